Context: an optimization exercise on an open-source flow, tuned for a short achievable clock period and few clock cycles. The choices shown serve that exercise and are no tape-out recipe.
In this exercise RTL edits were held to simulation tests only and were not proved equivalent to the original.
Runs are listed by start time; runs that overlapped did not see each other's results, and the first one shown may already differ from the original design.
Some runs may be left out. An edit can pass the tests and still lose a function that they never use.
No activity file was given, so power comes from the tool's default toggle rates.

$ cat design.v
`default_nettype none
`timescale 1ns / 10ps
module alu(
    input [3:0] aluControl,
    input [31:0] aluIn1,
    input [31:0] aluIn2,
    output logic [31:0] aluRes,
    output wire isZero
);
  always_comb begin
    case (aluControl)
      4'b0000: aluRes = aluIn1 + aluIn2;
      4'b0001: aluRes = aluIn1 - aluIn2;
      4'b0011: aluRes = (aluIn1 | aluIn2);
      4'b0010: aluRes = (aluIn1 & aluIn2);
      4'b0110: aluRes = (aluIn1 ^ aluIn2);
      4'b0101: aluRes = {31'b0, {(($signed(aluIn1) < $signed(aluIn2)))}};
      4'b0111: aluRes = {31'b0, {(aluIn1 < aluIn2)}};
      4'b1000: aluRes = aluIn1 << aluIn2[4:0];
      4'b1001: aluRes = aluIn1 >> aluIn2[4:0];
      4'b1010: aluRes = $signed(aluIn1) >>> aluIn2[4:0];
      default: aluRes = 32'b0;
    endcase
  end
  assign isZero = (aluRes == 32'b0);
endmodule
`default_nettype none
`timescale 1ns / 10ps
module immgen (
    input [31:0] instr,
    output logic [31:0] imm
);
wire [31:0] Uimm = {instr[31], instr[30:12], {12{1'b0}}};
wire [31:0] Iimm = {{21{instr[31]}}, instr[30:20]};
wire [31:0] Simm = {{21{instr[31]}}, instr[30:25], instr[11:7]};
wire [31:0] Bimm = {{20{instr[31]}}, instr[7], instr[30:25], instr[11:8], 1'b0};
wire [31:0] Jimm = {{12{instr[31]}}, instr[19:12], instr[20], instr[30:21], 1'b0};
wire isALUimm = (instr[6:0] == 7'b0010011);   
wire isBranch = (instr[6:0] == 7'b1100011);   
wire isJALR = (instr[6:0] == 7'b1100111);   
wire isJAL = (instr[6:0] == 7'b1101111);   
wire isAUIPC = (instr[6:0] == 7'b0010111);   
wire isLUI = (instr[6:0] == 7'b0110111);   
wire isLoad = (instr[6:0] == 7'b0000011);   
wire isStore = (instr[6:0] == 7'b0100011);   
wire isUtype = isAUIPC || isLUI;
wire isItype = isALUimm || isJALR || isLoad;
wire isStype = isStore;
wire isBtype = isBranch;
wire isJtype = isJAL;
always_comb begin
    if (isUtype) imm = Uimm;
    else if (isItype) imm = Iimm;
    else if (isStype) imm = Simm;
    else if (isBtype) imm = Bimm;
    else if (isJtype) imm = Jimm;
    else imm = 32'b0;
end
endmodule
`default_nettype none
`timescale 1ns / 10ps
module regfile (
    input clk,
    input write_en,
    input [4:0] A1,
    input [4:0] A2,
    input [4:0] A3,
    input [31:0] WD,
    output wire [31:0] RD1,
    output wire [31:0] RD2
);
reg [31:0] RegisterFile [32];
assign RD1 = (A1 != 0) ? RegisterFile[A1] : 0;
assign RD2 = (A2 != 0) ? RegisterFile[A2] : 0;
always @(posedge clk) begin
    if((write_en) && (A3 != 32'b0)) begin
        RegisterFile[A3] <= WD;
    end
end
endmodule
`default_nettype none
`timescale 1ns / 10ps
module controller (
    input clk,
    input rst,
    input [6:0] opcode,
    input [2:0] funct3,
    input funct7_5,
    input aluIsZero,
    output logic PCWrite,
    output logic AdrSrc,
    output logic MemWrite,
    output logic IRWrite,
    output logic [1:0] ResultSrc,
    output logic [3:0] aluControl,
    output logic [1:0] ALUSrcB,
    output logic [1:0] ALUSrcA,
    output logic RegWrite
);
localparam FETCH = 5'd0, DECODE = 5'd1, MEMADR = 5'd2, MEMREAD = 5'd3, MEMWB = 5'd4,
MEMWRITE = 5'd5, EXECUTER = 5'd6, ALUWB = 5'd7, EXECUTEI = 5'd8, JAL = 5'd9,
JALR = 5'd10, LUI = 5'd11, AUIPC = 5'd12,
BEQ = 5'd13, BNE = 5'd14, BLT = 5'd15, BGE = 5'd16, BLTU = 5'd17, BGEU = 5'd18;
reg [4:0] state;
reg [4:0] next_state;
logic PCUpdate;
logic Branch;
logic BranchSel;
logic BranchCondition;
assign BranchCondition = BranchSel ? (!aluIsZero) : aluIsZero;
assign PCWrite = ((BranchCondition & Branch) || PCUpdate);
always @(posedge clk) begin
    if (rst)
        state <= FETCH;
    else
        state <= next_state;
end
always_comb begin
    case(state)
      FETCH:
        next_state = DECODE;
      DECODE: begin
        case(opcode)
          7'b0000011, 7'b0100011, 7'b1100111: next_state = MEMADR;
          7'b0110011: next_state = EXECUTER;
          7'b0010011: next_state = EXECUTEI;
          7'b1101111: next_state = JAL;
          7'b0110111: next_state = LUI;
          7'b0010111: next_state = AUIPC;
          7'b1100011: begin
            case(funct3)
              3'b000: next_state = BEQ;
              3'b001: next_state = BNE;
              3'b100: next_state = BLT;
              3'b101: next_state = BGE;
              3'b110: next_state = BLTU;
              3'b111: next_state = BGEU;
              default: next_state = DECODE;
            endcase
          end
          default: next_state = DECODE;
        endcase
      end
      MEMADR: begin
        case(opcode)
          7'b0000011: next_state = MEMREAD;
          7'b0100011: next_state = MEMWRITE;
          7'b1100111: next_state = JALR;
          default: next_state = MEMADR;
        endcase
      end
      EXECUTER, EXECUTEI, AUIPC, JAL, JALR: next_state = ALUWB;
      MEMREAD: next_state = MEMWB;
      MEMWRITE, MEMWB, ALUWB, LUI: next_state = FETCH;
      BEQ, BNE, BLT, BGE, BLTU, BGEU: next_state = FETCH;
      default: next_state = state;
    endcase
end
logic [1:0] ALUOp;
always_comb begin
    AdrSrc = 1'b0;
    ALUSrcA = 2'b00;
    ALUSrcB = 2'b00;
    ALUOp = 2'b00;
    ResultSrc = 2'b10;
    IRWrite = 1'b0;
    RegWrite = 1'b0;
    MemWrite = 1'b0;
    PCUpdate = 1'b0;
    Branch = 1'b0;
    BranchSel = 1'b0;
    case(state)
      FETCH: begin
        ALUSrcB = 2'b10;
        IRWrite = 1'b1;
        PCUpdate = 1'b1;
      end
      DECODE: begin
        ALUSrcA = 2'b01;
        ALUSrcB = 2'b01;
      end
      EXECUTER: begin
        ALUSrcA = 2'b10;
        ALUSrcB = 2'b00;
        ALUOp = 2'b10;
      end
      EXECUTEI: begin
        ALUSrcA = 2'b10;
        ALUSrcB = 2'b01;
        ALUOp = 2'b10;
      end
      LUI: begin
        ALUSrcA = 2'b11;
        ALUSrcB = 2'b01;
        ResultSrc = 2'b10;
        RegWrite = 1'b1;
      end
      AUIPC: begin
        ALUSrcA = 2'b01;
        ALUSrcB = 2'b01;
      end
      JAL: begin
        ALUSrcA = 2'b01;
        ALUSrcB = 2'b10;
        ResultSrc = 2'b00;
        PCUpdate = 1'b1;
      end
      ALUWB: begin
        ResultSrc = 2'b00;
        RegWrite = 1'b1;
        ALUSrcB = 2'b10;
      end
      JALR: begin
        ResultSrc = 2'b00;
        ALUSrcA = 2'b01;
        ALUSrcB = 2'b10;
        PCUpdate = 1'b1;
      end
      MEMADR: begin
        ALUSrcA = 2'b10;
        ALUSrcB = 2'b01;
      end
      MEMREAD: begin
        ALUSrcA = 2'b10;
        ALUSrcB = 2'b01;
        ResultSrc = 2'b00;
        AdrSrc = 1'b1;
      end
      MEMWRITE: begin
        ALUSrcA = 2'b10;
        ALUSrcB = 2'b01;
        ResultSrc = 2'b00;
        AdrSrc = 1'b1;
        MemWrite = 1'b1;
      end
      MEMWB: begin
        ALUSrcA = 2'b10;
        ALUSrcB = 2'b01;
        ResultSrc = 2'b01;
        RegWrite = 1'b1;
      end
      BEQ, BNE, BLT, BGE, BLTU, BGEU: begin
        ALUSrcA = 2'b10;
        ALUSrcB = 2'b00;
        ALUOp = 2'b01;
        ResultSrc = 2'b00;
        Branch = 1'b1;
        BranchSel = (state == BNE) || (state == BLT) || (state == BLTU);
      end
      default: ;
    endcase
end
always_comb begin
    case(ALUOp)
      2'b00: aluControl = 4'b0000;
      2'b01: begin
        case(funct3)
          3'b000, 3'b001: aluControl = 4'b0001;  
          3'b100, 3'b101: aluControl = 4'b0101;  
          3'b110, 3'b111: aluControl = 4'b0111;  
          default: aluControl = 4'b0000;
        endcase
      end
      2'b10: begin
        case(funct3)
          3'b000: begin
            if({opcode[5], funct7_5} == 2'b11) begin
              aluControl = 4'b0001;
            end else begin
              aluControl = 4'b0000;
            end
          end
          3'b101: begin
            if(funct7_5 == 1'b1) begin
              aluControl = 4'b1010;
            end else begin
              aluControl = 4'b1001;
            end
          end
          3'b001: aluControl = 4'b1000;
          3'b010: aluControl = 4'b0101;
          3'b011: aluControl = 4'b0111;
          3'b100: aluControl = 4'b0110;
          3'b110: aluControl = 4'b0011;
          3'b111: aluControl = 4'b0010;
          default: aluControl = 4'b0000;
        endcase
      end
      default: aluControl = 4'b0000;
    endcase
end
endmodule
`default_nettype none
`timescale 1ns / 10ps
module rv32i_mc (
    input clk,
    input rst,
    output wire [31:0] mem_addr,
    output wire [3:0] mem_wstrb,
    output wire [31:0] mem_wdata,
    input [31:0] mem_rdata
);
reg [31:0] pc;
always @(posedge clk) begin
  if(rst) begin
    pc <= 32'h1000;
  end else if(PCWrite) begin
    pc <= res;
  end
end
wire [31:0] Adr;
wire [31:0] instr;
wire [31:0] data;
reg decode;
reg [31:0] ir;
always @(posedge clk) begin
  decode <= IRWrite;
  if(decode) begin
    ir <= mem_rdata;
  end
end
assign instr = decode ? mem_rdata : ir;
wire [2:0] funct3 = instr[14:12];
wire [1:0] ld_off = aluOut[1:0];
wire [15:0] ld_half = ld_off[1] ? mem_rdata[31:16] : mem_rdata[15:0];
logic [7:0] ld_byte;
always_comb begin
  case (ld_off)
    2'b00: ld_byte = mem_rdata[7:0];
    2'b01: ld_byte = mem_rdata[15:8];
    2'b10: ld_byte = mem_rdata[23:16];
    default: ld_byte = mem_rdata[31:24];
  endcase
end
assign data = funct3[1] ? mem_rdata :
              funct3[0] ? {{16{ld_half[15] & ~funct3[2]}}, ld_half} :
                          {{24{ld_byte[7] & ~funct3[2]}}, ld_byte};
wire [1:0] st_off = Adr[1:0];
logic [3:0] st_strb;
always_comb begin
  if (funct3[1]) st_strb = 4'b1111;
  else if (funct3[0]) st_strb = st_off[1] ? 4'b1100 : 4'b0011;
  else st_strb = 4'b0001 << st_off;
end
assign mem_wstrb = MemWrite ? st_strb : 4'b0000;
assign mem_wdata = funct3[1] ? B :
                   funct3[0] ? {2{B[15:0]}} :
                               {4{B[7:0]}};
assign mem_addr = Adr;
assign Adr = AdrSrc ? res : pc;
reg [31:0] oldpc;
always @(posedge clk) begin
  if(IRWrite) begin
    oldpc <= pc;
  end
end
wire [31:0] imm;
immgen immgen (
  .instr(instr),
  .imm(imm)
);
wire [4:0] A1 = instr[19:15];
wire [4:0] A2 = instr[24:20];
wire [4:0] A3 = instr[11:7];
wire [31:0] RD1;
wire [31:0] RD2;
regfile regfile (
  .clk(clk),
  .write_en(RegWrite),
  .A1(A1),
  .A2(A2),
  .A3(A3),
  .WD(res),
  .RD1(RD1),
  .RD2(RD2)
);
reg [31:0] A;
reg [31:0] B;
always @(posedge clk) begin
  A <= RD1;
  B <= RD2;
end
logic [31:0] aluIn1;
logic [31:0] aluIn2;
wire [31:0] aluRes;
wire isZero;
always_comb begin
  case (ALUSrcA)
    2'b00: aluIn1 = pc;
    2'b01: aluIn1 = oldpc;
    2'b10: aluIn1 = A;
    default: aluIn1 = 0;
  endcase
  case (ALUSrcB)
    2'b00: aluIn2 = B;
    2'b01: aluIn2 = imm;
    2'b10: aluIn2 = 32'd4;
    2'b11: aluIn2 = aluOut;
    default: aluIn2 = 0;
  endcase
end
alu alu (
  .aluControl(aluControl),
  .aluIn1(aluIn1),
  .aluIn2(aluIn2),
  .aluRes(aluRes),
  .isZero(isZero)
);
reg [31:0] aluOut;
always @(posedge clk) begin
  aluOut <= aluRes;
end
logic [31:0] res;
always_comb begin
  case (ResultSrc)
    2'b00: res = aluOut;
    2'b01: res = data;
    2'b10: res = aluRes;
    default: res = 0;
  endcase
end
wire PCWrite;
wire AdrSrc;
wire MemWrite;
wire IRWrite;
wire [1:0] ResultSrc;
wire [3:0] aluControl;
wire [1:0] ALUSrcB;
wire [1:0] ALUSrcA;
wire RegWrite;
controller controller (
  .clk(clk),
  .rst(rst),
  .opcode(instr[6:0]),
  .funct3(instr[14:12]),
  .funct7_5(instr[30]),
  .aluIsZero(isZero),
  .PCWrite(PCWrite),
  .AdrSrc(AdrSrc),
  .MemWrite(MemWrite),
  .IRWrite(IRWrite),
  .ResultSrc(ResultSrc),
  .aluControl(aluControl),
  .ALUSrcB(ALUSrcB),
  .ALUSrcA(ALUSrcA),
  .RegWrite(RegWrite)
);
endmodule
$ cat run.sh
#!/bin/bash
# synth_recipe.tcl (not shown) runs the flow's synth.tcl, then flattens the netlist and writes it again
# the make line also repeats each setting of config.mk as NAME=value (left out here)
make -C /OpenROAD-flow-scripts/flow DESIGN_CONFIG=/design/flow/config.mk WORK_HOME=/design/flow/orfs CLKGATE_MAP_FILE= SYNTH_SCRIPT=/design/flow/synth_recipe.tcl finish
$ cat config.mk
export PLATFORM = sky130hd
export DESIGN_NAME = rv32i_mc
export DESIGN_NICKNAME = rv32i_mc
export VERILOG_FILES = /design/flow/design.v
export SDC_FILE = /design/flow/constraint.sdc
export NUM_CORES = 4
export LEC_CHECK = 0
export CAP_MARGIN = 20
export CORE_MARGIN = 2
export CORE_UTILIZATION = 40
export SLEW_MARGIN = 20
$ cat constraint.sdc
create_clock -name core_clock -period 12.0 [get_ports {clk}]
set_input_delay 2.4000 -clock core_clock [delete_from_list [all_inputs] [get_ports {clk}]]
set_output_delay 2.4000 -clock core_clock [all_outputs]
set_load 0.01 [all_outputs]
==> flow_metrics.py, run 1 <==
metrics = {
    "status": {
        "status": "no timing/DRC/antenna violations",
    },
    "critical_path": {
        "end_kind": "primary output",
        "critPathArrivalTime_ns": 9.39,
        "reg2reg_depth": 26,
        "critPathMaxFanout": 6,
        "critPathTopFamily": "compound AO/OA/AOI/OAI gates",
        "critPathLaunchType": "input pin",
        "r2r-start": "controller.state[2]",
        "r2r_slack_ns": 3.25,
        "cp_data_required_time_ns": 9.60,
        "path_buf_inv": 6,
        "slowest_delay_ns": 0.56,
        "cp_slowest_cell": "clkdlybuf4s50_1",
        "crit_type": "in2out",
        "rr_endpoint": "pc[28]",
    },
    "finish": {
        "fill_cells": 15684,
        "layout.nets": 6693,
        "syn2layout_area_growth_pct": 13.0,
        "layout-drive-gt1-share_pct": 14.0,
        "final_util_pct": 45.5,
    },
    "placed_design": {
        "place.gp.congestion": 1.06,
        "post-dp-hpwl_um": 197000,
        "pre_cts_slack_ns": 0.258,
        "port_buffers": 101,
    },
    "floorplanning": {
        "fp.dieW_um": 417,
        "rows": 151,
        "coreArea_um2": 169000,
        "die_area_um2": 174000,
        "start_util_pct": 40.3,
        "die_y_um": 417,
        "boundaryPins": 102,
    },
    "sta": {
        "max_freq_ghz": 0.0848,
        "fin_crit_sh_pct": 98.2,
        "finalMaxSlewViolations": 0,
        "setup_viol": 0,
        "rsz0062_at_grt": "false",
        "slew_headroom_pct": 21.1,
        "tightest_slew_ns": 1.18,
        "hold-worst-slack_ns": 0.480,
        "finClkSkew_ns": 0.0277,
        "setup_ws_ns": 0.213,
        "min_period_ns": 11.79,
        "finalSetupTns_ns": 0,
        "hold_viol": 0,
    },
    "global_routing": {
        "use_met1_pct": 41.5,
        "track_usage_pct": 34.4,
        "grt_use_met2_pct": 54.4,
        "grt_antenna_before_repair": 8,
        "grt_max_degree": 156,
        "grt_busiest_layer": "met2",
        "overflow": 0,
        "grt_pass1_wl_um": 427000,
        "use_met3_pct": 5.97,
        "grt_pass1_vias": 55301,
    },
    "clock_tree": {
        "hold_buffers": 0,
        "cts_sinks": 1222,
        "cts_buffer_depth": 3,
        "cts_buffers": 118,
        "ctsResizeCount": 0,
        "clk_latency_ns": 0.76,
        "clk_transition_reported_paths_ns": 0.06,
        "htreeDepth": 3,
        "cts_tree": "built",
        "root_buffer": "clkbuf_16",
        "cts_setup_buffers": 0,
    },
    "synth": {
        "syn_avg_cell_area_um2": 10.4,
        "synthesis.area_um2": 68100,
        "synth-edff-count": 1056,
        "yosys-top-cells-count": "nand2_1, edfxtp_1, nand3_1",
        "netlist_instances": 6535,
        "yosys_warnings": 5,
        "synthFlopType": "edfxtp_1",
        "synth_cell_type_count": 104,
        "ys_ff_latch": 1222,
        "synth_top_area_share_pct": 46.5,
        "synth.largest_area_cell": "edfxtp_1",
        "synth_seq_area_share_pct": 51.4,
        "synthTopCellsByArea": "edfxtp_1, mux4_2, nand2_1",
        "yosysMostFrequentCell": "nand2_1",
        "async_flop_share_pct": 0,
    },
    "drt": {
        "dr.pass1.iters": 6,
        "wl_per_cell_um": 34.5,
        "drt_wl_total_um": 306000,
        "drc": 0,
        "vias_per_cell": 6.55,
        "vias": 58196,
        "first_iter_violations": 7771,
        "drtAntennaViolNets": 0,
    },
    "flow_run": {
        "drv_cap": 0,
    },
    "pwr": {
        "irDropWorstVdd_v": 0.000124,
        "p_per_area_nw_per_um2": 176,
        "power_leakage_nw": 27.4,
    },
    "hold_path": {
        "hold_class": "reg2reg",
        "worstHoldEndpoint": "oldpc[6]",
        "hold_depth": 0,
        "min-delay-start": "pc[6]",
    },
}
[per-stage QoR]
| stage | instances | total power, mW | cell area, µm² |
|---|---|---|---|
| 6_report | 8886 | 13.5 | 77000 |
| 5_1_grt | 8878 | 13.9 | 77000 |
| 4_1_cts | 8875 | 13.4 | 76900 |
| 3_5_place_dp | 8653 | 9.60 | 72900 |
| 3_3_place_gp | 8653 | 9.61 | 72900 |
| 2_1_floorplan | 6566 | 7.67 | 68300 |
[worst max-delay path by stage]
stage,from,endpoint,depth (start not counted),slack (ns)
6_report,mem_rdata[6],mem_addr[29],27,0.21
5_1_grt,mem_rdata[6],mem_addr[29],20,0.04
4_1_cts,mem_rdata[6],mem_addr[29],23,0.25
3_5_place_dp,mem_rdata[6],mem_addr[29],23,0.26
3_3_place_gp,mem_rdata[5],mem_addr[29],27,0.34
2_1_floorplan,mem_rdata[4],mem_wstrb[1],25,0.85
[layout by cell type, fill, tap and decap left out, types with 21 or more instances in the layout]
master	n
a211oi_1	30
a21oi_1	224
a221oi_1	36
a22o_1	30
a22oi_1	32
a311oi_1	205
a31oi_1	107
and3_1	108
buf_4	289
clkbuf_1	26
clkbuf_16	122
clkdlybuf4s50_1	101
clkinv_1	31
conb_1	32
dfxtp_1	165
edfxtp_1	1056
ha_1	99
inv_1	132
mux2_2	43
mux2i_1	93
mux4_2	261
nand2_1	1543
nand3_1	625
nor2_1	312
nor2_4	30
nor2b_1	21
nor3_1	52
o2111ai_1	34
o211a_1	32
o211ai_1	58
o21ai_0	145
o221ai_1	26
o22ai_1	45
or4_1	39
[report_power, final]
part | internal (mW) | switching (mW) | total [mW]
clock | 2.21 | 1.66 | 3.86
sequential | 5.14 | 0.220 | 5.36
combinational | 1.32 | 2.98 | 4.30
total | 8.67 | 4.86 | 13.5
[sequential cells by signal (all words and copies together), names as in the netlist]
name and flops:
aluOut 32, A 32, B 32, regfile.RegisterFile 1024, controller.state 5, ir 32
oldpc 32, decode 1, pc 32
[cell type report]
cell class / count / area, µm² / share of cell area (%)
sequential: 1222 / 35000 / 45.5
multi-input combinational: 4649 / 31000 / 40.2
timing repair buffer: 410 / 3600 / 4.68
clock buffer: 153 / 3220 / 4.18
tap: 2218 / 2780 / 3.60
clock inverter: 69 / 734 / 0.954
inverter: 157 / 634 / 0.824
antenna: 8 / 20.0 / 0.0260
[logic make-up (layout without fill, tap and decap cells)]
group / count (synthesis) / in the layout / synth area share (%)
AND/OR/NAND/NOR: 2850 / 2850 / 18.2
AO/OA/AOI/OAI: 1234 / 1234 / 13.1
flip-flops: 1222 / 1222 / 51.4
buffers and inverters: 695 / 789 / 4.13
multiplexers: 416 / 416 / 11.1
adder cells (fa/ha/maj): 101 / 101 / 1.88
XOR/XNOR: 16 / 16 / 0.206
other: 1 / 40 / 0.00550
[worst register-to-register path, delay by kind of cell, from the launching register on]
family	cells	cell delay, ns
simple gates	8	2.84
buf+inv	5	1.13
xor+xnor	1	0.17
fa+ha+maj	1	0.36
compound gates	11	3.30
flops	1	0.87
[per-layer routing]
metal | wire (µm) | vias to the layer above
li1 | - | 24651
met1 | 109000 | 29024
met2 | 139000 | 3616
met3 | 28200 | 899
met4 | 29300 | 6
met5 | 42 | -
Testbench counts, summed over its fixed seeds: cycles 229,612.
==> run 2, diff against run 1 <==
==> design.v (replaced) <==
`default_nettype none
`timescale 1ns / 10ps
module alu (
    input [31:0] a,
    input [31:0] b,
    input        sub,       
    input        s_add,
    input        s_sll,
    input        s_srl,
    input        s_sra,
    input        s_slt,
    input        s_sltu,
    input        s_xor,
    input        s_or,
    input        s_and,
    output wire [31:0] sum,   
    output wire [31:0] res,
    output wire eq,
    output wire lt,
    output wire ltu
);
  assign sum = a + (b ^ {32{sub}}) + {31'b0, sub};
  wire [32:0] diff = {1'b0, a} - {1'b0, b};
  assign ltu = diff[32];
  assign lt  = (a[31] ^ b[31]) ? a[31] : diff[31];
  assign eq  = (a == b);
  wire [31:0] sll = a << b[4:0];
  wire [31:0] srl = a >> b[4:0];
  wire [31:0] sra = $signed(a) >>> b[4:0];
  assign res = ({32{s_add}}  & sum)
             | ({32{s_sll}}  & sll)
             | ({32{s_srl}}  & srl)
             | ({32{s_sra}}  & sra)
             | ({32{s_slt}}  & {31'b0, lt})
             | ({32{s_sltu}} & {31'b0, ltu})
             | ({32{s_xor}}  & (a ^ b))
             | ({32{s_or}}   & (a | b))
             | ({32{s_and}}  & (a & b));
endmodule
`default_nettype none
`timescale 1ns / 10ps
module immgen (
    input [31:0] instr,
    output wire [31:0] imm_x,
    output wire [31:0] imm_t,
    output wire [31:0] imm_u
);
wire [31:0] Uimm = {instr[31:12], 12'b0};
wire [31:0] Iimm = {{21{instr[31]}}, instr[30:20]};
wire [31:0] Simm = {{21{instr[31]}}, instr[30:25], instr[11:7]};
wire [31:0] Bimm = {{20{instr[31]}}, instr[7], instr[30:25], instr[11:8], 1'b0};
wire [31:0] Jimm = {{12{instr[31]}}, instr[19:12], instr[20], instr[30:21], 1'b0};
assign imm_x = (instr[6:5] == 2'b01) ? Simm : Iimm;
assign imm_t = instr[2] ? (instr[3] ? Jimm : Uimm) : Bimm;
assign imm_u = Uimm;
endmodule
`default_nettype none
`timescale 1ns / 10ps
module regfile (
    input clk,
    input we1,
    input [4:0] wa1,
    input [31:0] wd1,
    input we2,
    input [4:0] wa2,
    input [31:0] wd2,
    input [4:0] A1,
    input [4:0] A2,
    output wire [31:0] RD1,
    output wire [31:0] RD2
);
reg [31:0] RegisterFile [32];
assign RD1 = (A1 != 0) ? RegisterFile[A1] : 0;
assign RD2 = (A2 != 0) ? RegisterFile[A2] : 0;
always @(posedge clk) begin
    if (we2 && !(we1 && wa1 == wa2))
        RegisterFile[wa2] <= wd2;
    if (we1)
        RegisterFile[wa1] <= wd1;
end
endmodule
`default_nettype none
`timescale 1ns / 10ps
module controller (
    input [31:0] instr,
    output wire isLUI,
    output wire isAUIPC,
    output wire isJAL,
    output wire isJALR,
    output wire isBR,
    output wire isLD,
    output wire isST,
    output wire uses1,     
    output wire uses2,     
    output wire bReg,      
    output wire wen,       
    output wire lwen,      
    output wire useConst,  
    output wire sub,
    output wire s_add,
    output wire s_sll,
    output wire s_srl,
    output wire s_sra,
    output wire s_slt,
    output wire s_sltu,
    output wire s_xor,
    output wire s_or,
    output wire s_and
);
wire [6:0] op = instr[6:0];
wire [2:0] f3 = instr[14:12];
wire f7 = instr[30];
wire rdnz = (instr[11:7] != 5'd0);
assign isLUI   = (op == 7'b0110111);
assign isAUIPC = (op == 7'b0010111);
assign isJAL   = (op == 7'b1101111);
assign isJALR  = (op == 7'b1100111);
assign isBR    = (op == 7'b1100011);
assign isLD    = (op == 7'b0000011);
assign isST    = (op == 7'b0100011);
wire isOPI     = (op == 7'b0010011);
wire isOP      = (op == 7'b0110011);
assign uses1 = isJALR | isBR | isLD | isST | isOPI | isOP;
assign uses2 = isBR | isST | isOP;
assign bReg  = isBR | isOP;
assign wen   = (isLUI | isAUIPC | isJAL | isJALR | isOPI | isOP) & rdnz;
assign lwen  = isLD & rdnz;
assign useConst = isLUI | isAUIPC | isJAL | isJALR;
wire arith = isOPI | isOP;
assign sub    = isOP & (f3 == 3'b000) & f7;
assign s_add  = arith & (f3 == 3'b000);
assign s_sll  = arith & (f3 == 3'b001);
assign s_slt  = arith & (f3 == 3'b010);
assign s_sltu = arith & (f3 == 3'b011);
assign s_xor  = arith & (f3 == 3'b100);
assign s_srl  = arith & (f3 == 3'b101) & !f7;
assign s_sra  = arith & (f3 == 3'b101) & f7;
assign s_or   = arith & (f3 == 3'b110);
assign s_and  = arith & (f3 == 3'b111);
endmodule
`default_nettype none
`timescale 1ns / 10ps
module rv32i_mc (
    input clk,
    input rst,
    output wire [31:0] mem_addr,
    output wire [3:0] mem_wstrb,
    output wire [31:0] mem_wdata,
    input [31:0] mem_rdata
);
reg [31:0] ma;       
reg        fv;       
reg [31:0] nfa;      
reg        av;       
reg [31:0] apc;      
reg        apt;      
assign mem_addr = ma;
reg [15:0] bv;
reg [25:0] btag [16];
reg [29:0] btgt [16];
wire [3:0] bidx = ma[5:2];
wire bhit = bv[bidx] && (btag[bidx] == ma[31:6]);
wire [31:0] pred = bhit ? {btgt[bidx], 2'b00} : ma + 32'd4;
reg [3:0]   qv;      
reg [127:0] qi;      
reg [127:0] qp;      
reg [3:0]   qt;      
wire kill;           
wire pop;            
wire push = av;
wire [4:0]   qv_x = {1'b0, qv};
wire [159:0] qi_x = {32'b0, qi};
wire [159:0] qp_x = {32'b0, qp};
wire [4:0]   qt_x = {1'b0, qt};
reg [3:0]   qv_n;
reg [127:0] qi_n;
reg [127:0] qp_n;
reg [3:0]   qt_n;
wire [3:0] qkeep = pop ? qv_x[4:1] : qv;       
wire [3:0] qprev = {qkeep[2:0], 1'b1};          
integer qk;
always @* begin
  for (qk = 0; qk < 4; qk = qk + 1) begin
    if (qkeep[qk]) begin
      qi_n[32*qk +: 32] = pop ? qi_x[32*(qk+1) +: 32] : qi_x[32*qk +: 32];
      qp_n[32*qk +: 32] = pop ? qp_x[32*(qk+1) +: 32] : qp_x[32*qk +: 32];
      qt_n[qk] = pop ? qt_x[qk+1] : qt_x[qk];
      qv_n[qk] = 1'b1;
    end else begin
      qi_n[32*qk +: 32] = mem_rdata;
      qp_n[32*qk +: 32] = apc;
      qt_n[qk] = apt;
      qv_n[qk] = push && qprev[qk];
    end
  end
end
always @(posedge clk) begin
  qi <= qi_n;
  qp <= qp_n;
  qt <= qt_n;
  if (rst || kill) qv <= 4'b0;
  else qv <= qv_n;
end
wire [2:0] qcnt = {2'b0, qv[0]} + {2'b0, qv[1]} + {2'b0, qv[2]} + {2'b0, qv[3]};
wire room = ({1'b0, qcnt} + {3'b0, av} + {3'b0, fv}) <= 4'd3;
wire        dv  = qv[0];
wire [31:0] ir  = qi[31:0];
wire [31:0] dpc = qp[31:0];
wire        dpt = qt[0];
wire dLUI, dAUIPC, dJAL, dJALR, dBR, dLD, dST, uses1, uses2, bReg, dWen, dLwen, dConst;
wire dSub, dAdd, dSll, dSrl, dSra, dSlt, dSltu, dXor, dOr, dAnd;
controller controller (
  .instr(ir),
  .isLUI(dLUI), .isAUIPC(dAUIPC), .isJAL(dJAL), .isJALR(dJALR), .isBR(dBR),
  .isLD(dLD), .isST(dST), .uses1(uses1), .uses2(uses2), .bReg(bReg),
  .wen(dWen), .lwen(dLwen), .useConst(dConst),
  .sub(dSub), .s_add(dAdd), .s_sll(dSll), .s_srl(dSrl), .s_sra(dSra),
  .s_slt(dSlt), .s_sltu(dSltu), .s_xor(dXor), .s_or(dOr), .s_and(dAnd)
);
wire [31:0] imm_x, imm_t, imm_u;
immgen immgen (.instr(ir), .imm_x(imm_x), .imm_t(imm_t), .imm_u(imm_u));
wire [4:0] rs1 = ir[19:15];
wire [4:0] rs2 = ir[24:20];
wire [4:0] rd  = ir[11:7];
wire [31:0] tgt = dpc + imm_t;
wire [31:0] pc4 = dpc + 32'd4;
reg        wV;       
reg [4:0]  wRd;
reg [31:0] wRes;
reg        l2Wen;    
reg [4:0]  l2Rd;
wire [31:0] ldval;
wire [31:0] RD1, RD2;
regfile regfile (
  .clk(clk),
  .we1(wV), .wa1(wRd), .wd1(wRes),
  .we2(l2Wen), .wa2(l2Rd), .wd2(ldval),
  .A1(rs1), .A2(rs2), .RD1(RD1), .RD2(RD2)
);
wire [31:0] r1 = (wV && wRd == rs1) ? wRes : (l2Wen && l2Rd == rs1) ? ldval : RD1;
wire [31:0] r2 = (wV && wRd == rs2) ? wRes : (l2Wen && l2Rd == rs2) ? ldval : RD2;
reg        eV;
reg        eWen, eLwen, eLD, eST, eBR, eJAL, eJALR;
reg [4:0]  eRd;
reg        mWen;     
reg [4:0]  mRd;
reg        lWen;     
reg [4:0]  lRd;
wire haz1 = uses1 && rs1 != 5'd0 &&
            ((eV && eLwen && eRd == rs1) || (mWen && mRd == rs1) || (lWen && lRd == rs1));
wire haz2 = uses2 && rs2 != 5'd0 &&
            ((eV && eLwen && eRd == rs2) || (mWen && mRd == rs2) || (lWen && lRd == rs2));
wire stall = haz1 || haz2;
wire fA = eV && eWen && eRd == rs1;
wire fB = eV && eWen && eRd == rs2;
wire sTaken = !dpt && (dJAL || (dBR && ir[31]));
wire go = dv && !stall;
wire redD = go && sTaken;
wire dPt = dpt || sTaken;
wire redE;
assign pop = go;
reg [31:0] eA, eB, eS, eConst, eTgt, eRtgt, ePc;
reg        efA, efB, efS;
reg        eSub, eAdd, eSll, eSrl, eSra, eSlt, eSltu, eXor, eOr, eAnd, eCst;
reg [2:0]  eF3;
reg        ePt, eBpt;
reg [31:0] resF;     
always @(posedge clk) begin
  if (rst) eV <= 1'b0;
  else eV <= go && !redE;
  eWen <= dWen; eLwen <= dLwen; eLD <= dLD; eST <= dST; eBR <= dBR;
  eJAL <= dJAL; eJALR <= dJALR;
  eRd <= rd;
  eA <= r1;
  eB <= bReg ? r2 : imm_x;
  eS <= r2;
  efA <= fA && uses1;
  efB <= fB && bReg;
  efS <= fB && dST;
  eSub <= dSub; eAdd <= dAdd; eSll <= dSll; eSrl <= dSrl; eSra <= dSra;
  eSlt <= dSlt; eSltu <= dSltu; eXor <= dXor; eOr <= dOr; eAnd <= dAnd;
  eCst <= dConst;
  eConst <= dLUI ? imm_u : dAUIPC ? tgt : pc4;
  eF3 <= ir[14:12];
  eTgt <= tgt;
  eRtgt <= dPt ? pc4 : tgt;
  ePc <= dpc;
  ePt <= dPt;
  eBpt <= dpt;
end
wire [31:0] a = efA ? resF : eA;
wire [31:0] b = efB ? resF : eB;
wire [31:0] s = efS ? resF : eS;
wire [31:0] sum, alures;
wire eq, lt, ltu;
alu alu (
  .a(a), .b(b), .sub(eSub),
  .s_add(eAdd), .s_sll(eSll), .s_srl(eSrl), .s_sra(eSra), .s_slt(eSlt),
  .s_sltu(eSltu), .s_xor(eXor), .s_or(eOr), .s_and(eAnd),
  .sum(sum), .res(alures), .eq(eq), .lt(lt), .ltu(ltu)
);
wire [31:0] res = alures | ({32{eCst}} & eConst);
wire cond = (eF3[2] ? (eF3[1] ? ltu : lt) : eq) ^ eF3[0];
wire taken = eBR && cond;
wire redB = eV && eBR && (cond ^ ePt);
wire redJ = eV && eJALR;
assign redE = redB || redJ;
assign kill = redE || redD;
wire ldst = eV && (eLD || eST);
wire [31:0] sumc = {sum[31:1], sum[0] & !eJALR};
wire [31:0] other = redD ? tgt : (fv ? pred : nfa);
wire issue = !ldst && (kill || room);
always @(posedge clk) begin
  if (rst) begin
    ma <= 32'h1000;
    nfa <= 32'h1000;
    fv <= 1'b1;
    av <= 1'b0;
  end else begin
    ma <= redB ? eRtgt : (ldst || redJ) ? sumc : other;
    nfa <= redB ? eRtgt : redJ ? sumc : other;
    fv <= issue;
    av <= fv && !kill;
  end
  apc <= ma;
  apt <= bhit;
end
wire bwr = eV && (eJAL || taken);
wire bclr = eV && eBR && eBpt && !cond;
wire [3:0] uidx = ePc[5:2];
always @(posedge clk) begin
  if (rst) bv <= 16'b0;
  else if (bwr) bv[uidx] <= 1'b1;
  else if (bclr) bv[uidx] <= 1'b0;
  if (bwr) begin
    btag[uidx] <= ePc[31:6];
    btgt[uidx] <= eTgt[31:2];
  end
end
always @(posedge clk) begin
  resF <= res;
  wRes <= res;
  wRd <= eRd;
  if (rst) wV <= 1'b0;
  else wV <= eV && eWen;
end
reg [3:0]  wstrb;
reg [31:0] wdata;
assign mem_wstrb = wstrb;
assign mem_wdata = wdata;
logic [3:0] st_strb;
always_comb begin
  if (eF3[1]) st_strb = 4'b1111;
  else if (eF3[0]) st_strb = sum[1] ? 4'b1100 : 4'b0011;
  else st_strb = 4'b0001 << sum[1:0];
end
wire eWr = eV && (eWen || eLwen);
reg [2:0] mF3, lF3, l2F3;
reg [1:0] mOff, lOff, l2Off;
reg [31:0] ldraw;
always @(posedge clk) begin
  if (rst) begin
    wstrb <= 4'b0;
    mWen <= 1'b0;
    lWen <= 1'b0;
    l2Wen <= 1'b0;
  end else begin
    wstrb <= (eV && eST) ? st_strb : 4'b0;
    mWen <= eV && eLwen;
    lWen <= mWen && !(eWr && eRd == mRd);
    l2Wen <= lWen && !(eWr && eRd == lRd);
  end
  wdata <= eF3[1] ? s : eF3[0] ? {2{s[15:0]}} : {4{s[7:0]}};
  mRd <= eRd; mF3 <= eF3; mOff <= sum[1:0];
  lRd <= mRd; lF3 <= mF3; lOff <= mOff;
  l2Rd <= lRd; l2F3 <= lF3; l2Off <= lOff;
  ldraw <= mem_rdata;
end
wire [15:0] ld_half = l2Off[1] ? ldraw[31:16] : ldraw[15:0];
logic [7:0] ld_byte;
always_comb begin
  case (l2Off)
    2'b00: ld_byte = ldraw[7:0];
    2'b01: ld_byte = ldraw[15:8];
    2'b10: ld_byte = ldraw[23:16];
    default: ld_byte = ldraw[31:24];
  endcase
end
assign ldval = l2F3[1] ? ldraw :
               l2F3[0] ? {{16{ld_half[15] & ~l2F3[2]}}, ld_half} :
                         {{24{ld_byte[7] & ~l2F3[2]}}, ld_byte};
endmodule
--- a/config.mk
+++ b/config.mk
@@ -7,2 +7,3 @@
 export LEC_CHECK = 0
+export ABC_CLOCK_PERIOD_IN_PS = 3000
 export CAP_MARGIN = 20
@@ -10,2 +11,3 @@
 export CORE_UTILIZATION = 40
+export SETUP_SLACK_MARGIN = 5
 export SLEW_MARGIN = 20
==> run 2 against run 1 <==
Effect of this change:
- hold slack got worse by 0.15 ns
- area after synthesis rose by 94%
- die area rose by 93%
- setup slack improved by 4.9 ns
- first-iteration DRC count rose by 66%
- sequential power rose by 120%
- routed wire length rose by 56%
- flip-flop and latch count rose by 1473
- power rose by 100%
- non-clock buffer count fell by 14
- global-route usage fell by 6.6 points
- critical path type is now reg2reg
- largest cell class unchanged
- highest routed layer unchanged
==> flow_metrics.py, run 2 <==
metrics = {
    "pwr": {
        "p_per_area_nw_per_um2": 184,
        "irDropWorstVdd_v": 0.000150,
        "power_leakage_nw": 50.8,
        "p_total_mw": 27.4,
    },
    "finish": {
        "layout.nets": 10040,
        "layout_commonest_cell": "edfxtp_1",
        "final_util_pct": 45.1,
        "final_cell_mix": "edfxtp_1, mux4_2, nor2_1, nand2_1, a21oi_1",
        "stdcell_area_um2": 149000,
        "final_cell_count_no_fill": 14446,
        "layout-drive-gt1-share_pct": 21.0,
        "reg_top3": "regfile.RegisterFile x1024, btgt x480, btag x416",
        "largest_reg_flops": 1024,
        "largest_register": "regfile.RegisterFile",
        "syn2layout_area_growth_pct": 12.3,
    },
    "clock_tree": {
        "clk_transition_reported_paths_ns": 0.06,
        "cts_setup_buffers": 0,
        "hold_buffers": 0,
        "clk_latency_ns": 0.94,
        "cts_buffer_depth": 4,
        "cts_buffers": 295,
        "cts_tree": "built",
        "cts_sinks": 2695,
        "htreeDepth": 5,
        "root_buffer": "clkbuf_16",
    },
    "placed_design": {
        "place_inst": 13880,
        "place.gp.congestion": 0.989,
        "pre_cts_slack_ns": 4.44,
        "post-dp-hpwl_um": 309000,
        "port_buffers": 101,
        "place_area_um2": 139000,
    },
    "sta": {
        "finalSetupTns_ns": 0,
        "setup_viol": 0,
        "fin_crit_sh_pct": 57.3,
        "setup_ws_ns": 5.12,
        "min_period_ns": 6.88,
        "rsz0062_at_grt": "true",
        "hold_viol": 0,
        "max_freq_ghz": 0.145,
        "hold-worst-slack_ns": 0.327,
        "slew_headroom_pct": 13.6,
        "finalMaxSlewViolations": 0,
        "finClkSkew_ns": 0.0456,
        "tightest_slew_ns": 1.26,
    },
    "drt": {
        "vias_per_cell": 6.29,
        "drc": 0,
        "drtAntennaViolNets": 0,
        "wl_per_cell_um": 33.0,
        "vias": 90894,
        "first_iter_violations": 12909,
        "dr.pass1.iters": 10,
        "drt_wl_total_um": 477000,
    },
    "floorplanning": {
        "coreArea_um2": 330000,
        "fp.dieW_um": 579,
        "rows": 211,
        "start_util_pct": 40.1,
        "boundaryPins": 102,
        "die_area_um2": 336000,
        "die_y_um": 579,
    },
    "flow_run": {
        "drv_cap": 0,
    },
    "global_routing": {
        "grt_antenna_before_repair": 28,
        "track_usage_pct": 27.8,
        "grt_pass1_vias": 87568,
        "grt_max_degree": 120,
        "grt_pass1_wl_um": 664000,
        "overflow": 0,
    },
    "critical_path": {
        "r2r_slack_ns": 5.12,
        "r2r-start": "efB",
        "crit_type": "reg2reg",
        "end_kind": "register",
        "rr_endpoint": "btgt[13][16]",
        "reg2reg_depth": 23,
        "critPathLaunchType": "register",
        "critPathMaxFanout": 36,
        "cp_data_required_time_ns": 12.54,
        "critPathArrivalTime_ns": 7.42,
    },
    "synth": {
        "synth.largest_area_cell": "edfxtp_1",
        "synthesis.area_um2": 132000,
        "async_flop_share_pct": 0,
        "synth_seq_area_share_pct": 57.2,
        "synth_top_area_share_pct": 49.4,
        "synth_cell_type_count": 86,
        "synthTopCellsByArea": "edfxtp_1, mux4_2, dfxtp_1",
        "yosys_warnings": 2,
        "syn_avg_cell_area_um2": 13.2,
        "synth-edff-count": 2180,
        "yosys-top-cells-count": "edfxtp_1, nor2_1, mux4_2",
        "yosysMostFrequentCell": "edfxtp_1",
        "synthFlopType": "edfxtp_1",
        "netlist_instances": 10053,
        "ys_ff_latch": 2695,
    },
    "hold_path": {
        "min-delay-start": "lOff[1]",
        "hold_depth": 0,
        "worstHoldEndpoint": "l2Off[1]",
        "hold_class": "reg2reg",
    },
    "status": {
        "status": "no timing/DRC/antenna violations",
    },
}
## run 2: how the worst max path moves through the flow
stage	cells after the start	from	slack, ns	endpoint
global route	22	efB	4.96	btag[15][24]
floorplan	23	efB	5.25	btag[12][0]
detailed placement	23	efB	4.44	btag[4][21]
CTS	24	efB	5.12	nfa[15]
finish	23	efB	5.12	btgt[13][16]
global placement	23	efB	4.41	btgt[6][8]
## run 2: final cells by class
type,count,area (µm²)
Multi-Input combinational cell,6285,53800
Sequential cell,2695,75800
Tap cell,4366,5460
Clock inverter,140,1430
Fill cell,29166,181000
Inverter,164,617
Timing Repair Buffer,396,3480
Antenna cell,11,27.5
Clock buffer,389,8130
## run 2: metal layers
metal	global-route usage, %	vias up	share of wire (%)
met1	37.0	46098	38
met4	13.2	14	5.4
met3	5.64	1071	10
li1	-	38186	-
met2	43.8	5525	46
met5	0.0284	-	0.022
## run 2: what timing repair did
item                                    4_1_cts  5_1_grt
gates resized for setup                      17        9
endpoints found under the setup margin      947      238
cloned                                       14        1
endpoints found under the hold margin         0        0
pin swaps                                    14        1
## run 2: kinds of logic after synthesis
group                    synth area share [%]
XOR/XNOR                                 1.39
AND/OR/NAND/NOR                          7.19
multiplexers                             19.3
flip-flops                               57.2
adder cells (fa/ha/maj)                  1.63
AO/OA/AOI/OAI                            10.1
buffers and inverters                    3.16
## run 2: power breakdown
part	leakage, nW	total, mW	internal, mW	switching, mW
Sequential	24.5	11.6	11.0	0.652
Clock	4.68	9.12	5.25	3.87
Combinational	21.6	6.69	2.39	4.29
Total	50.8	27.4	18.6	8.81
## run 2: worst max-delay path: stages, from the launching register on
cell and delay, ns:
dfxtp_2 0.32, buf_6 0.42, mux2i_4 0.15, clkinv_1 0.07, buf_4 0.45, ha_1 0.25
o21bai_1 0.08, a221oi_2 0.44, o21bai_1 0.12, a21oi_1 0.18, nor2_1 0.08, o2111ai_1 0.22
a21oi_1 0.12, o21ai_0 0.31, a2111oi_0 0.18, nor3_1 0.42, fa_1 0.32, inv_1 0.05
o21ai_0 0.17, a31oi_1 0.08, o221a_2 0.41, a21oi_1 0.22, o21a_4 0.44, and3_2 0.89
Testbench counts for the RTL of run 2, summed over its fixed seeds: cycles 79,356.
==> run 3, diff against run 2 <==
==> flow/run.sh (new file) <==
#!/bin/bash
# Standard layout, with repair_timing aiming well below the design's period.
cat standard.sh > standard_sh_copy.log
echo "export SETUP_SLACK_MARGIN = 8" >> config.mk
echo "export ABC_CLOCK_PERIOD_IN_PS = 3000" >> config.mk
bash standard.sh > standard.log 2>&1
==> standard.sh (new file) <==
#!/bin/bash
# synth_recipe.tcl (not shown) runs the flow's synth.tcl, then flattens the netlist and writes it again
# the make line also repeats each setting of config.mk as NAME=value (left out here)
make -C /OpenROAD-flow-scripts/flow DESIGN_CONFIG=/design/flow/config.mk WORK_HOME=/design/flow/orfs CLKGATE_MAP_FILE= SYNTH_SCRIPT=/design/flow/synth_recipe.tcl "${@:-finish}"
--- a/config.mk
+++ b/config.mk
@@ -7,3 +7,2 @@
 export LEC_CHECK = 0
-export ABC_CLOCK_PERIOD_IN_PS = 3000
 export CAP_MARGIN = 20
@@ -11,3 +10,4 @@
 export CORE_UTILIZATION = 40
-export SETUP_SLACK_MARGIN = 5
 export SLEW_MARGIN = 20
+export SETUP_SLACK_MARGIN = 8
+export ABC_CLOCK_PERIOD_IN_PS = 3000
removed: run.sh
==> run 3 against run 2 <==
Effect of this change:
- critical path depth shrank 2
- clock skew grew 0.039 ns
- non-clock buffer count grew 437
- clock power shrank 2.7%
- first-iteration DRC count grew 7.6%
- flip-flop and latch count is the same
- hold slack is essentially flat
- die area is the same
- power grew 1.6%
- fmax grew 25%
- largest cell class unchanged
- largest power group unchanged
==> flow_metrics.py, run 3 <==
metrics = {
    "status": {
        "status": "no timing/DRC/antenna violations",
    },
    "clock_tree": {
        "cts_buffer_depth": 4,
        "htreeDepth": 5,
        "root_buffer": "clkbuf_16",
        "cts_tree": "built",
        "clk_latency_ns": 0.95,
        "clk_transition_reported_paths_ns": 0.06,
        "cts_sinks": 2695,
        "cts_buffers": 290,
    },
    "critical_path": {
        "crit_type": "reg2reg",
        "crit_chain": "buf_12, buf_4, buf_12, buf_4, mux2i_1, ha_1, nor4_2, nand3_1, nor2_1, a2111oi_0, o2bb2ai_1, o2111ai_2, a21oi_4, buf_6, buf_12, o21a_4, buf_6, buf_6, buf_6, and3_4, buf_12",
        "critPathLaunchType": "register",
        "cp_data_required_time_ns": 12.64,
        "critPathArrivalTime_ns": 6.15,
        "cp_slowest_cell": "o2111ai_2",
        "critPathTopFamily": "compound AO/OA/AOI/OAI gates",
        "path_buf_inv": 10,
        "critPathMaxFanout": 10,
        "end_kind": "register",
        "slowest_delay_ns": 0.63,
    },
    "sta": {
        "min_period_ns": 5.51,
        "slew_headroom_pct": 13.7,
        "hold-worst-slack_ns": 0.327,
        "fin_crit_sh_pct": 45.9,
        "finalMaxSlewViolations": 0,
        "finClkSkew_ns": 0.0848,
        "finalSetupTns_ns": 0,
        "hold_viol": 0,
        "setup_ws_ns": 6.49,
        "max_freq_ghz": 0.181,
        "tightest_slew_ns": 1.29,
        "setup_viol": 0,
        "rsz0062_at_grt": "true",
    },
    "pwr": {
        "irDropWorstVdd_v": 0.000128,
        "internal_power_mw": 18.8,
        "p_per_area_nw_per_um2": 177,
        "p_sw_mw": 9.13,
        "p_total_mw": 27.9,
        "power_frac_seq_pct": 41.5,
        "comb_power_share_pct": 26.7,
        "power_leakage_nw": 54.5,
        "swShare_pct": 32.7,
        "p_clk_share_pct": 31.8,
    },
    "global_routing": {
        "grt_pass1_vias": 90744,
        "grt_pass1_wl_um": 708000,
        "grt_max_degree": 119,
        "track_usage_pct": 30.0,
        "grt_antenna_before_repair": 54,
        "overflow": 0,
    },
    "hold_path": {
        "hold_class": "reg2reg",
    },
    "floorplanning": {
        "rows": 211,
        "fp.dieW_um": 579,
        "die_area_um2": 336000,
        "coreArea_um2": 330000,
        "start_util_pct": 40.1,
        "die_y_um": 579,
        "boundaryPins": 102,
    },
    "flow_run": {
        "drv_cap": 0,
    },
    "drt": {
        "drc": 0,
        "vias_per_cell": 6.41,
        "wl_met1_um": 189000,
        "first_iter_violations": 13891,
        "wl_met3_um": 58300,
        "wl_met2_um": 233000,
        "wl_per_cell_um": 34.7,
        "dr.pass1.iters": 9,
        "vias": 95694,
        "route.top_layer_used": "met5",
        "drt_wl_total_um": 518000,
        "drtAntennaViolNets": 0,
    },
    "placed_design": {
        "place.gp.congestion": 0.984,
        "port_buffers": 101,
        "post-dp-hpwl_um": 306000,
        "pre_cts_slack_ns": 4.94,
    },
    "synth": {
        "yosysMostFrequentCell": "edfxtp_1",
        "synth-edff-count": 2180,
        "synth_top_area_share_pct": 49.4,
        "synthTopCellsByArea": "edfxtp_1, mux4_2, dfxtp_1",
        "syn_avg_cell_area_um2": 13.2,
        "synth_cell_type_count": 86,
        "yosys-top-cells-count": "edfxtp_1, nor2_1, mux4_2",
        "async_flop_share_pct": 0,
        "synthesis.area_um2": 132000,
        "synth_seq_area_share_pct": 57.2,
        "netlist_instances": 10053,
        "ys_ff_latch": 2695,
        "synthFlopType": "edfxtp_1",
        "yosys_warnings": 2,
        "synth.largest_area_cell": "edfxtp_1",
    },
    "finish": {
        "regArea_um2": 75900,
        "largest_register": "regfile.RegisterFile",
        "fill_cells": 28429,
        "syn2layout_area_growth_pct": 18.7,
        "layout.nets": 10521,
        "final_cell_mix": "edfxtp_1, mux4_2, nor2_1, nand2_1, a21oi_1",
        "multiInputGateArea_um2": 56100,
        "largest_reg_flops": 1024,
        "layout_commonest_cell": "edfxtp_1",
        "layout-drive-gt1-share_pct": 27.1,
        "reg_top3": "regfile.RegisterFile x1024, btgt x480, btag x416",
    },
}
[run 3: cell counts after synthesis]
Identical to the previous run, type by type.
[run 3: kinds of logic (layout without fill, tap and decap cells)]
family	after synthesis	in the layout	share of synthesized area, %
compound gates	2242	2252	10.1
xor+xnor	210	210	1.39
fa+ha+maj	169	169	1.63
buf+inv	1088	1511	3.16
flops	2695	2695	57.2
mux	1419	1419	19.3
other cells	0	34	0
simple gates	2230	2284	7.19
[run 3: path summary, 6_finish.rpt]
check | cells after the start | end | from | slack, ns
worst min register to register | 0 | l2F3[0] | lF3[0] | 0.33
worst min-delay path | 0 | l2F3[0] | lF3[0] | 0.33
worst max register to register | 21 | btgt[4][15] | efB | 6.49
worst max-delay path | 21 | btgt[4][15] | efB | 6.49
[run 3: final cells by class]
class / instances / share of cell area [%]
antenna: 34 / 0.0541
clock buffer: 383 / 5.06
clock inverter: 131 / 0.759
inverter: 164 / 0.409
multi-input combinational: 6334 / 35.7
sequential: 2695 / 48.3
tap: 4366 / 3.47
timing repair buffer: 833 / 6.28
[run 3: power by group through the flow]
stage          sequential [mW]  clock, mW  combinational, mW
2_1_floorplan             11.4          0               4.07
3_3_place_gp              11.8          0               6.45
3_5_place_dp              11.8          0               6.50
4_1_cts                   11.6       8.92               6.97
5_1_grt                   11.6       9.29               7.72
6_report                  11.6       8.87               7.44
[run 3: through the flow]
step / util (%) / instance area (µm²) / instances
after floorplan: - / 133000 / 10053
after global placement: 42.1 / 139000 / 13881
after detailed placement: 42.1 / 139000 / 13881
after CTS: 47.0 / 155000 / 14796
after global routing: 47.6 / 157000 / 14911
final: 47.6 / 157000 / 14940
[run 3: layer usage]
| layer | vias up | track usage (%) |
|---|---|---|
| met1 | 48430 | 38.6 |
| met3 | 1426 | 7.07 |
| met4 | 38 | 17.9 |
| met5 | - | 0 |
| li1 | 39303 | - |
| met2 | 6497 | 46.1 |
[run 3: timing repair]
item | 4_1_cts | 5_1_grt
cloned | 82 | 18
resized for setup | 657 | 178
setup endpoints to repair | 1650 | 1140
pin swaps | 111 | 57
hold buffers | 0 | 0
buffers inserted | 319 | 88
==> run 4, diff against run 3 <==
--- a/design.v
+++ b/design.v
@@ -2,2 +2,33 @@
 `timescale 1ns / 10ps
+module ks_add #(parameter W = 32, parameter L = 5) (
+    input [W-1:0] a,
+    input [W-1:0] b,
+    input cin,
+    output wire [W-1:0] sum,
+    output wire cout
+);
+  wire [W-1:0] p0 = a ^ b;
+  wire [W-1:0] g0 = a & b;
+  wire [(L+1)*W-1:0] G;
+  wire [(L+1)*W-1:0] P;
+  assign G[W-1:0] = {g0[W-1:1], g0[0] | (p0[0] & cin)};
+  assign P[W-1:0] = p0;
+  genvar l, i;
+  generate
+    for (l = 0; l < L; l = l + 1) begin : lvl
+      for (i = 0; i < W; i = i + 1) begin : bit_
+        if (i >= (1 << l)) begin : comb
+          assign G[(l+1)*W+i] = G[l*W+i] | (P[l*W+i] & G[l*W+i-(1<<l)]);
+          assign P[(l+1)*W+i] = P[l*W+i] & P[l*W+i-(1<<l)];
+        end else begin : pass
+          assign G[(l+1)*W+i] = G[l*W+i];
+          assign P[(l+1)*W+i] = P[l*W+i];
+        end
+      end
+    end
+  endgenerate
+  wire [W-1:0] c = {G[L*W +: W-1], cin};
+  assign sum = p0 ^ c;
+  assign cout = G[L*W+W-1];
+endmodule
 module alu (
@@ -21,6 +52,9 @@
 );
-  assign sum = a + (b ^ {32{sub}}) + {31'b0, sub};
-  wire [32:0] diff = {1'b0, a} - {1'b0, b};
-  assign ltu = diff[32];
-  assign lt  = (a[31] ^ b[31]) ? a[31] : diff[31];
+  wire unused_c;
+  ks_add #(32) adder (.a(a), .b(b ^ {32{sub}}), .cin(sub), .sum(sum), .cout(unused_c));
+  wire [31:0] unused_d;
+  wire geu;
+  ks_add #(32) cmp (.a(a), .b(~b), .cin(1'b1), .sum(unused_d), .cout(geu));
+  assign ltu = !geu;
+  assign lt  = (a[31] ^ b[31]) ? a[31] : ltu;
   assign eq  = (a == b);
@@ -157,8 +191,21 @@
 assign mem_addr = ma;
-reg [15:0] bv;
-reg [25:0] btag [16];
-reg [29:0] btgt [16];
-wire [3:0] bidx = ma[5:2];
-wire bhit = bv[bidx] && (btag[bidx] == ma[31:6]);
-wire [31:0] pred = bhit ? {btgt[bidx], 2'b00} : ma + 32'd4;
+localparam BN = 4;
+reg [BN-1:0] bv;
+reg [29:0] bpc  [BN];
+reg [29:0] btgt [BN];
+reg [BN-1:0] bm;
+reg [29:0] btsel;
+integer bi;
+always @* begin
+  btsel = 30'b0;
+  for (bi = 0; bi < BN; bi = bi + 1) begin
+    bm[bi] = bv[bi] && (bpc[bi] == ma[31:2]);
+    btsel = btsel | ({30{bm[bi]}} & btgt[bi]);
+  end
+end
+wire bhit = |bm;
+wire [31:0] ma4;
+wire ma4_c;
+ks_add #(32) ma_inc (.a(ma), .b(32'd4), .cin(1'b0), .sum(ma4), .cout(ma4_c));
+wire [31:0] pred = bhit ? {btsel, 2'b00} : ma4;
 reg [3:0]   qv;      
@@ -224,4 +271,6 @@
 wire [4:0] rd  = ir[11:7];
-wire [31:0] tgt = dpc + imm_t;
-wire [31:0] pc4 = dpc + 32'd4;
+wire [31:0] tgt, pc4;
+wire tgt_c, pc4_c;
+ks_add #(32) tgt_add (.a(dpc), .b(imm_t), .cin(1'b0), .sum(tgt), .cout(tgt_c));
+ks_add #(32) pc4_add (.a(dpc), .b(32'd4), .cin(1'b0), .sum(pc4), .cout(pc4_c));
 reg        wV;       
@@ -262,3 +311,2 @@
 reg [31:0] eA, eB, eS, eConst, eTgt, eRtgt, ePc;
-reg        efA, efB, efS;
 reg        eSub, eAdd, eSll, eSrl, eSra, eSlt, eSltu, eXor, eOr, eAnd, eCst;
@@ -266,3 +314,3 @@
 reg        ePt, eBpt;
-reg [31:0] resF;     
+wire [31:0] res;     
 always @(posedge clk) begin
@@ -273,8 +321,5 @@
   eRd <= rd;
-  eA <= r1;
-  eB <= bReg ? r2 : imm_x;
-  eS <= r2;
-  efA <= fA && uses1;
-  efB <= fB && bReg;
-  efS <= fB && dST;
+  eA <= fA ? res : r1;
+  eB <= !bReg ? imm_x : fB ? res : r2;
+  eS <= fB ? res : r2;
   eSub <= dSub; eAdd <= dAdd; eSll <= dSll; eSrl <= dSrl; eSra <= dSra;
@@ -290,5 +335,5 @@
 end
-wire [31:0] a = efA ? resF : eA;
-wire [31:0] b = efB ? resF : eB;
-wire [31:0] s = efS ? resF : eS;
+wire [31:0] a = eA;
+wire [31:0] b = eB;
+wire [31:0] s = eS;
 wire [31:0] sum, alures;
@@ -301,3 +346,3 @@
 );
-wire [31:0] res = alures | ({32{eCst}} & eConst);
+assign res = alures | ({32{eCst}} & eConst);
 wire cond = (eF3[2] ? (eF3[1] ? ltu : lt) : eq) ^ eF3[0];
@@ -320,3 +365,3 @@
     ma <= redB ? eRtgt : (ldst || redJ) ? sumc : other;
-    nfa <= redB ? eRtgt : redJ ? sumc : other;
+    nfa <= other;    
     fv <= issue;
@@ -327,12 +372,43 @@
 end
-wire bwr = eV && (eJAL || taken);
-wire bclr = eV && eBR && eBpt && !cond;
-wire [3:0] uidx = ePc[5:2];
+reg [BN-1:0] em;      
+integer bj;
+always @* begin
+  for (bj = 0; bj < BN; bj = bj + 1)
+    em[bj] = bv[bj] && (bpc[bj] == ePc[31:2]);
+end
+reg        uwr, uclr;
+reg [BN-1:0] um;
+reg [29:0] upc;
+reg [29:0] utgt;
+reg [1:0] bptr;    
 always @(posedge clk) begin
-  if (rst) bv <= 16'b0;
-  else if (bwr) bv[uidx] <= 1'b1;
-  else if (bclr) bv[uidx] <= 1'b0;
-  if (bwr) begin
-    btag[uidx] <= ePc[31:6];
-    btgt[uidx] <= eTgt[31:2];
+  if (rst) begin
+    uwr <= 1'b0;
+    uclr <= 1'b0;
+  end else begin
+    uwr <= eV && (eJAL || taken);
+    uclr <= eV && eBR && eBpt && !cond;
+  end
+  um <= em;
+  upc <= ePc[31:2];
+  utgt <= eTgt[31:2];
+end
+integer bk;
+always @(posedge clk) begin
+  if (rst) begin
+    bv <= {BN{1'b0}};
+    bptr <= 0;
+  end else if (uwr) begin
+    if (um == 0) begin
+      bv[bptr] <= 1'b1;
+      bptr <= bptr + 1'b1;
+    end
+  end else if (uclr) begin
+    bv <= bv & ~um;
+  end
+  for (bk = 0; bk < BN; bk = bk + 1) begin
+    if (uwr && (um == 0 ? (bptr == bk) : um[bk])) begin
+      bpc[bk] <= upc;
+      btgt[bk] <= utgt;
+    end
   end
@@ -340,3 +416,2 @@
 always @(posedge clk) begin
-  resF <= res;
   wRes <= res;
==> flow/run.sh (replaced) <==
#!/bin/bash
# Standard layout (standard.sh), with repair_timing aiming well below
# the design's clock period.
echo "export SETUP_SLACK_MARGIN = 8.5" >> config.mk
echo "export ABC_CLOCK_PERIOD_IN_PS = 3000" >> config.mk
bash standard.sh > standard.log 2>&1
--- a/config.mk
+++ b/config.mk
@@ -11,3 +11,3 @@
 export SLEW_MARGIN = 20
-export SETUP_SLACK_MARGIN = 8
+export SETUP_SLACK_MARGIN = 8.5
 export ABC_CLOCK_PERIOD_IN_PS = 3000
==> run 4 against run 3 <==
Effect of this change:
- flip-flop and latch count down 603
- sequential power down about 20%
- area after synthesis fell by 18%
- die area is 18% lower
- fmax rose by 38%
- clock-buffer cell count is 67 lower
- largest cell class unchanged
- highest routed layer unchanged
==> flow_metrics.py, run 4 <==
metrics = {
    "synth": {
        "synthesis.area_um2": 109000,
        "synth_seq_area_share_pct": 52.6,
        "ys_ff_latch": 2092,
        "yosysMostFrequentCell": "edfxtp_1",
        "netlist_instances": 9132,
        "synth_cell_type_count": 96,
        "synth_top_area_share_pct": 42.1,
        "synthTopCellsByArea": "edfxtp_1, mux4_2, dfxtp_1",
        "yosys-top-cells-count": "edfxtp_1, nor2_1, nand2_1",
        "synthFlopType": "edfxtp_1",
        "synth-edff-count": 1524,
        "async_flop_share_pct": 0,
        "synth.largest_area_cell": "edfxtp_1",
        "yosys_warnings": 4,
        "syn_avg_cell_area_um2": 11.9,
    },
    "placed_design": {
        "place.gp.congestion": 0.997,
        "post-dp-hpwl_um": 265000,
        "pre_cts_slack_ns": 6.55,
        "place_inst": 12163,
        "port_buffers": 101,
        "place_area_um2": 114000,
    },
    "drt": {
        "wl_per_cell_um": 33.4,
        "dr.pass1.iters": 9,
        "vias": 82576,
        "first_iter_violations": 12525,
        "drt_wl_total_um": 433000,
        "drtAntennaViolNets": 0,
        "drc": 0,
        "vias_per_cell": 6.37,
    },
    "finish": {
        "layout.nets": 9409,
        "syn2layout_area_growth_pct": 18.4,
        "layout_commonest_cell": "edfxtp_1",
        "fill_cells": 23781,
        "layout-drive-gt1-share_pct": 28.0,
        "stdcell_area_um2": 129000,
        "final_cell_count_no_fill": 12970,
        "final_util_pct": 47.5,
        "final_cell_mix": "edfxtp_1, nor2_1, nand2_1, mux4_2, a21oi_1",
        "largest_register": "regfile.RegisterFile",
        "reg_top3": "regfile.RegisterFile x1024, qi x128, qp x128",
        "largest_reg_flops": 1024,
    },
    "pwr": {
        "power_frac_seq_pct": 39.1,
        "internal_power_mw": 15.7,
        "power_leakage_nw": 45.8,
        "p_sw_mw": 7.91,
        "p_clk_share_pct": 30.6,
        "irDropWorstVdd_v": 0.000129,
        "p_per_area_nw_per_um2": 184,
        "comb_power_share_pct": 30.3,
        "p_total_mw": 23.6,
        "swShare_pct": 33.5,
    },
    "global_routing": {
        "overflow": 0,
        "track_usage_pct": 30.3,
        "grt_antenna_before_repair": 22,
        "grt_pass1_vias": 78547,
        "grt_pass1_wl_um": 601000,
        "grt_max_degree": 68,
    },
    "hold_path": {
        "min-delay-start": "lF3[1]",
        "worstHoldEndpoint": "l2F3[1]",
        "hold_class": "reg2reg",
        "hold_depth": 0,
    },
    "sta": {
        "tightest_slew_ns": 1.22,
        "fin_crit_sh_pct": 33.3,
        "setup_ws_ns": 8.00,
        "slew_headroom_pct": 18.8,
        "finalMaxSlewViolations": 0,
        "finalSetupTns_ns": 0,
        "max_freq_ghz": 0.250,
        "min_period_ns": 4.00,
        "rsz0062_at_grt": "true",
        "hold-worst-slack_ns": 0.322,
        "setup_viol": 0,
        "hold_viol": 0,
        "finClkSkew_ns": 0.115,
    },
    "flow_run": {
        "drv_cap": 0,
    },
    "clock_tree": {
        "cts_buffers": 227,
        "cts_buffer_depth": 4,
        "cts_sinks": 2092,
        "htreeDepth": 4,
        "clk_transition_reported_paths_ns": 0.07,
        "hold_buffers": 0,
        "clk_latency_ns": 0.97,
        "cts_tree": "built",
        "root_buffer": "clkbuf_16",
    },
    "critical_path": {
        "r2r-start": "qi[2]",
        "cp_data_required_time_ns": 9.60,
        "r2r_slack_ns": 8.07,
        "crit_type": "reg2out",
        "critPathArrivalTime_ns": 1.60,
        "end_kind": "primary output",
        "critPathMaxFanout": 2,
        "reg2reg_depth": 16,
        "rr_endpoint": "ma[29]",
        "critPathLaunchType": "register",
        "cp-startpoint": "ma[29]",
    },
    "floorplanning": {
        "start_util_pct": 40.2,
        "coreArea_um2": 271000,
        "die_area_um2": 276000,
        "rows": 191,
        "boundaryPins": 102,
        "fp.dieW_um": 525,
        "die_y_um": 525,
    },
    "status": {
        "status": "no timing/DRC/antenna violations",
    },
}
## run 4: changes by cell type after synthesis, moves of 43 or more
cell      previous run  this run
edfxtp_1          2180      1524
mux4_2             882       698
xnor2_1            123       296
mux2i_1            253       130
nor2b_1             26       100
and2_1              83        26
dfxtp_1            515       568
clkbuf_1           792       740
xor2_1              87       138
nor2_1             894       943
nand4_1             36        84
mux2_2             284       241
## run 4: power by group through the flow
stage | logic [mW] | registers, mW | clock network (mW)
after floorplan | 3.78 | 8.98 | 0
after global placement | 5.60 | 9.47 | 0
after detailed placement | 5.64 | 9.49 | 0
after CTS | 6.57 | 9.22 | 7.27
after global routing | 7.47 | 9.28 | 7.53
final | 7.17 | 9.24 | 7.22
## run 4: what timing repair did
action                     4_1_cts  5_1_grt
resized for setup              895      303
setup buffers                  252       96
cloned                          26        5
pin swaps                      122      148
setup endpoints to repair      884      461
## run 4: routing by layer
metal  part of all wire (%)  track usage, %  vias up
li1                       -               -    34257
met1                     38            40.5    41453
met2                     44            46.0     5765
met3                     12            7.27     1091
met4                    6.1            15.6       10
met5                  0.016               0        -
## run 4: how the worst max path moves through the flow
stage,end,slack (ns),depth (start not counted)
floorplan,regfile.RegisterFile[24][0],7.75,8
global placement,eB[15],6.46,9
detailed placement,eB[10],6.55,10
CTS,mem_addr[29],7.97,2
global route,mem_addr[29],8.00,2
finish,mem_addr[29],8.00,2
## run 4: cell type report
class | count | area (µm²) | share of cell area, %
diodes | 9 | 22.5 | 0.0175
clock buffers | 316 | 6470 | 5.03
clock inverters | 103 | 1090 | 0.847
inverters | 138 | 554 | 0.431
multi-input cells | 6006 | 51000 | 39.6
flip-flops and latches | 2092 | 57400 | 44.6
well taps | 3570 | 4470 | 3.47
repair buffers | 736 | 7600 | 5.91
## run 4: worst max-delay path, stage by stage, from the launching register on
cell and delay [ns]:
dfxtp_4 0.37, buf_8 0.14, buf_6 0.12
## run 4: cell families (layout without fill, tap and decap cells)
family	after synthesis	count (layout)	share of synthesized area (%)
mux	1071	1072	18.2
fa+ha+maj	174	174	2.03
buf+inv	1041	1293	3.68
flops	2092	2092	52.6
simple gates	2284	2289	8.97
other cells	0	9	0
compound gates	2036	2037	11.0
xor+xnor	434	434	3.50
Testbench counts for the RTL of run 4, summed over its fixed seeds: cycles 79,356.
==> run 5, diff against run 4 <==
--- a/design.v
+++ b/design.v
@@ -184,6 +184,10 @@
 );
+reg [31:0] fpc;      
+reg        fen;      
 reg [31:0] ma;       
-reg        fv;       
-reg [31:0] nfa;      
+reg        bf;       
 reg        av;       
+reg        afc;      
+reg [31:0] acw;      
+reg        afill;    
 reg [31:0] apc;      
@@ -201,3 +205,3 @@
   for (bi = 0; bi < BN; bi = bi + 1) begin
-    bm[bi] = bv[bi] && (bpc[bi] == ma[31:2]);
+    bm[bi] = bv[bi] && (bpc[bi] == fpc[31:2]);
     btsel = btsel | ({30{bm[bi]}} & btgt[bi]);
@@ -206,6 +210,24 @@
 wire bhit = |bm;
-wire [31:0] ma4;
-wire ma4_c;
-ks_add #(32) ma_inc (.a(ma), .b(32'd4), .cin(1'b0), .sum(ma4), .cout(ma4_c));
-wire [31:0] pred = bhit ? {btsel, 2'b00} : ma4;
+wire [31:0] fpc4;
+wire fpc4_c;
+ks_add #(32) fpc_inc (.a(fpc), .b(32'd4), .cin(1'b0), .sum(fpc4), .cout(fpc4_c));
+wire [31:0] pred = bhit ? {btsel, 2'b00} : fpc4;
+localparam CK = 5;
+localparam CN = 1 << CK;
+reg [CN-1:0] cv;
+reg [29-CK:0] ctag [CN];
+reg [31:0] cdat [CN];
+wire [CK-1:0] cidx = fpc[CK+1:2];
+wire chit = cv[cidx] && (ctag[cidx] == fpc[31:CK+2]);
+wire fok = fen && (chit || bf);      
+wire [31:0] incoming = afc ? acw : mem_rdata;
+wire [CK-1:0] fidx = apc[CK+1:2];
+always @(posedge clk) begin
+  if (rst) cv <= {CN{1'b0}};
+  else if (afill) cv[fidx] <= 1'b1;
+  if (afill) begin
+    ctag[fidx] <= apc[31:CK+2];
+    cdat[fidx] <= mem_rdata;
+  end
+end
 reg [3:0]   qv;      
@@ -236,3 +258,3 @@
     end else begin
-      qi_n[32*qk +: 32] = mem_rdata;
+      qi_n[32*qk +: 32] = incoming;
       qp_n[32*qk +: 32] = apc;
@@ -251,3 +273,3 @@
 wire [2:0] qcnt = {2'b0, qv[0]} + {2'b0, qv[1]} + {2'b0, qv[2]} + {2'b0, qv[3]};
-wire room = ({1'b0, qcnt} + {3'b0, av} + {3'b0, fv}) <= 4'd3;
+wire room = ({1'b0, qcnt} + {3'b0, av} + {3'b0, fen}) <= 4'd3;
 wire        dv  = qv[0];
@@ -355,4 +377,3 @@
 wire [31:0] sumc = {sum[31:1], sum[0] & !eJALR};
-wire [31:0] other = redD ? tgt : (fv ? pred : nfa);
-wire issue = !ldst && (kill || room);
+wire [31:0] other = redD ? tgt : (fok ? pred : fpc);
 always @(posedge clk) begin
@@ -360,12 +381,18 @@
     ma <= 32'h1000;
-    nfa <= 32'h1000;
-    fv <= 1'b1;
+    fpc <= 32'h1000;
+    fen <= 1'b1;
+    bf <= 1'b1;
     av <= 1'b0;
+    afill <= 1'b0;
   end else begin
     ma <= redB ? eRtgt : (ldst || redJ) ? sumc : other;
-    nfa <= other;    
-    fv <= issue;
-    av <= fv && !kill;
+    fpc <= redB ? eRtgt : redJ ? sumc : other;
+    fen <= kill || room;
+    bf <= !ldst;
+    av <= fok && !kill;
+    afill <= fen && bf && !chit;
   end
-  apc <= ma;
+  afc <= chit;
+  acw <= cdat[cidx];
+  apc <= fpc;
   apt <= bhit;
==> run 5 against run 4 <==
Effect of this change:
- still clean on timing, DRC and antenna
- clock-buffer cell count rose by 234
- core utilization down 0.31 points
- clock skew decreased by 0.047 ns
- clock power up about 80%
- sequential power grew 79%
- critical path type is now reg2reg
- highest routed layer unchanged
==> flow_metrics.py, run 5 <==
metrics = {
    "placed_design": {
        "port_buffers": 101,
        "post-dp-hpwl_um": 369000,
        "place.gp.congestion": 0.979,
    },
    "floorplanning": {
        "start_util_pct": 40.1,
        "die_area_um2": 459000,
        "boundaryPins": 102,
        "rows": 247,
        "die_y_um": 677,
        "fp.dieW_um": 677,
        "coreArea_um2": 452000,
    },
    "clock_tree": {
        "htreeDepth": 5,
        "cts_buffers": 405,
        "cts_buffer_depth": 4,
        "hold_buffers": 0,
        "root_buffer": "clkbuf_16",
        "clk_transition_reported_paths_ns": 0.06,
        "clk_latency_ns": 1.02,
        "cts_tree": "built",
        "cts_sinks": 3983,
    },
    "finish": {
        "layout_commonest_cell": "edfxtp_1",
        "layout.nets": 13006,
        "syn2layout_area_growth_pct": 17.7,
        "layout-drive-gt1-share_pct": 28.0,
        "reg_top3": "cdat x1024, regfile.RegisterFile x1024, ctag x800",
        "final_cell_mix": "edfxtp_1, mux4_2, nor2_1, a21oi_1, nand2_1",
    },
    "pwr": {
        "p_per_area_nw_per_um2": 178,
        "irDropWorstVdd_v": 0.000141,
        "power_leakage_nw": 70.8,
        "p_total_mw": 37.9,
    },
    "sta": {
        "setup_viol": 0,
        "slew_headroom_pct": 18.3,
        "finalMaxSlewViolations": 0,
        "max_freq_ghz": 0.234,
        "hold_viol": 0,
        "min_period_ns": 4.27,
        "fin_crit_sh_pct": 35.6,
        "finClkSkew_ns": 0.0679,
        "tightest_slew_ns": 1.22,
        "finalSetupTns_ns": 0,
        "rsz0062_at_grt": "true",
    },
    "drt": {
        "drt_wl_total_um": 636000,
        "vias_per_cell": 6.23,
        "first_iter_violations": 17633,
        "drtAntennaViolNets": 0,
        "dr.pass1.iters": 9,
        "drc": 0,
        "wl_per_cell_um": 33.3,
        "vias": 119263,
    },
    "global_routing": {
        "grt_pass1_wl_um": 885000,
        "grt_max_degree": 89,
        "overflow": 0,
        "track_usage_pct": 26.9,
        "grt_pass1_vias": 113555,
        "grt_antenna_before_repair": 24,
    },
    "synth": {
        "synthesis.area_um2": 181000,
        "synthFlopType": "edfxtp_1",
        "synth.largest_area_cell": "edfxtp_1",
        "synth_cell_type_count": 96,
        "syn_avg_cell_area_um2": 14.5,
        "synthTopCellsByArea": "edfxtp_1, mux4_2, dfxtp_1",
        "synth_top_area_share_pct": 55.5,
        "yosys_warnings": 4,
        "synth_seq_area_share_pct": 62.5,
        "netlist_instances": 12516,
        "async_flop_share_pct": 0,
        "ys_ff_latch": 3983,
        "synth-edff-count": 3348,
        "yosys-top-cells-count": "edfxtp_1, mux4_2, nor2_1",
        "yosysMostFrequentCell": "edfxtp_1",
    },
    "critical_path": {
        "critPathLaunchType": "register",
        "crit_type": "reg2reg",
        "cp_data_required_time_ns": 12.89,
        "critPathArrivalTime_ns": 5.15,
        "critPathMaxFanout": 8,
        "end_kind": "register",
    },
    "status": {
        "status": "no timing/DRC/antenna violations",
    },
    "flow_run": {
        "drv_cap": 0,
    },
    "hold_path": {
        "hold_class": "reg2reg",
    },
}
==> run 5: per-layer routing <==
metal  global-route usage, %  routed length (µm)  up-vias
li1                        -                   -    49071
met1                    35.8              239000    61076
met2                    42.2              293000     7478
met3                    5.56               68400     1624
met4                    13.0               36700       14
met5                       0                 170        -
==> run 5: logic make-up after synthesis <==
group | after synthesis | synth area share (%)
mux | 1650 | 17.3
buf+inv | 1255 | 2.72
flops | 3983 | 62.5
fa+ha+maj | 179 | 1.25
compound gates | 2460 | 8.00
simple gates | 2571 | 6.19
xor+xnor | 418 | 2.02
==> run 5: final timing paths <==
kind / endpoint / startpoint / slack, ns / cells after the start
max reg2reg: fpc[21] / fpc[2] / 7.73 / 18
min reg2reg: utgt[8] / eTgt[10] / 0.33 / 0
max: fpc[21] / fpc[2] / 7.73 / 18
min: utgt[8] / eTgt[10] / 0.33 / 0
==> run 5: power by group <==
| part | leakage, nW | switching (mW) | total [mW] | internal, mW |
|---|---|---|---|---|
| clock network | 6.62 | 5.58 | 13.0 | 7.43 |
| logic | 29.0 | 4.85 | 8.43 | 3.58 |
| registers | 35.2 | 0.709 | 16.5 | 15.8 |
==> run 5: layout make-up <==
type / instances / area [µm²]
inverters: 167 / 654
diodes: 13 / 32.5
fillers: 38624 / 238000
clock inverters: 211 / 2280
flip-flops and latches: 3983 / 114000
repair buffers: 954 / 10500
clock buffers: 550 / 11300
well taps: 5976 / 7480
multi-input cells: 7282 / 67600
==> run 5: what timing repair did <==
action                      CTS  global route
pin swaps                   222           193
gates resized for setup    1043           356
gates cloned                 55             7
hold endpoints to repair      0             0
setup buffers               260           111
setup endpoints to repair  2372          1064
==> run 5: worst max-delay path, cell delays in order (launching register included) <==
cell       delay, ns
dfxtp_4         0.36
buf_16          0.17
buf_16          0.17
bufbuf_16       0.29
buf_4           0.16
mux4_2          0.33
mux2i_1         0.08
o22ai_1         0.25
nor3_4          0.11
or4bb_1         0.58
nor4bb_4        0.32
a41oi_4         0.16
buf_12          0.20
buf_12          0.14
buf_16          0.15
buf_4           0.15
o22ai_4         0.11
mux2i_1         0.11
a32o_1          0.27
==> run 5: metrics by stage <==
stage | hold slack (ns) | worst slack (ns) | area [µm²] | std cells | utilization [%]
after floorplan | 0.310 | 7.82 | 182000 | 12516 | -
after global placement | 0.310 | 5.83 | 190000 | 17927 | 42.1
after detailed placement | 0.312 | 5.85 | 190000 | 17928 | 42.1
after CTS | 0.326 | 7.84 | 211000 | 19004 | 46.7
after global routing | 0.330 | 7.65 | 213000 | 19131 | 47.2
final | 0.325 | 7.73 | 213000 | 19136 | 47.2
Testbench counts for the RTL of run 5, summed over its fixed seeds: cycles 74,432.
==> run 6, diff against run 5 <==
--- a/design.v
+++ b/design.v
@@ -78,3 +78,4 @@
     output wire [31:0] imm_x,
-    output wire [31:0] imm_t,
+    output wire [31:0] imm_b,
+    output wire [31:0] imm_j,
     output wire [31:0] imm_u
@@ -87,3 +88,4 @@
 assign imm_x = (instr[6:5] == 2'b01) ? Simm : Iimm;
-assign imm_t = instr[2] ? (instr[3] ? Jimm : Uimm) : Bimm;
+assign imm_b = Bimm;
+assign imm_j = Jimm;
 assign imm_u = Uimm;
@@ -214,3 +216,3 @@
 wire [31:0] pred = bhit ? {btsel, 2'b00} : fpc4;
-localparam CK = 5;
+localparam CK = 4;
 localparam CN = 1 << CK;
@@ -219,6 +221,17 @@
 reg [31:0] cdat [CN];
-wire [CK-1:0] cidx = fpc[CK+1:2];
-wire chit = cv[cidx] && (ctag[cidx] == fpc[31:CK+2]);
+reg        chit;     
+reg [31:0] cword;    
+wire fast = fen && chit && !av;
 wire fok = fen && (chit || bf);      
-wire [31:0] incoming = afc ? acw : mem_rdata;
+wire slowok = fok && !fast;          
+wire [31:0] incoming = fast ? cword : afc ? acw : mem_rdata;
+wire [31:0] inpc = fast ? fpc : apc;
+wire        inpt = fast ? bhit : apt;
+wire [31:0] eRtgt_w;
+wire [CK-1:0] iP = pred[CK+1:2];
+wire [CK-1:0] iH = fpc[CK+1:2];
+wire [CK-1:0] iB = eRtgt_w[CK+1:2];
+wire hitP = cv[iP] && (ctag[iP] == pred[31:CK+2]);
+wire hitH = cv[iH] && (ctag[iH] == fpc[31:CK+2]);
+wire hitB = cv[iB] && (ctag[iB] == eRtgt_w[31:CK+2]);
 wire [CK-1:0] fidx = apc[CK+1:2];
@@ -238,3 +251,3 @@
 wire pop;            
-wire push = av;
+wire push = av || fast;
 wire [4:0]   qv_x = {1'b0, qv};
@@ -259,4 +272,4 @@
       qi_n[32*qk +: 32] = incoming;
-      qp_n[32*qk +: 32] = apc;
-      qt_n[qk] = apt;
+      qp_n[32*qk +: 32] = inpc;
+      qt_n[qk] = inpt;
       qv_n[qk] = push && qprev[qk];
@@ -288,4 +301,4 @@
 );
-wire [31:0] imm_x, imm_t, imm_u;
-immgen immgen (.instr(ir), .imm_x(imm_x), .imm_t(imm_t), .imm_u(imm_u));
+wire [31:0] imm_x, imm_b, imm_j, imm_u;
+immgen immgen (.instr(ir), .imm_x(imm_x), .imm_b(imm_b), .imm_j(imm_j), .imm_u(imm_u));
 wire [4:0] rs1 = ir[19:15];
@@ -293,5 +306,8 @@
 wire [4:0] rd  = ir[11:7];
-wire [31:0] tgt, pc4;
-wire tgt_c, pc4_c;
-ks_add #(32) tgt_add (.a(dpc), .b(imm_t), .cin(1'b0), .sum(tgt), .cout(tgt_c));
+wire [31:0] tgtB, tgtJ, tgtU, pc4;
+wire tgtB_c, tgtJ_c, tgtU_c, pc4_c;
+ks_add #(32) tgtB_add (.a(dpc), .b(imm_b), .cin(1'b0), .sum(tgtB), .cout(tgtB_c));
+ks_add #(32) tgtJ_add (.a(dpc), .b(imm_j), .cin(1'b0), .sum(tgtJ), .cout(tgtJ_c));
+ks_add #(32) tgtU_add (.a(dpc), .b(imm_u), .cin(1'b0), .sum(tgtU), .cout(tgtU_c));
+wire [31:0] tgt = ir[3] ? tgtJ : tgtB;    
 ks_add #(32) pc4_add (.a(dpc), .b(32'd4), .cin(1'b0), .sum(pc4), .cout(pc4_c));
@@ -333,2 +349,3 @@
 reg [31:0] eA, eB, eS, eConst, eTgt, eRtgt, ePc;
+assign eRtgt_w = eRtgt;
 reg        eSub, eAdd, eSll, eSrl, eSra, eSlt, eSltu, eXor, eOr, eAnd, eCst;
@@ -349,3 +366,3 @@
   eCst <= dConst;
-  eConst <= dLUI ? imm_u : dAUIPC ? tgt : pc4;
+  eConst <= dLUI ? imm_u : dAUIPC ? tgtU : pc4;
   eF3 <= ir[14:12];
@@ -391,7 +408,10 @@
     bf <= !ldst;
-    av <= fok && !kill;
+    av <= slowok && !kill;
     afill <= fen && bf && !chit;
   end
+  if (rst || (!redB && (redJ || redD))) chit <= 1'b0;
+  else chit <= redB ? hitB : fok ? hitP : hitH;
+  cword <= redB ? cdat[iB] : fok ? cdat[iP] : cdat[iH];
   afc <= chit;
-  acw <= cdat[cidx];
+  acw <= cword;
   apc <= fpc;
==> run 6 against run 5 <==
Effect of this change:
- still clean
- flip-flop and latch count decreased by 879
- non-clock buffer count is 198 higher
- clock skew increased by 0.017 ns
- sequential share of layout area shrank 9.3 points
- hold slack got worse by 0.0026 ns
- combinational power decreased by 34%
- power shrank 24%
- clock-buffer cell count shrank 84
- global-route usage rose by 4.2 points
- die area decreased by 9.4%
- critical path type unchanged
- largest cell class unchanged
==> flow_metrics.py, run 6 <==
metrics = {
    "status": {
        "status": "no timing/DRC/antenna violations",
    },
    "synth": {
        "synth_top_area_share_pct": 44.9,
        "synthFlopType": "edfxtp_1",
        "synthTopCellsByArea": "edfxtp_1, mux4_2, dfxtp_1",
        "netlist_instances": 13330,
        "synth_cell_type_count": 94,
        "syn_avg_cell_area_um2": 12.3,
        "yosysMostFrequentCell": "edfxtp_1",
        "synth_seq_area_share_pct": 52.8,
        "ys_ff_latch": 3104,
        "async_flop_share_pct": 0,
        "yosys-top-cells-count": "edfxtp_1, nand2_1, mux4_2",
        "synthesis.area_um2": 164000,
        "synth.largest_area_cell": "edfxtp_1",
        "yosys_warnings": 4,
        "synth-edff-count": 2452,
    },
    "placed_design": {
        "place.gp.congestion": 0.980,
        "port_buffers": 101,
        "place_area_um2": 172000,
        "post-dp-hpwl_um": 380000,
    },
    "clock_tree": {
        "cts_sinks": 3104,
        "cts_buffers": 340,
        "clk_latency_ns": 1.00,
        "clk_transition_reported_paths_ns": 0.06,
        "cts_tree": "built",
        "htreeDepth": 5,
        "root_buffer": "clkbuf_16",
        "cts_buffer_depth": 4,
    },
    "finish": {
        "final_cell_mix": "edfxtp_1, nand2_1, mux4_2, nor2_1, o21ai_0",
        "largest_register": "regfile.RegisterFile",
        "fill_cells": 35096,
        "layout.nets": 13830,
        "syn2layout_area_growth_pct": 20.7,
        "layout_commonest_cell": "edfxtp_1",
        "stdcell_area_um2": 198000,
        "regArea_um2": 87000,
        "reg_top3": "regfile.RegisterFile x1024, cdat x512, ctag x416",
        "largest_reg_flops": 1024,
        "layout-drive-gt1-share_pct": 29.0,
        "multiInputGateArea_um2": 78200,
    },
    "sta": {
        "rsz0062_at_grt": "true",
        "tightest_slew_ns": 1.22,
        "fin_crit_sh_pct": 37.6,
        "min_period_ns": 4.51,
        "finClkSkew_ns": 0.0849,
        "hold-worst-slack_ns": 0.323,
        "finalMaxSlewViolations": 0,
        "slew_headroom_pct": 18.6,
        "max_freq_ghz": 0.222,
        "setup_viol": 0,
        "hold_viol": 0,
        "finalSetupTns_ns": 0,
    },
    "global_routing": {
        "overflow": 0,
        "track_usage_pct": 31.1,
        "grt_pass1_vias": 118720,
        "grt_max_degree": 143,
        "grt_antenna_before_repair": 52,
        "grt_pass1_wl_um": 922000,
    },
    "pwr": {
        "irDropWorstVdd_v": 0.000126,
        "p_total_mw": 28.9,
        "power_leakage_nw": 68.9,
        "p_per_area_nw_per_um2": 146,
    },
    "critical_path": {
        "endpoint": "chit",
        "r2r_slack_ns": 7.49,
        "end_kind": "register",
        "crit_chain": "xnor2_2, nand4_1, nor4_4, and2_4, nor4_4, inv_2, mux2i_4, buf_6, buf_12, clkbuf_16, mux2i_1, mux2i_1, xor2_1, o221ai_1, or4_4, o31ai_4, o2111ai_2, o41ai_2",
        "r2r-start": "bpc[2][22]",
        "critPathMaxFanout": 4,
        "critPathArrivalTime_ns": 5.40,
        "rr_endpoint": "chit",
        "cp_data_required_time_ns": 12.88,
        "reg2reg_depth": 18,
        "cp_slowest_cell": "or4_4",
        "critPathLaunchType": "register",
        "crit_type": "reg2reg",
        "slowest_delay_ns": 0.47,
        "cp-startpoint": "bpc[2][22]",
    },
    "floorplanning": {
        "fp.dieW_um": 645,
        "die_area_um2": 416000,
        "coreArea_um2": 409000,
        "boundaryPins": 102,
        "start_util_pct": 40.1,
        "rows": 235,
        "die_y_um": 645,
    },
    "drt": {
        "dr.pass1.iters": 10,
        "vias": 126376,
        "drt_wl_total_um": 672000,
        "drc": 0,
        "vias_per_cell": 6.53,
        "wl_per_cell_um": 34.7,
        "drtAntennaViolNets": 0,
        "first_iter_violations": 20965,
    },
    "flow_run": {
        "drv_cap": 0,
    },
    "hold_path": {
        "hold_class": "reg2reg",
        "min-delay-start": "eTgt[21]",
    },
}
==> run 6: kinds of logic (layout without fill, tap and decap cells) <==
kind of cell,after synthesis,count (layout),synth area share [%]
other,0,20,0
muxes,1772,1777,20.5
AOI/OAI and AO/OA,2783,2784,9.90
DFF,3104,3104,52.8
adders and majority gates,201,201,1.56
buffers and inverters,1413,1951,3.36
xor gates and xnor gates,542,542,2.89
and+or+nand+nor,3515,3523,8.98
==> run 6: layout make-up <==
class,count,share of cell area [%]
Clock inverter,163,0.954
Sequential cell,3104,43.9
Clock buffer,466,4.84
Tap cell,5451,3.44
Timing Repair Buffer,1152,6.98
Antenna cell,20,0.0253
Inverter,170,0.339
Multi-Input combinational cell,8827,39.5
==> run 6: timing repair <==
item | in CTS | in global routing
setup buffers | 381 | 150
pin swaps | 265 | 280
cloned | 99 | 24
gates resized for setup | 1454 | 561
hold buffers | 0 | 0
endpoints found under the setup margin | 883 | 578
==> run 6: worst max-delay path, delay by kind of cell (launching register included) <==
family	cells	cell delay (ns)
AOI/OAI and AO/OA	4	0.80
DFF	1	0.44
xor gates and xnor gates	2	0.43
muxes	3	0.69
and+or+nand+nor	5	1.46
buffers and inverters	4	0.59
==> run 6: worst min-delay path by stage <==
stage / end / slack (ns) / cells after the start
final: utgt[19] / 0.32 / 0
after global routing: utgt[0] / 0.33 / 0
after CTS: utgt[19] / 0.32 / 0
after detailed placement: l2F3[2] / 0.31 / 0
after global placement: utgt[25] / 0.31 / 0
after floorplan: l2F3[0] / 0.31 / 0
==> run 6: stage by stage <==
step	cells	setup WS [ns]	util [%]
floorplan	13330	7.70	-
global placement	18046	5.21	42.0
detailed placement	18050	5.12	42.0
CTS	19159	7.60	47.4
global route	19340	7.46	48.4
finish	19353	7.49	48.4
==> run 6: routing by layer <==
metal / vias up / GRT usage, % / part of all wire, %
li1: 51279 / - / -
met1: 63117 / 41.5 / 36
met2: 9956 / 45.5 / 43
met3: 2004 / 8.71 / 14
met4: 20 / 18.3 / 7.2
met5: - / 0 / 0.018
==> run 6: power breakdown <==
part	internal, mW	leakage, nW	switching, mW
Clock	6.32	5.58	4.64
Sequential	12.0	28.0	0.354
Combinational	2.36	35.3	3.21
Total	20.6	68.9	8.21
Testbench counts for the RTL of run 6, summed over its fixed seeds: cycles 74,218.
==> run 7, diff against run 6 <==
--- a/design.v
+++ b/design.v
@@ -230,8 +230,37 @@
 wire [31:0] eRtgt_w;
-wire [CK-1:0] iP = pred[CK+1:2];
 wire [CK-1:0] iH = fpc[CK+1:2];
 wire [CK-1:0] iB = eRtgt_w[CK+1:2];
-wire hitP = cv[iP] && (ctag[iP] == pred[31:CK+2]);
-wire hitH = cv[iH] && (ctag[iH] == fpc[31:CK+2]);
+reg        hitS, hitH;
+reg [31:0] wordS, wordH;
+integer ck;
+always @* begin
+  hitS = 1'b0;
+  hitH = 1'b0;
+  wordS = 32'b0;
+  wordH = 32'b0;
+  for (ck = 0; ck < CN; ck = ck + 1) begin
+    hitH = hitH | ((iH == ck) && cv[ck] && (ctag[ck] == fpc[31:CK+2]));
+    wordH = wordH | ({32{iH == ck}} & cdat[ck]);
+    if (ck < CN - 1) begin
+      hitS = hitS | ((iH == ck) && cv[ck+1] && (ctag[ck+1] == fpc[31:CK+2]));
+      wordS = wordS | ({32{iH == ck}} & cdat[ck+1]);
+    end
+  end
+end
 wire hitB = cv[iB] && (ctag[iB] == eRtgt_w[31:CK+2]);
+reg        hitT;
+reg [31:0] wordT;
+reg [CK-1:0] iT;
+integer ti;
+always @* begin
+  hitT = 1'b0;
+  wordT = 32'b0;
+  for (ti = 0; ti < BN; ti = ti + 1) begin
+    iT = btgt[ti][CK-1:0];
+    hitT = hitT | (bm[ti] && cv[iT] && (ctag[iT] == btgt[ti][29:CK]));
+    wordT = wordT | ({32{bm[ti]}} & cdat[iT]);
+  end
+end
+wire hitP = bhit ? hitT : hitS;
+wire [31:0] wordP = bhit ? wordT : wordS;
 wire [CK-1:0] fidx = apc[CK+1:2];
@@ -413,3 +442,3 @@
   else chit <= redB ? hitB : fok ? hitP : hitH;
-  cword <= redB ? cdat[iB] : fok ? cdat[iP] : cdat[iH];
+  cword <= redB ? cdat[iB] : fok ? wordP : wordH;
   afc <= chit;
==> run 7 against run 6 <==
Effect of this change:
- area after synthesis increased by 16%
- register-to-register slack gained 0.24 ns
- non-clock buffer count down 82
- synthesized cell count rose by 12%
- via count up 23%
- power fell by 0.45%
==> flow_metrics.py, run 7 <==
metrics = {
    "critical_path": {
        "path_buf_inv": 1,
        "critPathMaxFanout": 21,
        "critPathLaunchType": "register",
        "cp_slowest_cell": "nor4_1",
        "crit_type": "reg2reg",
        "cp_data_required_time_ns": 12.97,
        "critPathTopFamily": "simple AND/OR/NAND/NOR gates",
        "critPathArrivalTime_ns": 5.24,
        "end_kind": "register",
        "crit_chain": "buf_4, xor2_1, nor4_1, nand4_1, o2111ai_1, nor3_2, a211o_1, o22ai_2",
        "slowest_delay_ns": 1.00,
    },
    "placed_design": {
        "post-dp-hpwl_um": 562000,
        "place.gp.congestion": 1.09,
        "port_buffers": 101,
    },
    "drt": {
        "drt_wl_total_um": 907000,
        "dr.pass1.iters": 10,
        "first_iter_violations": 31116,
        "vias_per_cell": 7.21,
        "vias": 155043,
        "drtAntennaViolNets": 0,
        "wl_per_cell_um": 42.2,
        "drc": 0,
    },
    "floorplanning": {
        "rows": 253,
        "start_util_pct": 40.1,
        "boundaryPins": 102,
        "fp.dieW_um": 694,
        "die_y_um": 694,
        "die_area_um2": 481000,
        "coreArea_um2": 474000,
    },
    "sta": {
        "finalMaxSlewViolations": 0,
        "hold_viol": 0,
        "slew_headroom_pct": 11.7,
        "min_period_ns": 4.28,
        "setup_viol": 0,
        "tightest_slew_ns": 1.32,
        "max_freq_ghz": 0.234,
        "rsz0062_at_grt": "true",
        "finClkSkew_ns": 0.0849,
        "fin_crit_sh_pct": 35.6,
        "finalSetupTns_ns": 0,
        "hold-worst-slack_ns": 0.318,
    },
    "clock_tree": {
        "cts_tree": "built",
        "htreeDepth": 5,
        "cts_sinks": 3120,
        "root_buffer": "clkbuf_16",
        "clk_transition_reported_paths_ns": 0.07,
        "cts_buffer_depth": 4,
        "hold_buffers": 0,
        "cts_buffers": 345,
        "clk_latency_ns": 1.07,
    },
    "synth": {
        "synth.area.mux_share_pct": 26.8,
        "ys_ff_latch": 3120,
        "synth_seq_area_share_pct": 45.7,
        "synth_cell_type_count": 85,
        "synth.largest_area_cell": "edfxtp_1",
        "syn_avg_cell_area_um2": 12.7,
        "synth_top_family_by_area": "multiplexers",
        "synthFlopType": "edfxtp_1",
        "synth_compound_area_share_pct": 10.8,
        "synthTopCellsByArea": "edfxtp_1, mux4_2, dfxtp_1",
        "yosys-top-cells-count": "edfxtp_1, mux4_2, nor2_1",
        "async_flop_share_pct": 0,
        "netlist_instances": 14995,
        "synthSimpleGateAreaFrac_pct": 7.31,
        "synth_top_area_share_pct": 38.7,
        "yosysMostFrequentCell": "edfxtp_1",
        "synth-edff-count": 2452,
        "synth_fa_ha_area_share_pct": 1.37,
        "synth-xor-area-share_pct": 4.53,
        "synthesis.area_um2": 190000,
        "yosys_warnings": 4,
    },
    "finish": {
        "largest_register": "regfile.RegisterFile",
        "fill_cells": 41248,
        "layout-drive-gt1-share_pct": 30.7,
        "largest_reg_flops": 1024,
        "layout_commonest_cell": "edfxtp_1",
        "regArea_um2": 87400,
        "multiInputGateArea_um2": 102000,
        "syn2layout_area_growth_pct": 17.0,
        "reg_top3": "regfile.RegisterFile x1024, cdat x512, ctag x416",
        "layout.nets": 15160,
        "final_cell_mix": "edfxtp_1, mux4_2, nand2_1, nor2_1, o21ai_0",
    },
    "pwr": {
        "p_total_mw": 28.7,
        "swShare_pct": 29.1,
        "internal_power_mw": 20.4,
        "p_sw_mw": 8.35,
        "power_leakage_nw": 74.3,
        "p_per_area_nw_per_um2": 129,
        "comb_power_share_pct": 17.5,
        "p_clk_share_pct": 38.8,
        "irDropWorstVdd_v": 0.000111,
        "power_frac_seq_pct": 43.7,
    },
    "global_routing": {
        "grt_pass1_vias": 142919,
        "overflow": 0,
        "grt_max_degree": 103,
        "grt_pass1_wl_um": 1220000,
        "grt_antenna_before_repair": 74,
        "track_usage_pct": 36.4,
    },
    "hold_path": {
        "hold_class": "reg2reg",
    },
    "flow_run": {
        "drv_cap": 0,
    },
    "status": {
        "status": "no timing/DRC/antenna violations",
    },
}
[run 7: cell type report]
| type | count | area share, % |
|---|---|---|
| antenna | 36 | 0.0405 |
| clock buffer | 447 | 4.31 |
| clock inverter | 190 | 0.910 |
| inverter | 193 | 0.368 |
| multi-input combinational | 10191 | 45.9 |
| sequential | 3120 | 39.3 |
| tap | 6247 | 3.51 |
| timing repair buffer | 1070 | 5.70 |
| timing repair inverter | 1 | 0.00393 |
[run 7: routing by layer]
layer	routed length, µm	vias up	track usage [%]
met3	151000	3227	15.2
met4	69100	57	20.9
met1	318000	77509	47.7
met5	695	-	0.440
met2	367000	15102	50.4
li1	-	59148	-
[run 7: path summary, 6_finish.rpt]
| kind | endpoint | slack, ns | cells past startpoint | startpoint |
|---|---|---|---|---|
| setup / recovery | chit | 7.72 | 8 | fpc[21] |
| hold / removal | l2Off[0] | 0.32 | 0 | lOff[0] |
| setup reg to reg | chit | 7.72 | 8 | fpc[21] |
| hold reg to reg | l2Off[0] | 0.32 | 0 | lOff[0] |
[run 7: worst reg2reg max path, delay by kind of cell, from the launching register on]
family / cells / cell delay (ns)
XOR/XNOR: 1 / 0.41
buffers and inverters: 1 / 0.43
AO/OA/AOI/OAI: 3 / 0.98
AND/OR/NAND/NOR: 3 / 1.87
flip-flops: 1 / 0.49
[run 7: cell families (layout without fill, tap and decap cells)]
kind of cell | after synthesis | after routing
AOI/OAI and AO/OA | 3331 | 3334
xor gates and xnor gates | 982 | 982
adders and majority gates | 204 | 204
buffers and inverters | 1695 | 1901
DFF | 3120 | 3120
muxes | 2512 | 2512
other | 0 | 36
and+or+nand+nor | 3151 | 3159
[run 7: power by group through the flow]
stage	Sequential, mW	Clock, mW	Combinational [mW]
after CTS	12.5	11.1	4.60
after detailed placement	12.8	0	4.13
after global routing	12.5	11.6	5.15
after floorplan	12.4	0	2.65
after global placement	12.8	0	4.10
final	12.5	11.2	5.03
[run 7: repair_timing]
item / CTS / global route
cloned: 79 / 14
buffers inserted: 322 / 105
pin swaps: 139 / 132
resized for setup: 1364 / 410
endpoints found under the setup margin: 1809 / 908
[run 7: per-stage QoR]
step	utilization, %	instances	setup slack, ns	cell area (µm²)
finish	46.9	21495	7.72	223000
global route	46.9	21462	7.98	222000
CTS	46.3	21339	7.98	219000
detailed placement	41.8	20301	6.07	198000
global placement	41.8	20300	6.11	198000
floorplan	-	14995	7.68	190000
Testbench counts for the RTL of run 7, summed over its fixed seeds: cycles 74,327.

-- port drivers added, routing unchanged --
No port has a modelled driver above. Below, the same layouts with a new extraction and two added sets of constraints. Step 1 (the two cells are an assumption about what drives the block):
set clk [get_ports {clk}]
set_driving_cell -lib_cell sky130_fd_sc_hd__clkbuf_16 $clk
set_driving_cell -lib_cell sky130_fd_sc_hd__buf_2 [delete_from_list [all_inputs] $clk]
Step 2, shift: input delay + t, output delay - t, t = (earliest + latest rising clock arrival at the registers) / 2. This alone moves slack from input paths to output paths. a / b / c = ideal / step 1 / step 2; a / b = the first two.
| run | shift t [ns] | setup WS [ns] | worst register clock-pin slew, ns |
|---|---|---|---|
| run 1 | 0.824 | 0.213 / 0.186 / 0.186 | 0.07 / 0.07 |
| run 2 | 1.024 | 5.123 / 5.123 / 5.123 | 0.07 / 0.07 |
| run 3 | 1.023 | 6.488 / 6.488 / 6.488 | 0.07 / 0.07 |
| run 4 | 1.004 | 8.004 / 7.908 / 7.736 | 0.07 / 0.07 |
| run 5 | 1.111 | 7.732 / 7.732 / 7.530 | 0.08 / 0.08 |
| run 6 | 1.084 | 7.488 / 7.488 / 7.423 | 0.07 / 0.07 |
| run 7 | 1.143 | 7.725 / 7.725 / 7.352 | 0.08 / 0.08 |
After both steps setup and hold are still met in every run listed. The setup slack of run 7, which loses most, moves by 0.000 ns with the drivers and by -0.373 ns with both steps.
